Background: an optimization exercise with open tools, aiming at small area. Do not read the settings as production practice. Only simulation tests tie the RTL to the original design; equivalence was not proved. The runs stand in the order in which they began. Some may have run side by side, so a run need not build on the results above it, and the first need not be the original design. Not every run is shown, and edits may drop behaviour that the tests do not exercise. The clock cells of runs 5 to 16 come from the design's own scripts or RTL, not from TritonCTS. No driver is modelled on the clock port, so clock power and skew are understated where the tree is cut down; a real chip needs a root buffer or a tree.

`flow/run.sh`:
```
#!/bin/bash
# synth_recipe.tcl (not shown) runs the flow's synth.tcl, then flattens the netlist and writes it again
# the make line also repeats each setting of config.mk as NAME=value (left out here)
make -C /OpenROAD-flow-scripts/flow DESIGN_CONFIG=/design/flow/config.mk WORK_HOME=/design/flow/orfs CLKGATE_MAP_FILE= SYNTH_SCRIPT=/design/flow/synth_recipe.tcl finish
```
`flow/config.mk`:
```
export PLATFORM = sky130hd
export DESIGN_NAME = vga_top
export DESIGN_NICKNAME = vga_top
export VERILOG_FILES = /design/flow/design.v
export SDC_FILE = /design/flow/constraint.sdc
export NUM_CORES = 4
export LEC_CHECK = 0
export CAP_MARGIN = 20
export CORE_MARGIN = 2
export CORE_UTILIZATION = 35
export PLACE_DENSITY = 0.6
export SLEW_MARGIN = 20
```
`flow/constraint.sdc`:
```
create_clock -name core_clock -period 10.0 [get_ports {ClkPort}]
set_input_delay 2.0000 -clock core_clock [delete_from_list [all_inputs] [get_ports {ClkPort}]]
set_output_delay 2.0000 -clock core_clock [all_outputs]
set_load 0.01 [all_outputs]
```
`flow/design.v`:
```
`timescale 1ns / 1ps
module display_controller(
	input clk,
	input rst,
	output hSync, vSync,
	output reg bright,
	output reg[9:0] hCount, 
	output reg [9:0] vCount  
	);
	reg pulse;
	reg clk25;
	always @(posedge clk, posedge rst)
		begin
		if (rst)
			begin
			pulse <= 0;
			clk25 <= 0;
			end
		else
			begin
			pulse <= ~pulse;
			if (~pulse)
				clk25 <= ~clk25;
			end
		end
	wire tick25;
	assign tick25 = ~pulse & ~clk25;
	always @ (posedge clk, posedge rst)
		begin
		if (rst)
			begin
			hCount <= 0;
			vCount <= 0;
			end
		else if (tick25)
			begin
			if (hCount < 10'd799)
				begin
				hCount <= hCount + 1;
				end
			else if (vCount < 10'd524)
				begin
				hCount <= 0;
				vCount <= vCount + 1;
				end
			else
				begin
				hCount <= 0;
				vCount <= 0;
				end
			end
		end
	assign hSync = (hCount < 96) ? 0:1;
	assign vSync = (vCount < 2) ? 0:1;
	always @(posedge clk, posedge rst)
		begin
		if (rst)
			bright <= 0;
		else if (tick25)
			begin
			if(hCount > 10'd143 && hCount < 10'd784 && vCount > 10'd34 && vCount < 10'd516)
				bright <= 1;
			else
				bright <= 0;
			end
		end	
endmodule
`timescale 1ns / 1ps
module block_controller(
	input clk,
	input move_en,  
	input bright,
	input rst,
	input up, input down, input left, input right,
	input [9:0] hCount, vCount,
	output reg [11:0] rgb,
	output reg [11:0] background
   );
	wire block_fill;
	wire apple_fill;
	reg [9:0] xpos, ypos;
	reg [9:0] appXPos, appYPos;
	reg [1:0] direction;
	reg apple, apple_inX, apple_inY;
	parameter RED   = 12'b1111_0000_0000;
	parameter BLUE = 12'b1111_1111_0000;
	parameter SPEED = 1'd1;
	always@ (*) begin
    	if(~bright )	 
			rgb = 12'b0000_0000_0000;
		else if (apple_fill) 
			rgb = RED; 
		else if (block_fill) 
			rgb = RED; 
		else	
			rgb=background;
	end
	assign apple_fill = vCount>=(appYPos-5) && vCount<=(appYPos+5) && hCount>=(appXPos-5) && hCount<=(appXPos+5);
	assign block_fill= vCount>=(ypos-5) && vCount<=(ypos+5) && hCount>=(xpos-5) && hCount<=(xpos+5);
	always@(posedge clk, posedge rst) 
	begin
		if(rst)
		begin 
			xpos<=450;
			ypos<=250;
			appXPos<=450;
			appYPos <= 250;
			direction<=2'b00;
		end
		else if (move_en) begin
			if(right)
			begin
				direction <= 2'b00;
			end
			else if(left)
			begin
				direction <= 2'b01;
			end
			else if(up)
			begin
				direction <= 2'b10;
			end
			else if(down)
			begin
				direction <= 2'b11;
			end
			if(direction == 2'b00) begin
				xpos<=xpos+SPEED;  
				if(xpos==800)  
					xpos<=150;
			end
			else if(direction == 2'b01) begin
				xpos<=xpos-SPEED;
				if(xpos==150)
					xpos<=800;
			end
			else if(direction == 2'b10) begin
				ypos<=ypos-SPEED;
				if(ypos==34)
					ypos<=514;
			end
			else if(direction == 2'b11) begin
				ypos<=ypos+SPEED;
				if(ypos==514)
					ypos<=34;
			end
		end
	end
	always@(posedge clk, posedge rst) begin
		if(rst)
			background <= 12'b1111_1111_1111;
		else if (move_en)
			background <= 12'b0000_1111_1111;
	end
endmodule
`timescale 1ns / 1ps
module vga_top(
	input ClkPort,
	input BtnC,
	input BtnU,
	input BtnR,
	input BtnL,
	input BtnD,
	output hSync, vSync,
	output [3:0] vgaR, vgaG, vgaB,
	output An0, An1, An2, An3, An4, An5, An6, An7,
	output Ca, Cb, Cc, Cd, Ce, Cf, Cg, Dp,
	output MemOE, MemWR, RamCS, QuadSpiFlashCS
	);
	wire Reset;
	assign Reset=BtnC;
	wire bright;
	wire[9:0] hc, vc;
	wire[15:0] score;
	wire up,down,left,right;
	wire [3:0] anode;
	wire [11:0] rgb;
	wire rst;
	reg [3:0]	SSD;
	wire [3:0]	SSD3, SSD2, SSD1, SSD0;
	reg [7:0]  	SSD_CATHODES;
	wire [1:0] 	ssdscan_clk;
	reg [27:0]	DIV_CLK;
	always @ (posedge ClkPort, posedge Reset)  
	begin : CLOCK_DIVIDER
      if (Reset)
			DIV_CLK <= 0;
	  else
			DIV_CLK <= DIV_CLK + 1'b1;
	end
	wire move_en;
	assign move_en=(DIV_CLK[11:0] == 12'h7FF);  
	wire [11:0] background;
	display_controller dc(.clk(ClkPort), .rst(Reset), .hSync(hSync), .vSync(vSync), .bright(bright), .hCount(hc), .vCount(vc));
	block_controller sc(.clk(ClkPort), .move_en(move_en), .bright(bright), .rst(BtnC), .up(BtnU), .down(BtnD),.left(BtnL),.right(BtnR),.hCount(hc), .vCount(vc), .rgb(rgb), .background(background));
	assign vgaR = rgb[11 : 8];
	assign vgaG = rgb[7  : 4];
	assign vgaB = rgb[3  : 0];
	assign {MemOE, MemWR, RamCS, QuadSpiFlashCS} = 4'b1111;
	assign SSD3 = 4'b0000;
	assign SSD2 = background[11:8];
	assign SSD1 = background[7:4];
	assign SSD0 = background[3:0];
	assign ssdscan_clk = DIV_CLK[19:18];
	assign An0	= !(~(ssdscan_clk[1]) && ~(ssdscan_clk[0]));   
	assign An1	= !(~(ssdscan_clk[1]) &&  (ssdscan_clk[0]));   
	assign An2	=  !((ssdscan_clk[1]) && ~(ssdscan_clk[0]));   
	assign An3	=  !((ssdscan_clk[1]) &&  (ssdscan_clk[0]));   
	assign {An7, An6, An5, An4} = 4'b1111;
	always @ (ssdscan_clk, SSD0, SSD1, SSD2, SSD3)
	begin : SSD_SCAN_OUT
		case (ssdscan_clk) 
				  2'b00: SSD = SSD0;
				  2'b01: SSD = SSD1;
				  2'b10: SSD = SSD2;
				  2'b11: SSD = SSD3;
		endcase 
	end
	always @ (SSD) 
	begin : HEX_TO_SSD
		case (SSD)  
			4'b0000: SSD_CATHODES = 8'b00000010;  
			4'b0001: SSD_CATHODES = 8'b10011110;  
			4'b0010: SSD_CATHODES = 8'b00100100;  
			4'b0011: SSD_CATHODES = 8'b00001100;  
			4'b0100: SSD_CATHODES = 8'b10011000;  
			4'b0101: SSD_CATHODES = 8'b01001000;  
			4'b0110: SSD_CATHODES = 8'b01000000;  
			4'b0111: SSD_CATHODES = 8'b00011110;  
			4'b1000: SSD_CATHODES = 8'b00000000;  
			4'b1001: SSD_CATHODES = 8'b00001000;  
			4'b1010: SSD_CATHODES = 8'b00010000;  
			4'b1011: SSD_CATHODES = 8'b11000000;  
			4'b1100: SSD_CATHODES = 8'b01100010;  
			4'b1101: SSD_CATHODES = 8'b10000100;  
			4'b1110: SSD_CATHODES = 8'b01100000;  
			4'b1111: SSD_CATHODES = 8'b01110000;  
			default: SSD_CATHODES = 8'bXXXXXXXX;  
		endcase
	end	
	assign {Ca, Cb, Cc, Cd, Ce, Cf, Cg, Dp} = {SSD_CATHODES};
endmodule
```
==> notes.md, run 1 <==
reg2reg end=sc.ypos[8]; Initial Utilization=0.355; GRT Resource Usage Total=0.166; distinct cell type count after synthesis=64; commonest non-fill, non-tap cell in the layout=o21ai_0; H-Tree Depth=3; clk sink count=66; Worst Path Arrival=4.11 ns; outcome=timing/DRC/antenna clean; PostCTS Resize Cnt=0; # rows=46; Seq cells post-synth=66; worst reg2reg path depth=7; Clock Skews=0.00511 ns; syn_area_per_cell=8.21 µm²; Cell Chain, Critical Path=inv_1 -> ha_1 -> nor2b_1 -> nor3_1 -> nand2_1 -> xor2_1 -> ha_1 -> nand4_1 -> nor3_1 -> a211o_1 -> o311ai_0 -> o41ai_1 -> clkdlybuf4s50_1; unrepaired setup endpoints after global routing=no; CTS tree=done; CP max FO=7; cts bufs inserted=9; Peak Freq=164 MHz; layout cells sized above 1=0.0603; DRC=0; Hold Crit Class=reg2reg; Worst Setup EP=vgaR[0]; hpwl dp=9820 µm; WS Path Type=reg2out; vias in the first global route=4,630; DR WL/cell=15.0 µm; setup_tns=0 ns; clk slew on worst S/H paths=0.06 ns; postcts setup bufs=0; sequential share of the synthesized area=0.298; top-area cell type share of the netlist area=0.246; first-pass GRT wire length=22,600 µm; pin count of the biggest net entering global routing=67; clock root cell=clkbuf_16; highest-delay cell along the critical path=clkdlybuf4s50_1; R2R Path Start=sc.ypos[0]; Setup violations, final=0; fin crit share=0.611; Horiz. Die Dim=130 µm; # IOs=40; core outline area=15,700 µm²; Hold Buf Count CTS=0; Synth Instances=680; initial antenna violation count=0; Startpoint Class=register; worst skew pair latency=0.34 ns; first-iteration detailed-routing DRC count=352; CP max stage delay=0.67 ns; I/O Buffers=27; crit end category=output pin; Worst slew margin=0.312; Worst Max-Slew Pin Slew=1.02 ns; area grow syn2layout=10.9%; Vias=4,917; final max-slew violation count=0; Worst R2R Setup Slack=7.44 ns; MaxCap Viol Count=0; Synth area leaders=dfrtp_1, ha_1, o21ai_0, xnor2_1, dfstp_2; number of flops mapped to enable cells by yosys=0; asr flop ratio synth=1.00; required time of the critical path=8.00 ns; cell taking the most area after synthesis=dfrtp_1; Cell Area, Synth=5590 µm²; DRT Wirelength=13,500 µm; Synth Flop Type=dfrtp_1; Yosys warnings=3; Antenna Nets Post-Route=0; nets@finish=732; CTS max path bufs=2; Final Hold Fails=0; Pre-antenna DRT Iters=5; # diodes=0; crit path time final=6.11 ns; GPL Wtd Cong=0.888; die extent in y=130 µm; most frequent cells in the layout=o21ai_0, nor2_1, dfrtp_1; vias per inst=5.49; Setup crit start=sc.xpos[0]; grt total ovfl=0; total die area=17,000 µm²
## worst max-delay path: cells and delay by family, from the launching register on
| kind | cells | cell delay [ns] |
|---|---|---|
| simple gates | 5 | 0.82 |
| flops | 1 | 0.44 |
| fa+ha+maj | 2 | 0.58 |
| buf+inv | 2 | 0.85 |
| compound gates | 3 | 0.94 |
| xor+xnor | 1 | 0.16 |
## cell families (layout without fill, tap and decap cells)
logic type,after synthesis,in the layout,synth area share
AOI/OAI and AO/OA,169,169,0.188
xor gates and xnor gates,56,56,0.0878
adders and majority gates,51,51,0.114
buffers and inverters,82,72,0.0726
DFF,66,66,0.298
muxes,3,3,0.00560
other,2,12,0.00134
and+or+nand+nor,251,251,0.232
## worst min path at each step
stage / cells past startpoint / to / slack [ns] / start
floorplan: 2 / sc.background[10] / 0.43 / sc.background[10]
global placement: 1 / DIV_CLK[17] / 0.45 / DIV_CLK[17]
detailed placement: 1 / DIV_CLK[17] / 0.47 / DIV_CLK[17]
CTS: 1 / DIV_CLK[17] / 0.48 / DIV_CLK[17]
global route: 1 / DIV_CLK[17] / 0.48 / DIV_CLK[17]
finish: 1 / DIV_CLK[17] / 0.47 / DIV_CLK[17]
## cell usage after synthesis (11+ instances only)
| cell | instances |
|---|---|
| a31oi_1 | 11 |
| a21oi_1 | 24 |
| nand4_1 | 17 |
| dfstp_2 | 11 |
| xnor2_1 | 35 |
| nand3_1 | 26 |
| nor3_1 | 24 |
| inv_1 | 28 |
| xor2_1 | 21 |
| ha_1 | 51 |
| buf_4 | 24 |
| clkbuf_1 | 23 |
| nor2_1 | 63 |
| nand2_1 | 46 |
| o21ai_0 | 72 |
| dfrtp_1 | 55 |
## sequential cells by signal, summed over array words and instances (netlist names)
register and count:
sc.xpos 10, dc.bright 1, sc.ypos 10, dc.vCount 10, dc.hCount 10, dc.clk25 1
dc.pulse 1, DIV_CLK 20, sc.background 1, sc.direction 2
## through the flow
step                      cell area [µm²]  hold slack, ns   util  instances  worst slack, ns
after floorplan                      5620           0.428      -        690             4.90
after global placement               5870           0.454  0.374        880             4.41
after detailed placement             5880           0.466  0.374        880             4.22
after CTS                            6190           0.479  0.394        896             3.84
after global routing                 6190           0.485  0.394        896             3.56
final                                6190           0.471  0.394        896             3.89
## per-layer routing
metal | track usage | vias to the layer above | wire (µm)
met2 | 0.268 | 134 | 6210
met5 | 0 | - | 0
li1 | - | 2407 | -
met3 | 0.0299 | 21 | 591
met1 | 0.224 | 2355 | 6400
met4 | 0.0595 | 0 | 249
## final cells by class
| type | instances | area [µm²] |
|---|---|---|
| Sequential cell | 66 | 1670 |
| Inverter | 28 | 105 |
| Fill cell | 1618 | 9520 |
| Multi-Input combinational cell | 542 | 3560 |
| Tap cell | 216 | 270 |
| Clock buffer | 10 | 229 |
| Timing Repair Buffer | 28 | 278 |
| Clock inverter | 6 | 90.1 |
Power of run 1 is not shown: the default activity estimate is doubtful for this run.
==> inputs of run 2 (changes only) <==
==> flow/design.v (replaced) <==
`timescale 1ns / 1ps
module vga_top(
	input ClkPort,
	input BtnC,
	input BtnU,
	input BtnR,
	input BtnL,
	input BtnD,
	output hSync, vSync,
	output [3:0] vgaR, vgaG, vgaB,
	output An0, An1, An2, An3, An4, An5, An6, An7,
	output Ca, Cb, Cc, Cd, Ce, Cf, Cg, Dp,
	output MemOE, MemWR, RamCS, QuadSpiFlashCS
	);
	reg [6:0] E;
	reg [19:7] D;
	reg [4:0] hh;
	reg [9:0] v;
	reg [9:0] p;	 
	reg [8:0] q;	 
	reg [1:0] dir;
	wire [9:0] h = {hh, E[6:2]};
	wire [7:0] cE;
	assign cE[0] = 1'b1;
	wire dtick = (E == 7'd2);		 
	wire [13:0] cD;
	assign cD[0] = dtick;
	wire [5:0] cH;
	assign cH[0] = cE[7];
	wire hend = hh[4] & hh[3];		 
	wire vtick = cE[7] & hend;
	wire [10:0] cV;
	assign cV[0] = vtick;
	wire vend = v[9] & v[3] & v[2];		 
	wire step = dtick & (D[11:7] == 5'b01111);
	wire dnx = dir[0];		 
	wire dny = ~dir[0];		 
	wire [10:0] cx;
	wire [9:0] cy;
	assign cx[0] = 1'b1;
	assign cy[0] = 1'b1;
	genvar i;
	generate
		for (i = 0; i < 7; i = i + 1) begin : gE
			assign cE[i+1] = cE[i] & E[i];
		end
		for (i = 0; i < 13; i = i + 1) begin : gD
			assign cD[i+1] = cD[i] & D[i+7];
		end
		for (i = 0; i < 5; i = i + 1) begin : gH
			assign cH[i+1] = cH[i] & hh[i];
		end
		for (i = 0; i < 10; i = i + 1) begin : gV
			assign cV[i+1] = cV[i] & v[i];
		end
		for (i = 0; i < 10; i = i + 1) begin : gx
			assign cx[i+1] = cx[i] & (p[i] ^ dnx);
		end
		for (i = 0; i < 9; i = i + 1) begin : gy
			assign cy[i+1] = cy[i] & (q[i] ^ dny);
		end
	endgenerate
	wire wrapx = dnx ? (~p[9] & ~p[8] & ~p[6] & ~p[5] & ~p[3] & ~p[2] & ~p[1])
	                 : (p[9] & p[8] & p[4] & p[3] & p[1] & p[0]);
	wire wrapy = dny ? (~q[8] & ~q[7] & ~q[6] & ~q[5] & ~q[1])
	                 : (&q[8:2] & q[0]);
	always @(posedge ClkPort, posedge BtnC) begin
		if (BtnC) begin
			E <= 7'd3;
			D <= 0;
			hh <= 0;
			v <= 0;
			p <= 10'd445;
			q <= 9'd245;
			dir <= 0;
		end else begin
			E <= E ^ cE[6:0];
			D <= D ^ cD[12:0];
			hh <= (cE[7] & hend) ? 5'd0 : hh ^ cH[4:0];
			v <= (vtick & vend) ? 10'd0 : v ^ cV[9:0];
			if (step) begin
				if (BtnR) dir <= 2'd0;
				else if (BtnL) dir <= 2'd1;
				else if (BtnU) dir <= 2'd2;
				else if (BtnD) dir <= 2'd3;
				if (~dir[1]) p <= wrapx ? (dir[0] ? 10'd795 : 10'd145) : p ^ cx[9:0];
				if (dir[1]) q <= wrapy ? (dir[0] ? 9'd29 : 9'd509) : q ^ cy[8:0];
			end
		end
	end
	wire bh = (h[9] & ~h[8]) | (~h[9] & h[8]) | (h[7] & h[5]) | (h[7] & h[6]) | (h[8] & ~h[4]) |
	          (h[7] & h[4] & (h[3] | h[2] | h[1] | h[0])) | (h[9] & ~h[3] & ~h[2] & ~h[1] & ~h[0]);
	wire bv = v[8] | v[7] | v[6] | (v[5] & (v[4] | v[3] | v[2] | (v[1] & v[0]))) | (v[9] & ~v[3] & ~v[2]);
	wire bright = bh & bv;
	wire [9:0] dx;
	wire [8:0] dy;
	wire [10:0] bx;
	wire [9:0] by;
	assign bx[0] = 1'b0;
	assign by[0] = 1'b0;
	generate
		for (i = 0; i < 10; i = i + 1) begin : gdx
			assign dx[i] = h[i] ^ p[i] ^ bx[i];
			assign bx[i+1] = (~h[i] & p[i]) | (~h[i] & bx[i]) | (p[i] & bx[i]);
		end
		for (i = 0; i < 9; i = i + 1) begin : gdy
			assign dy[i] = v[i] ^ q[i] ^ by[i];
			assign by[i+1] = (~v[i] & q[i]) | (~v[i] & by[i]) | (q[i] & by[i]);
		end
	endgenerate
	wire inx = (dx[9:4] == 0) & ~(dx[3] & (dx[2] | (dx[1] & dx[0])));
	wire iny = (dy[8:4] == 0) & ~(dy[3] & (dy[2] | (dy[1] & dy[0])));
	wire ah = h[8] & h[7] & ((h[6] & ~h[5] & ~h[4] & ~h[3]) | (~h[6] & h[5] & h[4] & h[3] & h[2] & (h[1] | h[0])));
	wire av = ~v[8] & v[7] & v[6] & v[5] & v[4] & (v[3] | (v[2] & (v[1] | v[0])));
	wire red = (inx & iny) | (ah & av);
	assign hSync = h[9] | h[8] | h[7] | (h[6] & h[5]);
	assign vSync = |v[9:1];
	assign vgaR = {4{bright & red}};
	assign vgaG = {4{bright & ~red}};
	assign vgaB = {4{bright & ~red}};
	assign An0 = ~(~D[19] & ~D[18]);
	assign An1 = ~(~D[19] & D[18]);
	assign An2 = ~(D[19] & ~D[18]);
	assign An3 = ~(D[19] & D[18]);
	assign {An7, An6, An5, An4} = 4'b1111;
	wire digF = ~D[19];
	assign {Ca, Cb, Cc, Cd, Ce, Cf, Cg, Dp} = {1'b0, digF, digF, digF, 1'b0, 1'b0, ~digF, 1'b0};
	assign {MemOE, MemWR, RamCS, QuadSpiFlashCS} = 4'b1111;
endmodule
==> run 2 against run 1 <==
Against the previous run:
- core utilization decreased by 0.55 points
- critical path type unchanged
- sequential share of layout area increased by 7.1 points
- worst hold slack improved by 0.0083 ns
- critical endpoint is now vgaR[1]
==> notes.md, run 2 <==
Reg with most FFs=D; grt total ovfl=0; Worst Max-Slew Pin Slew=0.711 ns; Setup violations, final=0; Antenna Nets Post-Route=0; Pre-antenna DRT Iters=4; Hold Buf Count CTS=0; Post-synth top cells=dfrtp_1, ha_1, inv_1, nor2_1, buf_4; DP Area=4080 µm²; # rows=38; CTS tree=done; Adder-Cell Fraction of Synth Area=0.197; outcome=timing/DRC/antenna clean; highest-delay cell along the critical path=clkdlybuf4s50_1; pin count of the biggest net entering global routing=57; hpwl dp=5330 µm; Initial Utilization=0.354; # diodes=0; crit end category=output pin; worst skew pair latency=0.32 ns; Startpoint Class=register; Synth Instances=386; asr flop ratio synth=1.00; fin crit share=0.777; crit path time final=7.77 ns; Horiz. Die Dim=108 µm; sequential share of the synthesized area=0.373; first-iteration detailed-routing DRC count=116; number of flops mapped to enable cells by yosys=0; CP max FO=4; vias per inst=5.01; GPL Wtd Cong=0.840; clk slew on worst S/H paths=0.11 ns; delay-heaviest family, CP=adder cells; required time of the critical path=8.00 ns; PostCTS Resize Cnt=0; cts bufs inserted=5; Hold Crit Class=reg2reg; Cell Area, Synth=3810 µm²; Vias=2,703; distinct cell type count after synthesis=59; MaxCap Viol Count=0; max reg flops=13; nets@finish=455; Fill cells=1,086; Worst Path Arrival=5.77 ns; CP max stage delay=0.63 ns; most frequent cell after synthesis=dfrtp_1; WS Path Type=reg2out; DR WL/cell=13.4 µm; Final Hold Fails=0; largest family of logic cells by synthesized area=adder cells; DRC=0; first-pass GRT wire length=12,700 µm; Synth area leaders=dfrtp_1, ha_1, dfstp_2, fa_1, buf_4; DRT Wirelength=7210 µm; Synth Flop Type=dfrtp_1; Worst slew margin=0.526; most frequent cells in the layout=dfrtp_1, ha_1, inv_1; Synth Area in Simple Gates=0.177; vias in the first global route=2,622; CTS max path bufs=2; final max-slew violation count=0; unrepaired setup endpoints after global routing=no; core outline area=10,700 µm²; I/O Buffers=27; die extent in y=108 µm; mux contribution to synthesized area=0.00789; area grow syn2layout=9.73%; Top Registers=D (13), p (10), v (10); GRT Resource Usage Total=0.135; H-Tree Depth=2; design area=4180 µm²; Synth Area in Compound Gates=0.122; # IOs=40; setup_tns=0 ns; layout cells sized above 1=0.0852; Clock Skews=0.00668 ns; clk sink count=56; Hold WS=0.479 ns; Most common cell on crit path=fa_1; clock root cell=clkbuf_8; Post-Synth XOR/XNOR Area=0.0276; top-area cell type share of the netlist area=0.269; Seq cells post-synth=56; Cell Chain, Critical Path=inv_1 -> ha_1 -> fa_1 -> inv_1 -> fa_1 -> inv_1 -> fa_1 -> inv_1 -> fa_1 -> inv_1 -> fa_1 -> fa_1 -> fa_1 -> fa_1 -> nand4_1 -> nor4_1 -> o221ai_1 -> o31a_1 -> nor3_1 -> clkdlybuf4s50_1; initial antenna violation count=0; buffers plus inverters on the worst setup path=6; syn_area_per_cell=9.86 µm²; Yosys warnings=1; total die area=11,700 µm²; Peak Freq=129 MHz; commonest non-fill, non-tap cell in the layout=dfrtp_1; cell taking the most area after synthesis=dfrtp_1; final core utilization=0.389; postcts setup bufs=0
[run 2: final cells by class]
type                            count  area [µm²]  share of cell area
Multi-Input combinational cell    271        2070               0.496
Sequential cell                    56        1420               0.340
Timing Repair Buffer               29         285              0.0683
Tap cell                          140         175              0.0419
Inverter                           35         131              0.0314
Clock buffer                        5        68.8              0.0165
Clock inverter                      3        26.3             0.00629
[run 2: kinds of logic (layout without fill, tap and decap cells)]
logic type / after synthesis / after routing
muxes: 3 / 3
and+or+nand+nor: 127 / 127
AOI/OAI and AO/OA: 66 / 66
adders and majority gates: 51 / 51
buffers and inverters: 69 / 72
DFF: 56 / 56
other: 2 / 12
xor gates and xnor gates: 12 / 12
[run 2: metal layers]
metal  share of wire  wire length (µm)  vias to the layer above  global-route usage
li1                -                 -                     1330                   -
met1            0.48              3430                     1313               0.182
met2            0.48              3440                       51               0.225
met3           0.029               209                        9              0.0175
met4           0.018               127                        0              0.0458
met5               0                 0                        -                   0
[run 2: metrics by stage]
stage | worst slack [ns] | std cells
4_1_cts | 2.16 | 539
5_1_grt | 1.87 | 539
3_5_place_dp | 2.56 | 531
3_3_place_gp | 2.79 | 531
2_1_floorplan | 3.16 | 396
6_report | 2.23 | 539
[run 2: path summary, 6_finish.rpt]
kind / start / to / slack (ns) / cells past startpoint
setup reg to reg: E[0] / v[9] / 6.21 / 19
hold reg to reg: E[0] / E[0] / 0.48 / 1
setup / recovery: E[2] / vgaR[1] / 2.23 / 20
max in group asynchronous: BtnC / q[3] / 7.34 / 3
min in group asynchronous: BtnC / p[9] / 2.19 / 3
hold / removal: E[0] / E[0] / 0.48 / 1
Power of run 2 is not shown: the default activity estimate is doubtful for this run.
==> inputs of run 3 (changes only) <==
--- a/flow/design.v
+++ b/flow/design.v
@@ -39,4 +39,10 @@
 	wire [9:0] cy;
-	assign cx[0] = 1'b1;
-	assign cy[0] = 1'b1;
+	wire wrapx = dnx ? (~p[9] & ~p[8] & ~p[6] & ~p[5] & ~p[3] & ~p[2] & ~p[1])
+	                 : (p[9] & p[8] & p[4] & p[3] & p[1] & p[0]);
+	wire wrapy = dny ? (~q[8] & ~q[7] & ~q[6] & ~q[5] & ~q[1])
+	                 : (&q[8:2] & q[0]);
+	wire mvx = step & ~dir[1];
+	wire mvy = step & dir[1];
+	assign cx[0] = mvx & ~wrapx;
+	assign cy[0] = mvy & ~wrapy;
 	genvar i;
@@ -62,6 +68,2 @@
 	endgenerate
-	wire wrapx = dnx ? (~p[9] & ~p[8] & ~p[6] & ~p[5] & ~p[3] & ~p[2] & ~p[1])
-	                 : (p[9] & p[8] & p[4] & p[3] & p[1] & p[0]);
-	wire wrapy = dny ? (~q[8] & ~q[7] & ~q[6] & ~q[5] & ~q[1])
-	                 : (&q[8:2] & q[0]);
 	always @(posedge ClkPort, posedge BtnC) begin
@@ -80,2 +82,4 @@
 			v <= (vtick & vend) ? 10'd0 : v ^ cV[9:0];
+			p <= (mvx & wrapx) ? (dir[0] ? 10'd795 : 10'd145) : p ^ cx[9:0];
+			q <= (mvy & wrapy) ? (dir[0] ? 9'd29 : 9'd509) : q ^ cy[8:0];
 			if (step) begin
@@ -85,4 +89,2 @@
 				else if (BtnD) dir <= 2'd3;
-				if (~dir[1]) p <= wrapx ? (dir[0] ? 10'd795 : 10'd145) : p ^ cx[9:0];
-				if (dir[1]) q <= wrapy ? (dir[0] ? 9'd29 : 9'd509) : q ^ cy[8:0];
 			end
==> flow/flow/run.sh (new file) <==
#!/bin/bash
# Own layout flow: the standard flow (standard synthesis unchanged), with
#  - port buffers of the smallest buffer cell,
#  - every combinational cell downsized to its smallest variant after floorplan
#    (repair_design / repair_timing later size up whatever needs it).
set -euo pipefail
W=$(pwd)
F=$W/flow
bash standard.sh \
  "BUFFER_PORTS_ARGS=-buffer_cell sky130_fd_sc_hd__buf_1" \
  "POST_FLOORPLAN_TCL=$F/downsize.tcl" \
  "CTS_ARGS=-sink_clustering_enable -repair_clock_nets -dont_use_dummy_load -buf_list sky130_fd_sc_hd__clkbuf_8" \
  finish > $W/flow_make.log 2>&1
==> flow/flow/downsize.tcl (new file) <==
# Replace each combinational cell by the smallest-area variant of the same function
# (same base name, different drive strength). Registers and physical cells are kept.
set_dont_use $::env(DONT_USE_CELLS)
proc smallest_variant { base } {
  set best ""
  set best_area 1e9
  foreach lc [get_lib_cells "*/sky130_fd_sc_hd__${base}_*"] {
    set n [get_name $lc]
    if { ![regexp "^sky130_fd_sc_hd__${base}_\[0-9\]+\$" $n] } { continue }
    if { [get_property $lc dont_use] } { continue }
    set a [get_property $lc area]
    if { $a < $best_area - 1e-6 || ($a < $best_area + 1e-6 && [string match "*_1" $n]) } {
      set best $n
      set best_area $a
    }
  }
  return $best
}
set n_changed 0
foreach inst [get_cells *] {
  set m [get_property $inst ref_name]
  if { ![regexp {^sky130_fd_sc_hd__(.+)_([0-9]+)$} $m -> base sz] } { continue }
  if { [string match "df*" $base] || [string match "sdf*" $base] || [string match "tap*" $base]
       || [string match "fill*" $base] || [string match "decap*" $base] || [string match "conb" $base] } { continue }
  set v [smallest_variant $base]
  if { $v ne "" && $v ne $m } {
    replace_cell $inst [lindex [get_lib_cells "*/$v"] 0]
    incr n_changed
  }
}
puts "downsize: replaced $n_changed cells"
==> flow/standard.sh (new file) <==
#!/bin/bash
# synth_recipe.tcl (not shown) runs the flow's synth.tcl, then flattens the netlist and writes it again
# the make line also repeats each setting of config.mk as NAME=value (left out here)
make -C /OpenROAD-flow-scripts/flow DESIGN_CONFIG=/design/flow/config.mk WORK_HOME=/design/flow/orfs CLKGATE_MAP_FILE= SYNTH_SCRIPT=/design/flow/synth_recipe.tcl "${@:-finish}"
removed: flow/run.sh
==> run 3 against run 2 <==
Against the previous run:
- clock skew rose by 0.014 ns
- sequential cell count unchanged
- synthesized area decreased by 3.0%
- sequential share of layout area grew 2.6 points
- cell count shrank 4.3%
- critical path type unchanged
==> notes.md, run 3 <==
grt total ovfl=0; core outline area=10,300 µm²; placed instance count=511; Most common cell on crit path=fa_1; area taken by flip-flops and latches=1420 µm²; area grow syn2layout=5.02%; Initial Utilization=0.359; clk slew on worst S/H paths=0.09 ns; asr flop ratio synth=1.00; postcts setup bufs=0; DRC=0; final max-slew violation count=0; vias per inst=4.93; fin crit share=0.716; required time of the critical path=8.00 ns; cts bufs inserted=5; setup_tns=0 ns; clock root cell=clkbuf_8; total die area=11,400 µm²; Worst slew margin=0.503; Seq cells post-synth=56; worst skew pair latency=0.32 ns; # IOs=40; die extent in y=107 µm; most frequent cells in the layout=dfrtp_1, ha_1, inv_1; Startpoint Class=register; Worst Path Arrival=5.16 ns; Antenna Nets Post-Route=0; highest-delay cell along the critical path=fa_1; Top Registers=D (13), p (10), v (10); # diodes=0; first-pass GRT wire length=11,400 µm; Fill cells=1,039; CP max stage delay=0.49 ns; Synth Flop Type=dfrtp_1; CTS tree=done; Worst Max-Slew Pin Slew=0.739 ns; Peak Freq=140 MHz; most frequent cell after synthesis=dfrtp_1; DR WL/cell=12.7 µm; vias in the first global route=2,365; sequential share of the synthesized area=0.385; post-route setup slack=2.84 ns; Hold Crit Class=reg2reg; pin count of the biggest net entering global routing=57; outcome=timing/DRC/antenna clean; I/O Buffers=27; Clock Skews=0.0208 ns; DRT Wirelength=6530 µm; H-Tree Depth=2; WS Path Type=reg2out; crit end category=output pin; Horiz. Die Dim=107 µm; cell taking the most area after synthesis=dfrtp_1; initial antenna violation count=0; Post-synth top cells=dfrtp_1, ha_1, inv_1, nor2_1, buf_4; Final Hold Fails=0; GRT Resource Usage Total=0.123; final core utilization=0.377; Synth area leaders=dfrtp_1, ha_1, dfstp_2, fa_1, buf_4; # rows=37; nets@finish=439; commonest non-fill, non-tap cell in the layout=dfrtp_1; distinct cell type count after synthesis=50; dpl ws=3.16 ns; number of flops mapped to enable cells by yosys=0; hpwl dp=4970 µm; area of the multi-input gates=1980 µm²; Worst R2R Setup Slack=6.19 ns; Pre-antenna DRT Iters=5; Layout Cells excl Fill=516; Cell Chain, Critical Path=inv_1 -> ha_1 -> fa_1 -> inv_1 -> fa_1 -> inv_1 -> fa_1 -> inv_1 -> fa_1 -> inv_1 -> fa_1 -> fa_1 -> fa_1 -> fa_1 -> nand4_1 -> nor4_1 -> o221ai_1 -> nor3_1 -> a21oi_1 -> nor3_1 -> buf_1; crit path time final=7.16 ns; Reg with most FFs=D; MaxCap Viol Count=0; GPL Wtd Cong=0.790; CP max FO=4; syn_area_per_cell=10.1 µm²; first-iteration detailed-routing DRC count=104; Yosys warnings=1; PostCTS Resize Cnt=0; Cell Area, Synth=3690 µm²; Setup violations, final=0; CTS max path bufs=2; top-area cell type share of the netlist area=0.278; max reg flops=13; Vias=2,546; Hold Buf Count CTS=0; Synth Instances=365; clk sink count=56; unrepaired setup endpoints after global routing=no; layout cells sized above 1=0.0632
==> run 3: path summary, 6_finish.rpt <==
kind	from	end	depth (start not counted)
max	E[2]	vgaR[3]	21
min	E[0]	E[0]	1
max reg2reg	E[0]	v[9]	19
min reg2reg	E[0]	E[0]	1
max in group asynchronous	BtnC	p[9]	3
min in group asynchronous	BtnC	dir[1]	3
==> run 3: routing by layer <==
layer,global-route usage,wire [µm],vias up
li1,-,-,1248
met1,0.170,3060,1233
met2,0.202,3120,57
met3,0.0213,278,8
met4,0.0306,75,0
met5,0,0,-
==> run 3: metrics by stage <==
| step | cell area [µm²] | hold slack [ns] |
|---|---|---|
| after floorplan | 3730 | 0.441 |
| final | 3880 | 0.475 |
| after global placement | 3810 | 0.450 |
| after global routing | 3880 | 0.500 |
| after CTS | 3880 | 0.479 |
| after detailed placement | 3810 | 0.455 |
==> run 3: logic make-up (layout without fill, tap and decap cells) <==
| group | count (synthesis) | after routing | synth area share |
|---|---|---|---|
| AOI/OAI and AO/OA | 50 | 50 | 0.0844 |
| xor gates and xnor gates | 20 | 20 | 0.0474 |
| adders and majority gates | 51 | 51 | 0.203 |
| buffers and inverters | 60 | 65 | 0.0861 |
| DFF | 56 | 56 | 0.385 |
| muxes | 5 | 5 | 0.0142 |
| other | 2 | 12 | 0.00203 |
| and+or+nand+nor | 121 | 121 | 0.178 |
==> run 3: final cells by class <==
cell class              count  area share
clock buffers               5      0.0177
inverters                  30      0.0290
multi-input cells         259       0.511
flip-flops and latches     56       0.366
well taps                 136      0.0439
repair buffers             30      0.0319
==> run 3: worst max-delay path: cells and delay by family (launching register included) <==
family | cells | cell delay (ns)
adders and majority gates | 9 | 2.85
AOI/OAI and AO/OA | 2 | 0.24
buffers and inverters | 6 | 0.51
and+or+nand+nor | 4 | 0.87
DFF | 1 | 0.39
Power of run 3 is not shown: the default activity estimate is doubtful for this run.
==> inputs of run 4 (changes only) <==
--- a/flow/design.v
+++ b/flow/design.v
@@ -18,3 +18,2 @@
 	reg [9:0] v;
-	reg [9:0] p;	 
 	reg [8:0] q;	 
@@ -35,13 +34,24 @@
 	wire step = dtick & (D[11:7] == 5'b01111);
-	wire dnx = dir[0];		 
+	reg [9:0] ex;
+	reg [1:0] xmode;
+	reg atend;
+	wire pix = (E[1:0] == 2'b11);
+	wire skip = ~xmode[1] & xmode[0];
+	wire pr = xmode[1] & ~xmode[0];
+	wire pl = xmode[1] & xmode[0];
+	wire right = step & ~dir[1] & ~dir[0];
+	wire left = step & ~dir[1] & dir[0];
+	wire h144 = ~h[9] & ~h[8] & h[7] & ~h[6] & ~h[5] & h[4] & ~h[3] & ~h[2] & ~h[1] & ~h[0];
+	wire h794 = h[9] & h[8] & h[4] & h[3] & ~h[2] & h[1] & ~h[0];
+	wire hS = dir[0] ? h144 : h794;
+	wire ld0 = pix & ((pr & h144) | (pl & h794));
+	wire exend = ex[9] & ex[8] & ex[4] & ex[3] & ex[2] & ex[1] & ex[0];	 
+	wire ex0 = ~|ex;
+	wire [10:0] cx;
+	assign cx[0] = (pix & ~skip) | left;
 	wire dny = ~dir[0];		 
-	wire [10:0] cx;
 	wire [9:0] cy;
-	wire wrapx = dnx ? (~p[9] & ~p[8] & ~p[6] & ~p[5] & ~p[3] & ~p[2] & ~p[1])
-	                 : (p[9] & p[8] & p[4] & p[3] & p[1] & p[0]);
 	wire wrapy = dny ? (~q[8] & ~q[7] & ~q[6] & ~q[5] & ~q[1])
 	                 : (&q[8:2] & q[0]);
-	wire mvx = step & ~dir[1];
 	wire mvy = step & dir[1];
-	assign cx[0] = mvx & ~wrapx;
 	assign cy[0] = mvy & ~wrapy;
@@ -62,3 +72,3 @@
 		for (i = 0; i < 10; i = i + 1) begin : gx
-			assign cx[i+1] = cx[i] & (p[i] ^ dnx);
+			assign cx[i+1] = cx[i] & ex[i];
 		end
@@ -74,3 +84,5 @@
 			v <= 0;
-			p <= 10'd445;
+			ex <= 10'd355;
+			xmode <= 2'd0;
+			atend <= 1'b0;
 			q <= 9'd245;
@@ -82,3 +94,7 @@
 			v <= (vtick & vend) ? 10'd0 : v ^ cV[9:0];
-			p <= (mvx & wrapx) ? (dir[0] ? 10'd795 : 10'd145) : p ^ cx[9:0];
+			ex <= (ld0 | (cx[0] & exend)) ? 10'd0 : ex ^ cx[9:0];
+			if (right) xmode <= atend ? 2'd2 : 2'd1;
+			else if (left & atend) xmode <= 2'd3;
+			else if (pix & (skip | ld0)) xmode <= 2'd0;
+			if (pix & hS) atend <= (~xmode[1] & ~xmode[0] & exend) | (skip & ex0) | (xmode[1] & (xmode[0] ^ dir[0]));
 			q <= (mvy & wrapy) ? (dir[0] ? 9'd29 : 9'd509) : q ^ cy[8:0];
@@ -96,13 +112,6 @@
 	wire bright = bh & bv;
-	wire [9:0] dx;
 	wire [8:0] dy;
-	wire [10:0] bx;
 	wire [9:0] by;
-	assign bx[0] = 1'b0;
 	assign by[0] = 1'b0;
 	generate
-		for (i = 0; i < 10; i = i + 1) begin : gdx
-			assign dx[i] = h[i] ^ p[i] ^ bx[i];
-			assign bx[i+1] = (~h[i] & p[i]) | (~h[i] & bx[i]) | (p[i] & bx[i]);
-		end
 		for (i = 0; i < 9; i = i + 1) begin : gdy
@@ -112,3 +121,4 @@
 	endgenerate
-	wire inx = (dx[9:4] == 0) & ~(dx[3] & (dx[2] | (dx[1] & dx[0])));
+	wire exlo = skip ? ((ex[3:0] != 4'd0) & ~(ex[3] & ex[2])) : ~(ex[3] & (ex[2] | (ex[1] & ex[0])));
+	wire inx = ~xmode[1] & (ex[9:4] == 6'd0) & exlo;
 	wire iny = (dy[8:4] == 0) & ~(dy[3] & (dy[2] | (dy[1] & dy[0])));
==> run 4 against run 3 <==
Against the previous run:
- still clean
- cell count is 5.2% lower
- design area fell by 2.6%
- worst hold slack worse by 0.013 ns
- sequential cell count is 3 higher
- synthesized area is 3.6% lower
- clock-buffer cell count grew 4
- wire length down 5.6%
- maximum frequency grew 7.0%
- core utilization grew 0.71 points
- die area decreased by 3.5%
- via count decreased by 5.1%
- global-route usage up 0.29 points
- critical path type unchanged
- critical endpoint unchanged
- largest cell class unchanged
==> notes.md, run 4 <==
outcome=timing/DRC/antenna clean; Peak Freq=149 MHz; vias per inst=4.94; final core utilization=0.384; Layout Cells excl Fill=489; Reg with most FFs=D; post-route setup slack=3.31 ns; max reg flops=13; Synth Instances=333; unrepaired setup endpoints after global routing=no; core outline area=9820 µm²; distinct cell type count after synthesis=51; sequential share of the synthesized area=0.419; GR peak layer=met2; placed instance count=480; H-Tree Depth=3; Most common cell on crit path=fa_1; I/O Buffers=27; routing usage on met3=0.0337; clk sink count=59; GR met1 Demand/Resource=0.154; layout cells sized above 1=0.0702; CTS max path bufs=2; Yosys warnings=1; first-iteration detailed-routing DRC count=117; Setup violations, final=0; worst skew pair latency=0.33 ns; commonest non-fill, non-tap cell in the layout=dfrtp_1; postcts setup bufs=0; Cell Chain, Critical Path=inv_1 -> ha_1 -> fa_1 -> inv_1 -> fa_1 -> inv_1 -> fa_1 -> fa_1 -> fa_1 -> fa_1 -> fa_1 -> nand4_1 -> nor2_1 -> o21ai_1 -> o41ai_1 -> and2_1 -> buf_1; Final Hold Fails=0; Vias=2,415; cts bufs inserted=9; Post-synth top cells=dfrtp_1, ha_1, inv_1, and2_1, buf_4; PostCTS Resize Cnt=0; Worst Max-Slew Pin Slew=0.809 ns; GRT met2 Usage=0.207; # IOs=40; area grow syn2layout=6.05%; hpwl dp=4590 µm; DRT Wirelength=6160 µm; fin crit share=0.669; Worst slew margin=0.456; syn_area_per_cell=10.7 µm²; crit path time final=6.69 ns; DRC=0; Seq cells post-synth=59; total die area=11,000 µm²; cell taking the most area after synthesis=dfrtp_1; clk slew on worst S/H paths=0.06 ns; GPL Wtd Cong=0.827; CP max stage delay=0.49 ns; Antenna Nets Post-Route=0; nets@finish=415; Startpoint Class=register; Horiz. Die Dim=105 µm; Initial Utilization=0.363; first-pass GRT wire length=11,100 µm; final max-slew violation count=0; WS Path Type=reg2out; Pre-antenna DRT Iters=4; Worst Path Arrival=4.69 ns; Synth area leaders=dfrtp_1, ha_1, dfstp_2, buf_4, and2_1; dpl ws=3.58 ns; Top Registers=D (13), ex (10), v (10); Clock Skews=0.0154 ns; number of flops mapped to enable cells by yosys=0; clock root cell=clkbuf_8; most frequent cell after synthesis=dfrtp_1; CP max FO=4; die extent in y=105 µm; initial antenna violation count=0; top-area cell type share of the netlist area=0.323; grt total ovfl=0; highest-delay cell along the critical path=fa_1; Synth Flop Type=dfrtp_1; required time of the critical path=8.00 ns; Cell Area, Synth=3560 µm²; # rows=36; pin count of the biggest net entering global routing=60; Hold Crit Class=reg2reg; most frequent cells in the layout=dfrtp_1, ha_1, and2_1, buf_1, inv_1; asr flop ratio synth=1.00; DR WL/cell=12.6 µm; crit end category=output pin; CTS tree=done; GRT Resource Usage Total=0.126; setup_tns=0 ns; vias in the first global route=2,408; MaxCap Viol Count=0; # diodes=0; Hold Buf Count CTS=0
[run 4: critical path, delay by kind of cell (launching register included)]
kind,cells,cell delay (ns)
AO/OA/AOI/OAI,2,0.49
adder cells (fa/ha/maj),8,2.72
buffers and inverters,4,0.36
flip-flops,1,0.38
AND/OR/NAND/NOR,3,0.41
[run 4: cell type report]
| cell class | instances | area, µm² |
|---|---|---|
| fill | 981 | 6040 |
| multi-input combinational | 233 | 1780 |
| sequential | 59 | 1490 |
| tap | 133 | 166 |
| clock buffer | 9 | 124 |
| timing repair buffer | 29 | 116 |
| inverter | 26 | 97.6 |
[run 4: metal layers]
layer / share of wire / up-vias
met5: 0 / -
met1: 0.45 / 1164
met4: 0.021 / 0
met3: 0.040 / 11
li1: - / 1190
met2: 0.49 / 50
[run 4: worst paths after layout]
kind	startpoint	to	slack, ns	depth (start not counted)
worst max-delay path	v[0]	vgaR[3]	3.31	17
worst min-delay path	E[0]	E[0]	0.46	1
worst max register to register	E[0]	v[9]	6.10	19
worst min register to register	E[0]	E[0]	0.46	1
max in group asynchronous	BtnC	v[8]	7.65	3
min in group asynchronous	BtnC	D[12]	1.85	3
[run 4: cells by family after synthesis]
group | synth area share
AO/OA/AOI/OAI | 0.102
XOR/XNOR | 0.0221
adder cells (fa/ha/maj) | 0.194
buffers and inverters | 0.0791
flip-flops | 0.419
multiplexers | 0.00703
other | 0.00211
AND/OR/NAND/NOR | 0.174
[run 4: metrics by stage]
stage,hold WS [ns],instance area [µm²]
global placement,0.448,3650
CTS,0.464,3770
floorplan,0.441,3600
finish,0.462,3770
detailed placement,0.450,3650
global route,0.503,3770
Power of run 4 is not shown: the default activity estimate is doubtful for this run.
==> inputs of run 5 (changes only) <==
--- a/flow/flow/run.sh
+++ b/flow/flow/run.sh
@@ -12,2 +12,3 @@
   "CTS_ARGS=-sink_clustering_enable -repair_clock_nets -dont_use_dummy_load -buf_list sky130_fd_sc_hd__clkbuf_8" \
+  "POST_CTS_TCL=$F/clock1.tcl" \
   finish > $W/flow_make.log 2>&1
==> flow/flow/clock1.tcl (new file) <==
# Replace the clock tree that CTS built by four clock buffers, each driving the
# clock sinks of one quarter of the layout directly (the design has only a few
# dozen registers); the clock port drives the four buffers.
set clk_buf_master "sky130_fd_sc_hd__clkbuf_8"
set block [ord::get_db_block]
set db [ord::get_db]
set root [$block findNet ClkPort]
set sinks {}
set bufs {}
set nets {}
set todo [list $root]
while { [llength $todo] > 0 } {
  set net [lindex $todo 0]
  set todo [lrange $todo 1 end]
  foreach it [$net getITerms] {
    if { [$it isOutputSignal] } { continue }
    set inst [$it getInst]
    set m [[$inst getMaster] getName]
    if { [string match "*clkbuf*" $m] || [string match "*clkinv*" $m] || [string match "*__buf_*" $m] } {
      if { [string match "*clkinv*" $m] } { error "clock1: inverter in the clock tree" }
      lappend bufs $inst
      foreach o [$inst getITerms] {
        if { [$o isOutputSignal] && [$o getNet] != "NULL" } {
          lappend todo [$o getNet]
          lappend nets [$o getNet]
        }
      }
    } else {
      lappend sinks $it
    }
  }
}
puts "clock1: [llength $bufs] clock buffers, [llength $sinks] sinks"
set master [$db findMaster $clk_buf_master]
# sink positions
set pts {}
foreach it $sinks {
  set b [[$it getInst] getBBox]
  lappend pts [list [expr { ([$b xMin] + [$b xMax]) / 2 }] [expr { ([$b yMin] + [$b yMax]) / 2 }] $it]
}
# split into four groups: by y at the median, then each half by x at its median
proc halves { pts idx } {
  set s [lsort -integer -index $idx $pts]
  set h [expr { [llength $s] / 2 }]
  return [list [lrange $s 0 [expr { $h - 1 }]] [lrange $s $h end]]
}
set groups {}
foreach half [halves $pts 1] {
  foreach q [halves $half 0] { lappend groups $q }
}
foreach inst $bufs {
  foreach it [$inst getITerms] { $it disconnect }
  odb::dbInst_destroy $inst
}
foreach net $nets { odb::dbNet_destroy $net }
set k 0
foreach g $groups {
  set newnet [odb::dbNet_create $block "clknet_leaf_$k"]
  $newnet setSigType CLOCK
  set newbuf [odb::dbInst_create $block $master "clkbuf_leaf_$k"]
  [$newbuf findITerm A] connect $root
  [$newbuf findITerm X] connect $newnet
  set sx 0
  set sy 0
  foreach p $g {
    set it [lindex $p 2]
    $it disconnect
    $it connect $newnet
    set sx [expr { $sx + [lindex $p 0] }]
    set sy [expr { $sy + [lindex $p 1] }]
  }
  set n [llength $g]
  $newbuf setLocation [expr { $sx / $n }] [expr { $sy / $n }]
  $newbuf setPlacementStatus PLACED
  puts "clock1: buffer $k drives $n sinks"
  incr k
}
global_connect
detailed_placement
check_placement -verbose
estimate_parasitics -placement
report_clock_min_period
report_checks -path_delay min -format full_clock_expanded -group_path_count 1
==> run 5 against run 4 <==
Against the previous run:
- die area unchanged
- first-iteration DRC count decreased by 4.3%
- sequential cell count unchanged
==> notes.md, run 5 <==
clk slew on worst S/H paths=0.09 ns; most frequent cell after synthesis=dfrtp_1; Antenna Nets Post-Route=0; final max-slew violation count=0; crit end category=output pin; Vias=2,369; area of the multi-input gates=1780 µm²; # diodes=0; crit path time final=6.53 ns; die extent in y=105 µm; Horiz. Die Dim=105 µm; GPL Wtd Cong=0.827; syn_area_per_cell=10.7 µm²; Setup violations, final=0; Pre-antenna DRT Iters=4; Hold Crit Class=reg2reg; DRC=0; most frequent cells in the layout=dfrtp_1, ha_1, and2_1, buf_1, inv_1; Startpoint Class=register; total die area=11,000 µm²; fin crit share=0.653; initial antenna violation count=0; commonest non-fill, non-tap cell in the layout=dfrtp_1; Synth Instances=333; worst skew pair latency=0.16 ns; clk sink count=59; distinct cell type count after synthesis=51; Initial Utilization=0.363; vias per inst=4.89; area grow syn2layout=4.11%; DR WL/cell=12.6 µm; hpwl dp=4590 µm; MaxCap Viol Count=0; pin count of the biggest net entering global routing=60; Peak Freq=153 MHz; Worst slew margin=0.455; number of flops mapped to enable cells by yosys=0; layout cells sized above 1=0.0570; # rows=36; Final Hold Fails=0; grt total ovfl=0; WS Path Type=reg2out; first-iteration detailed-routing DRC count=112; CP max FO=4; asr flop ratio synth=1.00; Seq cells post-synth=59; Fill cells=984; core outline area=9820 µm²; DRT Wirelength=6110 µm; max reg flops=13; first-pass GRT wire length=11,000 µm; outcome=timing/DRC/antenna clean; Clock Skews=0.0149 ns; Post-synth top cells=dfrtp_1, ha_1, inv_1, and2_1, buf_4; area taken by flip-flops and latches=1490 µm²; Reg with most FFs=D; unrepaired setup endpoints after global routing=no; Top Registers=D (13), ex (10), v (10); sequential share of the synthesized area=0.419; Synth Flop Type=dfrtp_1; required time of the critical path=8.00 ns; Synth area leaders=dfrtp_1, ha_1, dfstp_2, buf_4, and2_1; cell taking the most area after synthesis=dfrtp_1; top-area cell type share of the netlist area=0.323; nets@finish=410; Cell Area, Synth=3560 µm²; I/O Buffers=27; vias in the first global route=2,369; # IOs=40; Worst Max-Slew Pin Slew=0.810 ns; GRT Resource Usage Total=0.123; Yosys warnings=1; Worst Path Arrival=4.53 ns; setup_tns=0 ns
[run 5: cell counts after synthesis]
Identical to the previous run, type by type.
[run 5: cell families after synthesis]
group | share of synthesized area
muxes | 0.00703
and+or+nand+nor | 0.174
adders and majority gates | 0.194
other | 0.00211
AOI/OAI and AO/OA | 0.102
xor gates and xnor gates | 0.0221
buffers and inverters | 0.0791
DFF | 0.419
[run 5: layout make-up]
cell class,count,area share
Multi-Input combinational cell,233,0.480
Sequential cell,59,0.403
Tap cell,133,0.0449
Timing Repair Buffer,29,0.0314
Inverter,26,0.0263
Buffer,4,0.0149
[run 5: final timing paths]
kind	from	depth (start not counted)	slack, ns	end
worst min register to register	E[0]	1	0.47	E[0]
max in group asynchronous	BtnC	3	7.50	ex[2]
worst max-delay path	v[0]	17	3.47	vgaR[3]
worst min-delay path	E[0]	1	0.47	E[0]
min in group asynchronous	BtnC	3	2.02	atend
worst max register to register	E[0]	19	6.12	v[9]
[run 5: through the flow]
stage	worst slack, ns	utilization	area (µm²)	hold slack [ns]	std cells
floorplan	3.84	-	3600	0.441	343
global placement	3.67	0.372	3650	0.448	480
detailed placement	3.58	0.372	3650	0.450	480
global route	3.13	0.377	3710	0.509	484
finish	3.47	0.377	3710	0.470	484
[run 5: critical path, cell delays in order, from the launching register on]
cell and delay [ns]:
dfrtp_1 0.39, inv_1 0.07, ha_1 0.20, fa_1 0.35
inv_1 0.07, fa_1 0.16, inv_1 0.05, fa_1 0.37
fa_1 0.39, fa_1 0.38, fa_1 0.38, fa_1 0.49
nand4_1 0.09, nor2_1 0.08, o21ai_1 0.07, o41ai_1 0.42
and2_1 0.24, buf_1 0.17
[run 5: metal layers]
metal	up-vias	track usage	wire, µm
li1	1178	-	-
met1	1158	0.153	2780
met2	28	0.210	3010
met3	5	0.0318	237
met4	0	0.0400	84
met5	-	0	0
Power of run 5 is not shown: the default activity estimate is doubtful for this run.
==> inputs of run 6 (changes only) <==
--- a/flow/config.mk
+++ b/flow/config.mk
@@ -9,4 +9,4 @@
 export CORE_MARGIN = 2
-export CORE_UTILIZATION = 35
-export PLACE_DENSITY = 0.6
+export CORE_UTILIZATION = 60
+export PLACE_DENSITY = 0.75
 export SLEW_MARGIN = 20
==> run 6 against run 5 <==
Against the previous run:
- synthesized cell count unchanged
- first-iteration DRC count is 13% higher
- wire length fell by 3.1%
- sequential share of layout area is 0.80 points higher
==> notes.md, run 6 <==
asr flop ratio synth=1.00; fin crit share=0.651; top-area cell type share of the netlist area=0.323; CP max stage delay=0.49 ns; cell taking the most area after synthesis=dfrtp_1; GRT Resource Usage Total=0.201; Initial Utilization=0.612; sequential share of the synthesized area=0.419; GRT met2 Usage=0.344; DRC=0; Synth Flop Type=dfrtp_1; Cell Chain, Critical Path=inv_1 -> ha_1 -> fa_1 -> inv_1 -> fa_1 -> inv_1 -> fa_1 -> fa_1 -> fa_1 -> fa_1 -> fa_1 -> nand4_1 -> nor2_1 -> o21ai_1 -> o41ai_1 -> and2_1 -> buf_1; Antenna Nets Post-Route=0; Synth area leaders=dfrtp_1, ha_1, dfstp_2, buf_4, and2_1; CP max FO=4; most frequent cell after synthesis=dfrtp_1; most frequent cells in the layout=dfrtp_1, ha_1, and2_1, buf_1, inv_1; setup_tns=0 ns; worst reg2reg path depth=19; # IOs=40; MaxCap Viol Count=0; Min-Delay Endpoint=E[0]; crit end category=output pin; crit path time final=6.51 ns; Vias=2,388; Setup violations, final=0; outcome=timing/DRC/antenna clean; vias in the first global route=2,267; # rows=28; Startpoint Class=register; Horiz. Die Dim=81.0 µm; Final Hold Fails=0; Yosys warnings=1; Min-Delay Path Depth=1; Post-synth top cells=dfrtp_1, ha_1, inv_1, and2_1, buf_4; clk slew on worst S/H paths=0.10 ns; hold_sp=E[0]; first-pass GRT wire length=10,100 µm; syn_area_per_cell=10.7 µm²; routing usage on met3=0.0500; GR peak layer=met2; I/O Buffers=27; distinct cell type count after synthesis=51; layout cells sized above 1=0.0570; DRT Wirelength=5930 µm; max reg flops=13; Seq cells post-synth=59; # diodes=0; Worst slew margin=0.484; Peak Freq=154 MHz; Hold Crit Class=reg2reg; Worst Path Arrival=4.51 ns; WS Path Type=reg2out; initial antenna violation count=0; Pre-antenna DRT Iters=4; Top Registers=D (13), ex (10), v (10); highest-delay cell along the critical path=fa_1; reg2reg end=v[9]; Cell Area, Synth=3560 µm²; clk sink count=59; Reg with most FFs=D; number of flops mapped to enable cells by yosys=0; total die area=6570 µm²; hpwl dp=4450 µm; R2R Path Start=E[0]; dpl ws=3.66 ns; pin count of the biggest net entering global routing=60; nets@finish=410; first-iteration detailed-routing DRC count=126; post-route setup slack=3.49 ns; core outline area=5820 µm²; grt total ovfl=0; worst skew pair latency=0.16 ns; DR WL/cell=13.9 µm; required time of the critical path=8.00 ns; vias per inst=5.61; Synth Instances=333; unrepaired setup endpoints after global routing=no; Most common cell on crit path=fa_1; Hold WS=0.479 ns; Worst R2R Setup Slack=6.09 ns; GR met1 Demand/Resource=0.256; Clock Skews=0.0168 ns; GPL Wtd Cong=0.856; Worst Max-Slew Pin Slew=0.766 ns; commonest non-fill, non-tap cell in the layout=dfrtp_1; final max-slew violation count=0; die extent in y=81.0 µm; area grow syn2layout=2.07%
run 6: cell counts after synthesis:
No cell type changed its count.
run 6: cell type report:
class / count / area (µm²)
multi-input combinational: 233 / 1780
sequential: 59 / 1490
timing repair buffer: 29 / 116
tap: 75 / 93.8
inverter: 26 / 97.6
fill: 492 / 2180
buffer: 4 / 55.1
run 6: how the worst max path moves through the flow:
stage          start  endpoint  slack (ns)  depth (start not counted)
5_1_grt         v[0]   vgaR[1]        3.13                         17
3_3_place_gp    v[0]   vgaR[0]        3.78                         17
6_report        v[0]   vgaR[1]        3.49                         17
2_1_floorplan   v[0]   vgaR[1]        3.84                         17
3_5_place_dp    v[0]   vgaR[1]        3.66                         17
run 6: metrics by stage:
stage,utilization,cell area [µm²],cells
floorplan,-,3600,343
global placement,0.615,3580,422
detailed placement,0.615,3580,422
global route,0.625,3630,426
finish,0.625,3630,426
run 6: cell families after synthesis:
logic type / count (synthesis) / synth area share
xor+xnor: 9 / 0.0221
simple gates: 103 / 0.174
mux: 2 / 0.00703
other cells: 2 / 0.00211
fa+ha+maj: 51 / 0.194
flops: 59 / 0.419
compound gates: 56 / 0.102
buf+inv: 51 / 0.0791
run 6: metal layers:
layer | wire, µm | share of wire | up-vias
li1 | - | - | 1172
met1 | 2650 | 0.45 | 1156
met2 | 2920 | 0.49 | 48
met3 | 266 | 0.045 | 12
met4 | 93 | 0.016 | 0
met5 | 0 | 0 | -
run 6: worst max-delay path: cells and delay by family, from the launching register on:
family,cells,cell delay (ns)
AO/OA/AOI/OAI,2,0.42
AND/OR/NAND/NOR,3,0.42
buffers and inverters,4,0.37
flip-flops,1,0.38
adder cells (fa/ha/maj),8,2.76
Power of run 6 is not shown: the default activity estimate is doubtful for this run.
==> inputs of run 7 (changes only) <==
--- a/flow/flow/downsize.tcl
+++ b/flow/flow/downsize.tcl
@@ -31 +31,41 @@
 puts "downsize: replaced $n_changed cells"
+
+# Drive every constant output from one tie cell: its HI pin for the ones and its
+# LO pin for the zeros (the floorplan step left one tie cell per load).
+set block [ord::get_db_block]
+set keep ""
+set keep_hi ""
+set keep_lo ""
+set n_tie 0
+foreach inst [$block getInsts] {
+  if { [[$inst getMaster] getName] ne "sky130_fd_sc_hd__conb_1" } { continue }
+  incr n_tie
+  if { $keep eq "" } {
+    set keep $inst
+    continue
+  }
+  foreach pin { HI LO } {
+    set it [$inst findITerm $pin]
+    set net [$it getNet]
+    if { $net eq "NULL" } { continue }
+    set knet [[$keep findITerm $pin] getNet]
+    if { $knet eq "NULL" } {
+      $it disconnect
+      [$keep findITerm $pin] connect $net
+      continue
+    }
+    foreach l [$net getITerms] {
+      if { [$l getInst] == $inst } { continue }
+      $l disconnect
+      $l connect $knet
+    }
+    foreach bt [$net getBTerms] {
+      # a port on this net: move the port to the kept net
+      $bt connect $knet
+    }
+    $it disconnect
+    odb::dbNet_destroy $net
+  }
+  odb::dbInst_destroy $inst
+}
+puts "tie merge: $n_tie tie cells merged into one"
--- a/flow/config.mk
+++ b/flow/config.mk
@@ -9,4 +9,4 @@
 export CORE_MARGIN = 2
-export CORE_UTILIZATION = 60
-export PLACE_DENSITY = 0.75
+export CORE_UTILIZATION = 35
+export PLACE_DENSITY = 0.6
 export SLEW_MARGIN = 20
==> run 7 against run 6 <==
Against the previous run:
- highest routed layer unchanged
- largest cell class unchanged
- critical path depth did not move
- setup slack worse by 0.044 ns
- sequential share of layout area fell by 0.35 points
- global-route usage shrank 8.1 points
- still clean on timing, DRC and antenna
- first-iteration DRC count is 33% lower
- die area increased by 67%
- clock skew about the same
- critical endpoint is now vgaR[3]
==> notes.md, run 7 <==
outcome=timing/DRC/antenna clean; # diodes=0; Reg with most FFs=D; met2 routed WL=3090 µm; pin count of the biggest net entering global routing=60; MaxCap Viol Count=0; Startpoint Class=register; worst skew pair latency=0.16 ns; top-area cell type share of the netlist area=0.323; cell taking the most area after synthesis=dfrtp_1; Antenna Nets Post-Route=0; area grow syn2layout=2.95%; Min-Delay Path Depth=1; Synth Instances=333; # rows=36; commonest non-fill, non-tap cell in the layout=dfrtp_1; sequential share of the synthesized area=0.419; largest family of logic cells by synthesized area=adder cells; Top Registers=D (13), ex (10), v (10); total die area=11,000 µm²; Fill cells=1,016; grt total ovfl=0; WS Path Type=reg2out; asr flop ratio synth=1.00; Min-Delay Endpoint=E[0]; Worst R2R Setup Slack=6.11 ns; Synth Area in Simple Gates=0.174; Post-Synth XOR/XNOR Area=0.0221; DR WL/cell=13.3 µm; most frequent cell after synthesis=dfrtp_1; mux contribution to synthesized area=0.00703; first-pass GRT wire length=10,600 µm; met1 WL=2850 µm; core outline area=9820 µm²; GPL Wtd Cong=0.876; Top Layer Used=met4; Worst Max-Slew Pin Slew=0.753 ns; Peak Freq=153 MHz; Seq cells post-synth=59; buffers plus inverters on the worst setup path=4; CP max FO=4; metal3 WL=240 µm; Most common cell on crit path=fa_1; required time of the critical path=8.00 ns; Initial Utilization=0.363; post-route setup slack=3.45 ns; final core utilization=0.373; Cell Chain, Critical Path=inv_1 -> ha_1 -> fa_1 -> inv_1 -> fa_1 -> inv_1 -> fa_1 -> fa_1 -> fa_1 -> fa_1 -> fa_1 -> nand4_1 -> nor2_1 -> o21ai_1 -> o41ai_1 -> and2_1 -> buf_1; Setup violations, final=0; Vias=2,354; max reg flops=13; vias in the first global route=2,329; vias per inst=4.98; initial antenna violation count=0; syn_area_per_cell=10.7 µm²; GRT Resource Usage Total=0.120; crit end category=output pin; placed instance count=469; Hold Crit Class=reg2reg; Post-synth top cells=dfrtp_1, ha_1, inv_1, and2_1, buf_4; Synth Area in Compound Gates=0.102; number of flops mapped to enable cells by yosys=0; Layout Cells excl Fill=473; unrepaired setup endpoints after global routing=no; Adder-Cell Fraction of Synth Area=0.194; final max-slew violation count=0; hpwl dp=4680 µm; setup_tns=0 ns; fin crit share=0.655; clk slew on worst S/H paths=0.10 ns; Clock Skews=0.0164 ns; Horiz. Die Dim=105 µm; Synth area leaders=dfrtp_1, ha_1, dfstp_2, buf_4, and2_1; Pre-antenna DRT Iters=4; most frequent cells in the layout=dfrtp_1, ha_1, and2_1, buf_1, inv_1; I/O Buffers=27; R2R Path Start=E[0]; worst reg2reg path depth=19; Synth Flop Type=dfrtp_1; dpl ws=3.59 ns; highest-delay cell along the critical path=fa_1; Final Hold Fails=0; hold_sp=E[0]; area of the multi-input gates=1740 µm²; first-iteration detailed-routing DRC count=85; Cell Area, Synth=3560 µm²; distinct cell type count after synthesis=51; layout cells sized above 1=0.0588; clk sink count=59; Yosys warnings=1; DRC=0; CP max stage delay=0.49 ns; # IOs=40; area taken by flip-flops and latches=1490 µm²; reg2reg end=v[9]; die extent in y=105 µm; DRT Wirelength=6270 µm; Worst slew margin=0.498; delay-heaviest family, CP=adder cells; crit path time final=6.55 ns; Worst Path Arrival=4.55 ns; nets@finish=400
## run 7: cell counts after synthesis
No cell type changed its count.
## run 7: cells by family after synthesis
kind of cell / after synthesis
other: 2
muxes: 2
AOI/OAI and AO/OA: 56
DFF: 59
and+or+nand+nor: 103
buffers and inverters: 51
adders and majority gates: 51
xor gates and xnor gates: 9
## run 7: layout make-up
cell class | instances | area share
flip-flops and latches | 59 | 0.407
plain buffers | 4 | 0.0150
multi-input cells | 222 | 0.474
inverters | 26 | 0.0266
well taps | 133 | 0.0454
repair buffers | 29 | 0.0318
## run 7: per-layer routing
metal,vias to the layer above,global-route usage
li1,1158,-
met1,1147,0.149
met2,41,0.207
met3,8,0.0287
met4,0,0.0343
met5,-,0
## run 7: worst max path at each step
stage / from / to / slack [ns] / depth (start not counted)
2_1_floorplan: v[0] / vgaR[1] / 3.84 / 17
3_5_place_dp: v[0] / vgaG[2] / 3.59 / 16
5_1_grt: v[0] / vgaG[0] / 3.13 / 16
3_3_place_gp: v[0] / vgaB[1] / 3.74 / 16
6_report: v[0] / vgaR[3] / 3.45 / 17
## run 7: metrics by stage
| step | hold slack (ns) | instance area [µm²] |
|---|---|---|
| after floorplan | 0.441 | 3600 |
| after global placement | 0.447 | 3610 |
| after detailed placement | 0.452 | 3610 |
| after global routing | 0.497 | 3660 |
| final | 0.472 | 3660 |
Power of run 7 is not shown: the default activity estimate is doubtful for this run.
==> inputs of run 8 (changes only) <==
--- a/flow/flow/clock1.tcl
+++ b/flow/flow/clock1.tcl
@@ -47,5 +47,5 @@
 set groups {}
-foreach half [halves $pts 1] {
-  foreach q [halves $half 0] { lappend groups $q }
-}
+set s [lsort -integer -index 1 $pts]
+set n3 [expr { [llength $s] / 3 }]
+lappend groups [lrange $s 0 [expr { $n3 - 1 }]] [lrange $s $n3 [expr { 2 * $n3 - 1 }]] [lrange $s [expr { 2 * $n3 }] end]
 foreach inst $bufs {
==> run 8 against run 7 <==
Against the previous run:
- still clean on timing, DRC and antenna
- setup slack worse by 0.015 ns
- synthesized area unchanged
- die area unchanged
- core utilization down 0.14 points
- register-to-register slack worse by 0.03 ns
- via count up 0.81%
- wire length down 0.56%
- global-route usage down 0.16 points
- critical endpoint is now vgaB[1]
==> notes.md, run 8 <==
Post-synth top cells=dfrtp_1, ha_1, inv_1, and2_1, buf_4; CP max FO=8; Antenna Nets Post-Route=0; area grow syn2layout=2.57%; Final Hold Fails=0; CP max stage delay=0.50 ns; DRT Wirelength=6240 µm; MaxCap Viol Count=0; initial antenna violation count=0; Worst slew margin=0.502; Reg with most FFs=D; Seq cells post-synth=59; setup_tns=0 ns; crit path time final=6.57 ns; Synth Flop Type=dfrtp_1; layout cells sized above 1=0.0560; worst skew pair latency=0.17 ns; vias per inst=5.03; Peak Freq=152 MHz; Cell Area, Synth=3560 µm²; Most common cell on crit path=fa_1; area taken by flip-flops and latches=1490 µm²; final max-slew violation count=0; Vias=2,373; first-pass GRT wire length=10,700 µm; area of the multi-input gates=1740 µm²; highest-delay cell along the critical path=nor2b_1; Yosys warnings=1; first-iteration detailed-routing DRC count=101; required time of the critical path=8.00 ns; core outline area=9820 µm²; hpwl dp=4680 µm; I/O Buffers=27; Fill cells=1,018; total die area=11,000 µm²; Setup violations, final=0; max reg flops=13; clk slew on worst S/H paths=0.12 ns; cell taking the most area after synthesis=dfrtp_1; asr flop ratio synth=1.00; outcome=timing/DRC/antenna clean; buffers plus inverters on the worst setup path=4; WS Path Type=reg2out; distinct cell type count after synthesis=51; DRC=0; Worst Path Arrival=4.57 ns; crit end category=output pin; commonest non-fill, non-tap cell in the layout=dfrtp_1; Synth Instances=333; unrepaired setup endpoints after global routing=no; # rows=36; Pre-antenna DRT Iters=4; Clock Skews=0.00989 ns; pin count of the biggest net entering global routing=60; delay-heaviest family, CP=adder cells; GRT Resource Usage Total=0.118; Top Registers=D (13), ex (10), v (10); top-area cell type share of the netlist area=0.323; DR WL/cell=13.2 µm; GPL Wtd Cong=0.876; # IOs=40; nets@finish=399; Startpoint Class=register; Worst Max-Slew Pin Slew=0.747 ns; Horiz. Die Dim=105 µm; most frequent cell after synthesis=dfrtp_1; most frequent cells in the layout=dfrtp_1, ha_1, and2_1, buf_1, inv_1; grt total ovfl=0; fin crit share=0.657; Synth area leaders=dfrtp_1, ha_1, dfstp_2, buf_4, and2_1; sequential share of the synthesized area=0.419; Hold Crit Class=reg2reg; clk sink count=59; number of flops mapped to enable cells by yosys=0; vias in the first global route=2,331; Initial Utilization=0.363; syn_area_per_cell=10.7 µm²; Cell Chain, Critical Path=inv_1 -> ha_1 -> fa_1 -> inv_1 -> fa_1 -> inv_1 -> fa_1 -> fa_1 -> fa_1 -> fa_1 -> fa_1 -> xnor2_1 -> xnor2_1 -> o41ai_1 -> nor2b_1 -> buf_1; # diodes=0; die extent in y=105 µm
==> run 8: cells by family after synthesis <==
family	synth area share
AND/OR/NAND/NOR	0.174
buffers and inverters	0.0791
XOR/XNOR	0.0221
other	0.00211
adder cells (fa/ha/maj)	0.194
multiplexers	0.00703
flip-flops	0.419
AO/OA/AOI/OAI	0.102
==> run 8: through the flow <==
step | worst slack (ns) | instances | util | area [µm²] | hold slack, ns
after floorplan | 3.84 | 343 | - | 3600 | 0.441
after global placement | 3.74 | 469 | 0.368 | 3610 | 0.447
after detailed placement | 3.59 | 469 | 0.368 | 3610 | 0.452
after global routing | 3.10 | 472 | 0.372 | 3650 | 0.506
final | 3.43 | 472 | 0.372 | 3650 | 0.479
==> run 8: final cells by class <==
| class | instances | area share |
|---|---|---|
| multi-input combinational | 222 | 0.476 |
| buffer | 3 | 0.0113 |
| inverter | 26 | 0.0267 |
| timing repair buffer | 29 | 0.0319 |
| tap | 133 | 0.0456 |
| sequential | 59 | 0.409 |
==> run 8: worst reg2reg max path, delay by kind of cell, from the launching register on <==
family	cells	cell delay, ns
xor gates and xnor gates	1	0.14
adders and majority gates	15	2.87
buffers and inverters	1	0.11
DFF	1	0.39
and+or+nand+nor	2	0.29
==> run 8: worst paths after layout <==
path,start,end,slack [ns],cells after the start
min reg2reg,E[0],E[0],0.48,1
max in group asynchronous,BtnC,v[8],7.50,3
min,E[0],E[0],0.48,1
max,v[0],vgaB[1],3.43,16
max reg2reg,E[0],v[9],6.08,19
min in group asynchronous,BtnC,D[13],1.99,3
==> run 8: routing by layer <==
| layer | track usage | vias up | routed length [µm] |
|---|---|---|---|
| met5 | 0 | - | 0 |
| met4 | 0.0390 | 0 | 96 |
| met3 | 0.0137 | 8 | 148 |
| met2 | 0.205 | 38 | 3070 |
| met1 | 0.154 | 1167 | 2930 |
| li1 | - | 1160 | - |
Power of run 8 is not shown: the default activity estimate is doubtful for this run.
==> inputs of run 9 (changes only) <==
--- a/flow/flow/clock1.tcl
+++ b/flow/flow/clock1.tcl
@@ -3,3 +3,3 @@
 # dozen registers); the clock port drives the four buffers.
-set clk_buf_master "sky130_fd_sc_hd__clkbuf_8"
+set clk_buf_master "sky130_fd_sc_hd__clkbuf_16"
 set block [ord::get_db_block]
@@ -47,5 +47,3 @@
 set groups {}
-set s [lsort -integer -index 1 $pts]
-set n3 [expr { [llength $s] / 3 }]
-lappend groups [lrange $s 0 [expr { $n3 - 1 }]] [lrange $s $n3 [expr { 2 * $n3 - 1 }]] [lrange $s [expr { 2 * $n3 }] end]
+foreach half [halves $pts 1] { lappend groups $half }
 foreach inst $bufs {
==> run 9 against run 8 <==
Against the previous run:
- first-iteration DRC count rose by 13%
- global-route usage down 0.053 points
- die area unchanged
==> notes.md, run 9 <==
Adder-Cell Fraction of Synth Area=0.194; grt total ovfl=0; crit end category=output pin; Synth area leaders=dfrtp_1, ha_1, dfstp_2, buf_4, and2_1; die extent in y=105 µm; # rows=36; DR WL/cell=13.2 µm; # IOs=40; nets@finish=398; final max-slew violation count=0; number of flops mapped to enable cells by yosys=0; routing usage on met3=0.0137; WS Path Type=reg2out; Synth Instances=333; highest-delay cell along the critical path=nor2b_1; I/O Buffers=27; vias in the first global route=2,305; Initial Utilization=0.363; crit path time final=6.57 ns; Hold Crit Class=reg2reg; syn_area_per_cell=10.7 µm²; Synth Area in Simple Gates=0.174; area of the multi-input gates=1740 µm²; clk slew on worst S/H paths=0.11 ns; max reg flops=13; DRC=0; delay-heaviest family, CP=adder cells; area taken by flip-flops and latches=1490 µm²; total die area=11,000 µm²; commonest non-fill, non-tap cell in the layout=dfrtp_1; CP max stage delay=0.50 ns; largest family of logic cells by synthesized area=adder cells; Seq cells post-synth=59; area grow syn2layout=2.81%; unrepaired setup endpoints after global routing=no; distinct cell type count after synthesis=51; Cell Chain, Critical Path=inv_1 -> ha_1 -> fa_1 -> inv_1 -> fa_1 -> inv_1 -> fa_1 -> fa_1 -> fa_1 -> fa_1 -> fa_1 -> xnor2_1 -> xnor2_1 -> o41ai_1 -> nor2b_1 -> buf_1; GRT Resource Usage Total=0.118; worst skew pair latency=0.17 ns; GR peak layer=met2; asr flop ratio synth=1.00; Antenna Nets Post-Route=0; Fill cells=1,016; Startpoint Class=register; initial antenna violation count=0; cell taking the most area after synthesis=dfrtp_1; Synth Flop Type=dfrtp_1; Worst Max-Slew Pin Slew=0.740 ns; Peak Freq=152 MHz; outcome=timing/DRC/antenna clean; GRT met2 Usage=0.208; Setup violations, final=0; sequential share of the synthesized area=0.419; pin count of the biggest net entering global routing=60; Top Registers=D (13), ex (10), v (10); first-pass GRT wire length=10,600 µm; Cell Area, Synth=3560 µm²; # diodes=0; DRT Wirelength=6230 µm; Clock Skews=0.00801 ns; Yosys warnings=1; Synth Area in Compound Gates=0.102; GPL Wtd Cong=0.876; Worst Path Arrival=4.57 ns; Horiz. Die Dim=105 µm; mux contribution to synthesized area=0.00703; setup_tns=0 ns; Pre-antenna DRT Iters=4; GR met1 Demand/Resource=0.149; required time of the critical path=8.00 ns; hpwl dp=4680 µm; first-iteration detailed-routing DRC count=114; top-area cell type share of the netlist area=0.323; core outline area=9820 µm²; layout cells sized above 1=0.0533; MaxCap Viol Count=0; Post-Synth XOR/XNOR Area=0.0221; fin crit share=0.657; Post-synth top cells=dfrtp_1, ha_1, inv_1, and2_1, buf_4; most frequent cell after synthesis=dfrtp_1; Worst slew margin=0.507; vias per inst=5.01; clk sink count=59; buffers plus inverters on the worst setup path=4; Vias=2,361; Most common cell on crit path=fa_1; CP max FO=8; most frequent cells in the layout=dfrtp_1, ha_1, and2_1, buf_1, inv_1; Final Hold Fails=0; Reg with most FFs=D
## run 9: cell type report
class	instances	share of cell area
Buffer	2	0.0137
Inverter	26	0.0267
Multi-Input combinational cell	222	0.475
Sequential cell	59	0.408
Tap cell	133	0.0455
Timing Repair Buffer	29	0.0318
## run 9: metrics by stage
step	std cells	hold WS (ns)	setup slack, ns	area, µm²	utilization
floorplan	343	0.441	3.84	3600	-
global placement	469	0.447	3.74	3610	0.368
detailed placement	469	0.452	3.59	3610	0.368
global route	471	0.502	3.11	3660	0.373
finish	471	0.477	3.43	3660	0.373
## run 9: cell families (layout without fill, tap and decap cells)
family	after synthesis	in the layout
buf+inv	51	57
fa+ha+maj	51	51
compound gates	56	56
other cells	2	1
simple gates	103	103
flops	59	59
mux	2	2
xor+xnor	9	9
## run 9: path summary, 6_finish.rpt
path | from | endpoint | slack [ns] | cells past startpoint
min in group asynchronous | BtnC | D[13] | 1.99 | 3
worst min register to register | E[0] | E[0] | 0.48 | 1
worst max-delay path | v[0] | vgaB[1] | 3.43 | 16
worst max register to register | E[0] | v[9] | 6.09 | 19
worst min-delay path | E[0] | E[0] | 0.48 | 1
max in group asynchronous | BtnC | v[9] | 7.51 | 3
## run 9: worst register-to-register path, stage by stage, from the launching register on
cell,delay [ns]
dfstp_2,0.39
ha_1,0.26
ha_1,0.21
ha_1,0.18
ha_1,0.18
ha_1,0.18
ha_1,0.20
nand2_1,0.14
inv_1,0.11
ha_1,0.19
ha_1,0.18
ha_1,0.17
ha_1,0.19
ha_1,0.19
ha_1,0.19
ha_1,0.18
ha_1,0.18
ha_1,0.18
xor2_1,0.14
and2_1,0.15
## run 9: per-layer routing
metal	share of wire	routed length [µm]	up-vias
li1	-	-	1162
met5	0	0	-
met2	0.50	3090	35
met4	0.015	93	0
met3	0.026	159	5
met1	0.46	2880	1159
Power of run 9 is not shown: the default activity estimate is doubtful for this run.
==> inputs of run 10 (changes only) <==
--- a/flow/design.v
+++ b/flow/design.v
@@ -92,4 +92,4 @@
 			D <= D ^ cD[12:0];
-			hh <= (cE[7] & hend) ? 5'd0 : hh ^ cH[4:0];
-			v <= (vtick & vend) ? 10'd0 : v ^ cV[9:0];
+			hh <= (hh ^ cH[4:0]) & ~({5{cE[7] & hend}} & 5'b11001);
+			v <= (v ^ cV[9:0]) & ~({10{vtick & vend}} & 10'b1000001101);
 			ex <= (ld0 | (cx[0] & exend)) ? 10'd0 : ex ^ cx[9:0];
==> flow/flow/run.sh (replaced) <==
#!/bin/bash
# Own layout flow: the standard flow (standard.sh, with the standard synthesis
# unchanged) with these changes, all through ORFS's own variables and step hooks:
#  - input and output ports are buffered with the smallest buffer cell (buf_1);
#  - after floorplan (downsize.tcl) every combinational cell is set to its smallest
#    variant (repair_design / repair_timing later size up whatever needs it), and the
#    constant outputs share one tie cell;
#  - after CTS (clock1.tcl) the clock tree is rebuilt as four clkbuf_8 cells driven by
#    the clock port, each driving the registers of one quarter of the layout.
# make's full output goes to flow_make.log here; each ORFS step logs under orfs/logs/.
set -euo pipefail
W=$(pwd)
F=$W/flow
bash standard.sh \
  "BUFFER_PORTS_ARGS=-buffer_cell sky130_fd_sc_hd__buf_1" \
  "POST_FLOORPLAN_TCL=$F/downsize.tcl" \
  "CTS_ARGS=-sink_clustering_enable -repair_clock_nets -dont_use_dummy_load -buf_list sky130_fd_sc_hd__clkbuf_8" \
  "POST_CTS_TCL=$F/clock1.tcl" \
  finish > $W/flow_make.log 2>&1
--- a/flow/flow/clock1.tcl
+++ b/flow/flow/clock1.tcl
@@ -3,3 +3,3 @@
 # dozen registers); the clock port drives the four buffers.
-set clk_buf_master "sky130_fd_sc_hd__clkbuf_16"
+set clk_buf_master "sky130_fd_sc_hd__clkbuf_8"
 set block [ord::get_db_block]
@@ -47,3 +47,5 @@
 set groups {}
-foreach half [halves $pts 1] { lappend groups $half }
+foreach half [halves $pts 1] {
+  foreach q [halves $half 0] { lappend groups $q }
+}
 foreach inst $bufs {
==> run 10 against run 9 <==
Against the previous run:
- highest routed layer unchanged
- critical endpoint is now vgaR[2]
- cell count down 1.1%
- clock skew up 0.0084 ns
- synthesized cell count down 1.8%
- via count down 1.6%
- sequential share of layout area up 0.44 points
- core utilization down 0.22 points
- largest cell class unchanged
==> notes.md, run 10 <==
most frequent cells in the layout=dfrtp_1, ha_1, buf_1; hold_sp=E[0]; CP max FO=4; DRC=0; Post-synth top cells=dfrtp_1, ha_1, buf_4, inv_1, and2_1; post-route setup slack=3.51 ns; first-pass GRT wire length=10,800 µm; distinct cell type count after synthesis=50; initial antenna violation count=0; unrepaired setup endpoints after global routing=no; delay-heaviest family, CP=adder cells; outcome=timing/DRC/antenna clean; buffers plus inverters on the worst setup path=4; crit path time final=6.49 ns; GPL Wtd Cong=0.819; layout cells sized above 1=0.0601; Worst Max-Slew Pin Slew=0.731 ns; Min-Delay Endpoint=E[0]; dpl ws=3.65 ns; worst reg2reg path depth=18; Hold Crit Class=reg2reg; clk slew on worst S/H paths=0.09 ns; Most common cell on crit path=fa_1; WS Path Type=reg2out; MaxCap Viol Count=0; sequential share of the synthesized area=0.425; vias per inst=4.98; Worst Path Arrival=4.49 ns; Horiz. Die Dim=104 µm; # rows=36; fin crit share=0.649; core outline area=9770 µm²; Top Registers=D (13), ex (10), v (10); Seq cells post-synth=59; Antenna Nets Post-Route=0; Final Hold Fails=0; reg2reg end=v[9]; # diodes=0; total die area=10,900 µm²; Pre-antenna DRT Iters=4; GRT Resource Usage Total=0.121; crit end category=output pin; R2R Path Start=E[0]; Peak Freq=154 MHz; required time of the critical path=8.00 ns; Initial Utilization=0.360; worst skew pair latency=0.16 ns; # IOs=40; nets@finish=393; top-area cell type share of the netlist area=0.328; highest-delay cell along the critical path=fa_1; pin count of the biggest net entering global routing=60; area grow syn2layout=3.03%; Synth area leaders=dfrtp_1, ha_1, dfstp_2, buf_4, fa_1; asr flop ratio synth=1.00; syn_area_per_cell=10.7 µm²; die extent in y=104 µm; final max-slew violation count=0; max reg flops=13; I/O Buffers=27; Worst slew margin=0.513; first-iteration detailed-routing DRC count=123; Setup violations, final=0; Synth Instances=327; Cell Area, Synth=3510 µm²; Min-Delay Path Depth=1; DR WL/cell=13.1 µm; most frequent cell after synthesis=dfrtp_1; Vias=2,323; clk sink count=59; DRT Wirelength=6130 µm; setup_tns=0 ns; commonest non-fill, non-tap cell in the layout=dfrtp_1; Cell Chain, Critical Path=inv_1 -> ha_1 -> fa_1 -> inv_1 -> fa_1 -> inv_1 -> fa_1 -> fa_1 -> fa_1 -> fa_1 -> fa_1 -> nand4_1 -> nor2_1 -> o2111ai_1 -> o32a_1 -> nor2b_1 -> buf_1; Reg with most FFs=D; Synth Flop Type=dfrtp_1; grt total ovfl=0; CP max stage delay=0.49 ns; cell taking the most area after synthesis=dfrtp_1; hpwl dp=4620 µm; vias in the first global route=2,352; Worst R2R Setup Slack=6.11 ns; Yosys warnings=1; Startpoint Class=register; number of flops mapped to enable cells by yosys=0; Clock Skews=0.0164 ns
[run 10: cells by family (layout without fill, tap and decap cells)]
kind of cell             Yosys count  count (layout)  share of synthesized area
buffers and inverters             46              53                     0.0780
AND/OR/NAND/NOR                  106             106                      0.174
XOR/XNOR                           8               8                     0.0199
multiplexers                       1               1                    0.00320
adder cells (fa/ha/maj)           51              51                      0.197
flip-flops                        59              59                      0.425
AO/OA/AOI/OAI                     54              54                      0.101
other                              2               1                    0.00214
[run 10: layout make-up]
class	count	area (µm²)
Tap cell	133	166
Inverter	20	75.1
Sequential cell	59	1490
Timing Repair Buffer	29	116
Buffer	4	55.1
Multi-Input combinational cell	221	1720
Fill cell	980	6150
[run 10: metal layers]
layer,wire (µm),GRT usage,vias to the layer above
met3,183,0.0169,9
met5,0,0,-
met2,3100,0.214,30
met1,2720,0.147,1141
li1,-,-,1143
met4,127,0.0502,0
[run 10: how the worst max path moves through the flow]
stage,slack [ns],from,cells after the start,to
floorplan,3.79,v[0],17,vgaR[1]
global placement,3.79,v[0],17,vgaR[1]
detailed placement,3.65,v[0],17,vgaR[2]
global route,3.21,v[0],17,vgaR[2]
finish,3.51,v[0],17,vgaR[2]
[run 10: metrics by stage]
step	cell area [µm²]	hold WS (ns)	instances	util
6_report	3620	0.474	466	0.370
5_1_grt	3620	0.505	466	0.370
3_5_place_dp	3570	0.456	462	0.365
3_3_place_gp	3570	0.448	462	0.365
2_1_floorplan	3550	0.441	337	-
Power of run 10 is not shown: the default activity estimate is doubtful for this run.
==> inputs of run 11 (changes only) <==
--- a/flow/flow/run.sh
+++ b/flow/flow/run.sh
@@ -2,3 +2,5 @@
 # Own layout flow: the standard flow (standard.sh, with the standard synthesis
-# unchanged) with these changes, all through ORFS's own variables and step hooks:
+# otherwise unchanged) with these changes, all through ORFS's own variables and hooks:
+#  - synthesis (synth_area.tcl) is synth_recipe.tcl with an area-oriented ABC script
+#    for the final technology mapping (abc_area.script); the registers are untouched;
 #  - input and output ports are buffered with the smallest buffer cell (buf_1);
@@ -14,2 +16,3 @@
 bash standard.sh \
+  "SYNTH_SCRIPT=$F/synth_area.tcl" \
   "BUFFER_PORTS_ARGS=-buffer_cell sky130_fd_sc_hd__buf_1" \
==> flow/flow/abc_area.script (new file) <==
strash
&get -n
&deepsyn -T 60
&put
dch -f
amap
topo
==> flow/flow/synth_area.tcl (new file) <==
# The standard synthesis (synth_recipe.tcl in the work folder, unchanged), except
# that the final ABC technology mapping uses an area-oriented script (abc_area.script:
# deep AIG resynthesis, structural choices, area-only standard-cell mapping) in place
# of ORFS's speed script. ABC maps only the combinational logic, so the registers,
# their names and cell types are those of the standard synthesis.
set ::area_abc_script [file join [file dirname [file normalize [info script]]] abc_area.script]
proc abc {args} {
  set i [lsearch $args -script]
  if { $i >= 0 } {
    lset args [expr { $i + 1 }] $::area_abc_script
    puts "synth_area.tcl: ABC runs with $::area_abc_script in place of the script named above"
  }
  yosys abc {*}$args
}
source [file join [file dirname [file dirname $::area_abc_script]] synth_recipe.tcl]
==> run 11 against run 10 <==
Against the previous run:
- sequential cell count did not move
- still clean
- global-route usage fell by 0.17 points
- synthesized cell count fell by 0.31%
- design area fell by 4.1%
- cell count fell by 0.86%
- core utilization rose by 0.52 points
- maximum frequency fell by 3.1%
- die area fell by 5.1%
- synthesized area fell by 5.3%
- critical path depth rose by 1
==> notes.md, run 11 <==
outcome=timing/DRC/antenna clean; DRC=0; first-iteration detailed-routing DRC count=93; delay-heaviest family, CP=adder cells; clk slew on worst S/H paths=0.09 ns; vias per inst=4.78; mux contribution to synthesized area=0; # IOs=40; worst skew pair latency=0.15 ns; total die area=10,300 µm²; Reg with most FFs=D; DR WL/cell=11.8 µm; crit end category=output pin; Antenna Nets Post-Route=0; sequential share of the synthesized area=0.448; Worst slew margin=0.442; asr flop ratio synth=1.00; Synth Area in Simple Gates=0.144; Fill cells=912; MaxCap Viol Count=0; Synth Instances=326; setup_tns=0 ns; area of the multi-input gates=1500 µm²; required time of the critical path=8.00 ns; Synth area leaders=dfrtp_1, ha_1, dfstp_2, buf_4, clkinv_1; commonest non-fill, non-tap cell in the layout=dfrtp_1; Post-synth top cells=dfrtp_1, ha_1, clkinv_1, nor2_1, buf_4; # diodes=0; Layout Cells excl Fill=462; Top Registers=D (13), ex (10), v (10); syn_area_per_cell=10.2 µm²; nets@finish=393; initial antenna violation count=0; distinct cell type count after synthesis=37; most frequent cells in the layout=dfrtp_1, ha_1, clkinv_1; number of flops mapped to enable cells by yosys=0; final max-slew violation count=0; # rows=35; Final Hold Fails=0; Hold Crit Class=reg2reg; most frequent cell after synthesis=dfrtp_1; Cell Area, Synth=3330 µm²; unrepaired setup endpoints after global routing=no; Synth Area in Compound Gates=0.0973; layout cells sized above 1=0.0571; area grow syn2layout=4.25%; crit path time final=6.70 ns; Worst Max-Slew Pin Slew=0.826 ns; Most common cell on crit path=fa_1; Peak Freq=149 MHz; WS Path Type=reg2out; DRT Wirelength=5440 µm; grt total ovfl=0; Yosys warnings=1; largest family of logic cells by synthesized area=adder cells; die extent in y=102 µm; cell taking the most area after synthesis=dfrtp_1; Vias=2,207; Post-Synth XOR/XNOR Area=0; Startpoint Class=register; clk sink count=59; Horiz. Die Dim=102 µm; CP max stage delay=0.48 ns; GRT Resource Usage Total=0.119; Adder-Cell Fraction of Synth Area=0.207; pin count of the biggest net entering global routing=60; Cell Chain, Critical Path=clkinv_1 -> ha_1 -> fa_1 -> clkinv_1 -> fa_1 -> clkinv_1 -> fa_1 -> fa_1 -> fa_1 -> fa_1 -> fa_1 -> and3_1 -> o2111ai_1 -> nor3_1 -> nand4_1 -> o41ai_1 -> nor2b_1 -> buf_1; fin crit share=0.670; CP max FO=4; core outline area=9240 µm²; placed instance count=458; first-pass GRT wire length=9870 µm; GPL Wtd Cong=0.820; I/O Buffers=27; Worst Path Arrival=4.70 ns; Worst R2R Setup Slack=5.95 ns; hpwl dp=4260 µm; Setup violations, final=0; top-area cell type share of the netlist area=0.346; highest-delay cell along the critical path=fa_1; Pre-antenna DRT Iters=4; buffers plus inverters on the worst setup path=4; Synth Flop Type=dfrtp_1; Seq cells post-synth=59; max reg flops=13; Clock Skews=0.00746 ns; area taken by flip-flops and latches=1490 µm²; vias in the first global route=2,184; Initial Utilization=0.360
==> run 11: cell types whose count changed after synthesis, sizes merged, moves of 6 or more <==
cell and change:
clkinv +41, inv -20, nand2b -6, nor2b +9, a21oi -8, nor2 +20, and2 -18
==> run 11: routing by layer <==
layer  vias to the layer above  routed length [µm]  track usage  share of wire
li1                       1107                   -            -              -
met1                      1040                2590        0.156           0.48
met2                        50                2510        0.199           0.46
met3                        10                 229       0.0166          0.042
met4                         0                 102       0.0478          0.019
met5                         -                   0            0              0
==> run 11: worst paths after layout <==
path,startpoint,to,cells past startpoint
worst min-delay path,E[0],E[0],1
min in group asynchronous,BtnC,D[14],3
worst max register to register,E[3],ex[9],17
worst min register to register,E[0],E[0],1
worst max-delay path,v[0],vgaR[2],18
max in group asynchronous,BtnC,v[2],3
==> run 11: per-stage QoR <==
stage	hold slack [ns]	cell area, µm²	util	setup slack [ns]
6_report	0.460	3470	0.376	3.30
5_1_grt	0.475	3470	0.376	2.93
3_5_place_dp	0.439	3420	0.370	3.51
3_3_place_gp	0.433	3420	0.370	3.58
2_1_floorplan	0.427	3370	-	3.64
==> run 11: area by class of cell <==
class                      instances  share of cell area
buffer                             4              0.0159
inverter                          41              0.0443
multi-input combinational        201               0.432
sequential                        59               0.430
tap                              129              0.0465
timing repair buffer              28              0.0314
==> run 11: logic make-up (layout without fill, tap and decap cells) <==
| kind of cell | count (synthesis) | count (layout) |
|---|---|---|
| buf+inv | 65 | 73 |
| simple gates | 100 | 100 |
| flops | 59 | 59 |
| fa+ha+maj | 51 | 51 |
| compound gates | 49 | 49 |
| other cells | 2 | 1 |
Power of run 11 is not shown: the default activity estimate is doubtful for this run.
==> inputs of run 12 (changes only) <==
--- a/flow/design.v
+++ b/flow/design.v
@@ -48,3 +48,2 @@
 	wire exend = ex[9] & ex[8] & ex[4] & ex[3] & ex[2] & ex[1] & ex[0];	 
-	wire ex0 = ~|ex;
 	wire [10:0] cx;
@@ -98,4 +97,5 @@
 			else if (pix & (skip | ld0)) xmode <= 2'd0;
-			if (pix & hS) atend <= (~xmode[1] & ~xmode[0] & exend) | (skip & ex0) | (xmode[1] & (xmode[0] ^ dir[0]));
-			q <= (mvy & wrapy) ? (dir[0] ? 9'd29 : 9'd509) : q ^ cy[8:0];
+			if (pix & hS) atend <= (~xmode[1] & ~xmode[0] & exend) | (xmode[1] & (xmode[0] ^ dir[0]));
+			q <= ((q ^ cy[8:0]) | ({9{mvy & wrapy & dny}} & 9'b111100000))
+			     & ~({9{mvy & wrapy & ~dny}} & 9'b111100000);
 			if (step) begin
==> run 12 against run 11 <==
Against the previous run:
- sequential cell count unchanged
- global-route usage shrank 0.19 points
- setup slack gained 0.16 ns
- worst hold slack barely moved
- largest cell class unchanged
==> notes.md, run 12 <==
routing usage on met3=0.0317; hpwl dp=4200 µm; most frequent cell after synthesis=dfrtp_1; Worst Path Arrival=4.54 ns; commonest non-fill, non-tap cell in the layout=dfrtp_1; first-iteration detailed-routing DRC count=124; GRT met2 Usage=0.194; worst skew pair latency=0.15 ns; max reg flops=13; # IOs=40; GR met1 Demand/Resource=0.150; final core utilization=0.373; first-pass GRT wire length=9450 µm; core outline area=9200 µm²; asr flop ratio synth=1.00; Hold Crit Class=reg2reg; outcome=timing/DRC/antenna clean; fin crit share=0.654; layout cells sized above 1=0.0585; top-area cell type share of the netlist area=0.348; GR peak layer=met2; MaxCap Viol Count=0; CP max FO=8; Worst slew margin=0.491; Post-synth top cells=dfrtp_1, ha_1, clkinv_1, nor2_1, buf_4; WS Path Type=reg2out; pin count of the biggest net entering global routing=60; Startpoint Class=register; Synth Instances=318; grt total ovfl=0; DRC=0; Synth Flop Type=dfrtp_1; Antenna Nets Post-Route=0; Top Registers=D (13), ex (10), v (10); Yosys warnings=1; Horiz. Die Dim=101 µm; Reg with most FFs=D; nets@finish=385; clk slew on worst S/H paths=0.10 ns; Hold WS=0.460 ns; Cell Area, Synth=3310 µm²; Vias=2,181; Seq cells post-synth=59; syn_area_per_cell=10.4 µm²; Worst Max-Slew Pin Slew=0.753 ns; cell taking the most area after synthesis=dfrtp_1; R2R Path Start=E[2]; most frequent cells in the layout=dfrtp_1, ha_1, clkinv_1, nor2_1, buf_1; reg2reg end=ex[9]; Clock Skews=0.0121 ns; Worst Setup EP=vgaB[1]; crit end category=output pin; GRT Resource Usage Total=0.117; GPL Wtd Cong=0.771; Final Hold Fails=0; Fill cells=898; # rows=35; initial antenna violation count=0; required time of the critical path=8.00 ns; Pre-antenna DRT Iters=5; Initial Utilization=0.360; Worst R2R Setup Slack=5.94 ns; setup_tns=0 ns; vias per inst=5.00; crit path time final=6.54 ns; number of flops mapped to enable cells by yosys=0; worst reg2reg path depth=17; total die area=10,200 µm²; die extent in y=101 µm; distinct cell type count after synthesis=39; sequential share of the synthesized area=0.451; unrepaired setup endpoints after global routing=no; clk sink count=59; I/O Buffers=27; Setup crit start=v[0]; DR WL/cell=12.7 µm; DRT Wirelength=5520 µm; Setup violations, final=0; Synth area leaders=dfrtp_1, ha_1, dfstp_2, buf_4, fa_1; final max-slew violation count=0; # diodes=0; area grow syn2layout=3.59%; Peak Freq=153 MHz; vias in the first global route=2,062
run 12: routing by layer:
| metal | vias to the layer above | wire, µm |
|---|---|---|
| li1 | 1092 | - |
| met4 | 0 | 75 |
| met3 | 7 | 283 |
| met2 | 47 | 2630 |
| met5 | - | 0 |
| met1 | 1035 | 2540 |
run 12: logic make-up (layout without fill, tap and decap cells):
logic type | after synthesis | after routing | synth area share
flip-flops | 59 | 59 | 0.451
AO/OA/AOI/OAI | 49 | 49 | 0.0961
other | 2 | 1 | 0.00227
buffers and inverters | 59 | 67 | 0.0942
AND/OR/NAND/NOR | 98 | 98 | 0.147
adder cells (fa/ha/maj) | 51 | 51 | 0.209
run 12: worst min-delay path by stage:
stage	to	depth (start not counted)	startpoint
after global routing	E[0]	1	E[0]
after floorplan	E[0]	1	E[0]
final	E[0]	1	E[0]
after detailed placement	E[0]	1	E[0]
after global placement	E[0]	1	E[0]
run 12: area by class of cell:
class / instances / area [µm²] / area share
multi-input combinational: 199 / 1500 / 0.438
sequential: 59 / 1490 / 0.436
tap: 111 / 139 / 0.0405
inverter: 35 / 131 / 0.0383
timing repair buffer: 28 / 109 / 0.0318
buffer: 4 / 55.1 / 0.0161
run 12: worst max-delay path, cell delays in order, from the launching register on:
cell and delay [ns]:
dfrtp_1 0.41, clkinv_1 0.08, ha_1 0.20, fa_1 0.36
clkinv_1 0.06, fa_1 0.15, clkinv_1 0.07, fa_1 0.37
fa_1 0.39, fa_1 0.40, fa_1 0.39, fa_1 0.39
nor2_1 0.11, a21oi_1 0.06, nor2_1 0.09, a21oi_1 0.05
a31oi_1 0.17, nor2b_1 0.42, buf_1 0.20
run 12: per-stage QoR:
step                      worst slack (ns)  cells  cell area, µm²
after global routing                  3.17    436            3430
after detailed placement              3.64    432            3370
after global placement                3.75    432            3370
after floorplan                       3.75    328            3340
final                                 3.46    436            3430
Power of run 12 is not shown: the default activity estimate is doubtful for this run.
==> inputs of run 13 (changes only) <==
--- a/flow/design.v
+++ b/flow/design.v
@@ -18,3 +18,3 @@
 	reg [9:0] v;
-	reg [8:0] q;	 
+	reg [8:0] nq;	 
 	reg [1:0] dir;
@@ -50,6 +50,6 @@
 	assign cx[0] = (pix & ~skip) | left;
-	wire dny = ~dir[0];		 
+	wire upy = ~dir[0];		 
 	wire [9:0] cy;
-	wire wrapy = dny ? (~q[8] & ~q[7] & ~q[6] & ~q[5] & ~q[1])
-	                 : (&q[8:2] & q[0]);
+	wire wrapy = upy ? (nq[8] & nq[7] & nq[6] & nq[5] & nq[1])
+	                 : (~|nq[8:2] & ~nq[0]);
 	wire mvy = step & dir[1];
@@ -74,3 +74,3 @@
 		for (i = 0; i < 9; i = i + 1) begin : gy
-			assign cy[i+1] = cy[i] & (q[i] ^ dny);
+			assign cy[i+1] = cy[i] & ~(nq[i] ^ upy);
 		end
@@ -86,3 +86,3 @@
 			atend <= 1'b0;
-			q <= 9'd245;
+			nq <= ~9'd245;
 			dir <= 0;
@@ -98,4 +98,4 @@
 			if (pix & hS) atend <= (~xmode[1] & ~xmode[0] & exend) | (xmode[1] & (xmode[0] ^ dir[0]));
-			q <= ((q ^ cy[8:0]) | ({9{mvy & wrapy & dny}} & 9'b111100000))
-			     & ~({9{mvy & wrapy & ~dny}} & 9'b111100000);
+			nq <= ((nq ^ cy[8:0]) | ({9{mvy & wrapy & ~upy}} & 9'b111100000))
+			      & ~({9{mvy & wrapy & upy}} & 9'b111100000);
 			if (step) begin
@@ -113,8 +113,8 @@
 	wire [8:0] dy;
-	wire [9:0] by;
-	assign by[0] = 1'b0;
+	wire [9:0] ky;
+	assign ky[0] = 1'b1;
 	generate
 		for (i = 0; i < 9; i = i + 1) begin : gdy
-			assign dy[i] = v[i] ^ q[i] ^ by[i];
-			assign by[i+1] = (~v[i] & q[i]) | (~v[i] & by[i]) | (q[i] & by[i]);
+			assign dy[i] = v[i] ^ nq[i] ^ ky[i];
+			assign ky[i+1] = (v[i] & nq[i]) | (v[i] & ky[i]) | (nq[i] & ky[i]);
 		end
==> run 13 against run 12 <==
Against the previous run:
- largest cell class is now registers
- die area about the same
- clock skew about the same
- maximum frequency decreased by 2.8%
==> notes.md, run 13 <==
DR WL/cell=12.4 µm; Synth Instances=320; Pre-antenna DRT Iters=4; pin count of the biggest net entering global routing=60; commonest non-fill, non-tap cell in the layout=dfrtp_1; Setup violations, final=0; Antenna Nets Post-Route=0; asr flop ratio synth=1.00; Peak Freq=149 MHz; crit end category=output pin; Min-Delay Path Depth=1; GPL Wtd Cong=0.749; cell taking the most area after synthesis=dfrtp_1; Worst Path Arrival=4.73 ns; max reg flops=13; Startpoint Class=register; top-area cell type share of the netlist area=0.371; die extent in y=101 µm; total die area=10,200 µm²; area grow syn2layout=3.59%; Hold WS=0.459 ns; clk sink count=59; grt total ovfl=0; setup_tns=0 ns; # diodes=0; Seq cells post-synth=59; outcome=timing/DRC/antenna clean; vias in the first global route=2,100; Worst Max-Slew Pin Slew=0.818 ns; initial antenna violation count=0; Hold Crit Class=reg2reg; number of flops mapped to enable cells by yosys=0; final core utilization=0.373; Clock Skews=0.0124 ns; Yosys warnings=1; CP max FO=4; CP max stage delay=0.44 ns; first-iteration detailed-routing DRC count=76; vias per inst=4.97; hpwl dp=4200 µm; required time of the critical path=8.00 ns; fin crit share=0.673; Initial Utilization=0.360; Final Hold Fails=0; worst skew pair latency=0.16 ns; unrepaired setup endpoints after global routing=no; distinct cell type count after synthesis=36; Vias=2,176; core outline area=9200 µm²; Cell Area, Synth=3310 µm²; most frequent cells in the layout=dfrtp_1, ha_1, clkinv_1; Most common cell on crit path=fa_1; I/O Buffers=27; worst reg2reg path depth=16; final max-slew violation count=0; MaxCap Viol Count=0; stages on the worst setup path=18; Top Registers=D (13), ex (10), v (10); Synth Flop Type=dfrtp_1; most frequent cell after synthesis=dfrtp_1; nets@finish=387; DRC=0; GRT Resource Usage Total=0.120; crit path time final=6.73 ns; Worst slew margin=0.447; WS Path Type=reg2out; # IOs=40; sequential share of the synthesized area=0.450; Horiz. Die Dim=101 µm; syn_area_per_cell=10.3 µm²; Cell Chain, Critical Path=clkinv_1 -> ha_1 -> clkinv_1 -> fa_1 -> clkinv_1 -> fa_1 -> clkinv_1 -> fa_1 -> fa_1 -> fa_1 -> fa_1 -> fa_1 -> nor3_1 -> nand4_1 -> a2111oi_0 -> o22ai_1 -> nor2_1 -> buf_1; Post-synth top cells=dfrtp_1, ha_1, clkinv_1, nor2_1, buf_4; buffers plus inverters on the worst setup path=5; clk slew on worst S/H paths=0.10 ns; layout cells sized above 1=0.0489; first-pass GRT wire length=9690 µm; delay-heaviest family, CP=adder cells; highest-delay cell along the critical path=fa_1; DRT Wirelength=5440 µm; # rows=35; Reg with most FFs=D; Synth area leaders=dfrtp_1, ha_1, dfstp_2, buf_4, clkinv_1
## run 13: cell types whose count changed after synthesis, sizes merged, moves of 3 or more
cell	previous run	this run
clkinv	35	42
dfrtp	46	49
dfstp	13	10
nand2	18	15
nor2	34	28
nor3	5	10
o21ai	17	14
o22ai	2	6
## run 13: logic make-up (layout without fill, tap and decap cells)
group	count (synthesis)	after routing	share of synthesized area
flops	59	59	0.450
fa+ha+maj	51	51	0.209
simple gates	96	96	0.146
buf+inv	66	74	0.102
other cells	2	1	0.00227
compound gates	46	46	0.0915
## run 13: per-layer routing
layer | share of wire | global-route usage | vias to the layer above
met1 | 0.48 | 0.161 | 1048
met3 | 0.033 | 0.0235 | 6
met5 | 0 | 0 | -
met4 | 0.016 | 0.0457 | 0
li1 | - | - | 1086
met2 | 0.47 | 0.193 | 36
## run 13: final cells by class
class | instances | area, µm²
flip-flops and latches | 59 | 1490
plain buffers | 4 | 55.1
inverters | 42 | 158
well taps | 111 | 139
multi-input cells | 194 | 1480
repair buffers | 28 | 109
fillers | 929 | 5770
## run 13: worst paths after layout
| check | slack, ns | startpoint | endpoint |
|---|---|---|---|
| min in group asynchronous | 2.04 | BtnC | D[14] |
| max in group asynchronous | 7.48 | BtnC | ex[9] |
| worst max register to register | 5.85 | E[3] | ex[9] |
| worst max-delay path | 3.27 | nq[0] | vgaR[2] |
| worst min-delay path | 0.46 | E[0] | E[0] |
| worst min register to register | 0.46 | E[0] | E[0] |
## run 13: per-stage QoR
| stage | cell area [µm²] | worst slack (ns) | std cells |
|---|---|---|---|
| floorplan | 3350 | 3.60 | 330 |
| global placement | 3370 | 3.56 | 434 |
| detailed placement | 3370 | 3.40 | 434 |
| global route | 3430 | 2.88 | 438 |
| finish | 3430 | 3.27 | 438 |
Power of run 13 is not shown: the default activity estimate is doubtful for this run.
==> inputs of run 14 (changes only) <==
--- a/flow/flow/run.sh
+++ b/flow/flow/run.sh
@@ -4,3 +4,4 @@
 #  - synthesis (synth_area.tcl) is synth_recipe.tcl with an area-oriented ABC script
-#    for the final technology mapping (abc_area.script); the registers are untouched;
+#    for the final technology mapping, run with a few seeds, keeping the smallest
+#    result; the registers are untouched;
 #  - input and output ports are buffered with the smallest buffer cell (buf_1);
==> flow/flow/synth_area.tcl (replaced) <==
# The standard synthesis (synth_recipe.tcl in the work folder, unchanged), except
# that the final ABC technology mapping is area-oriented: deep AIG resynthesis
# (&deepsyn), structural choices and area-only standard-cell mapping (amap), in
# place of ORFS's speed script. &deepsyn is randomized (it stops after 200 steps
# without improvement, so each seed gives a fixed result), so the mapping is run
# with a few seeds and the smallest result is kept. ABC maps only the combinational
# logic, so the registers, their names and cell types are those of the standard
# synthesis.
set ::area_abc_seeds {0 11 22 33 44 55 66 77}
set ::area_flow_dir [file dirname [file normalize [info script]]]
proc abc {args} {
  set i [lsearch $args -script]
  if { $i < 0 } {
    yosys abc {*}$args
    return
  }
  set libs {}
  foreach lib $::env(LIB_FILES) {
    lappend libs -liberty $lib
  }
  yosys design -save pre_area_abc
  set best_area 1e12
  set best_seed -1
  foreach seed $::area_abc_seeds {
    set script [file join $::env(OBJECTS_DIR) abc_area_$seed.script]
    set f [open $script w]
    puts $f "strash\n&get -n\n&deepsyn -J 200 -T 600 -S $seed\n&put\ndch -f\namap\ntopo"
    close $f
    yosys design -load pre_area_abc
    lset args [expr { $i + 1 }] $script
    puts "synth_area.tcl: ABC with $script in place of the script named above"
    yosys abc {*}$args
    set st [yosys tee -q -s result.string stat {*}$libs]
    regexp {Chip area for module[^:]*:\s*([0-9.]+)} $st -> area
    puts "synth_area.tcl: seed $seed gives cell area $area"
    if { $area < $best_area } {
      set best_area $area
      set best_seed $seed
      yosys design -save best_area_abc
    }
  }
  yosys design -load best_area_abc
  puts "synth_area.tcl: kept seed $best_seed (cell area $best_area)"
}
source [file join [file dirname $::area_flow_dir] synth_recipe.tcl]
removed: flow/flow/abc_area.script
==> run 14 against run 13 <==
Against the previous run:
- clock skew fell by 0.0040 ns
- synthesized cell count did not move
- die area fell by 0.26%
- register-to-register slack improved by 0.33 ns
- sequential share of layout area barely moved
- setup slack got worse by 0.16 ns
- largest cell class unchanged
- highest routed layer unchanged
==> notes.md, run 14 <==
outcome=timing/DRC/antenna clean; Setup violations, final=0; Horiz. Die Dim=101 µm; DRC=0; syn_area_per_cell=10.3 µm²; reg2reg end=v[9]; area grow syn2layout=3.83%; Top Registers=D (13), ex (10), v (10); WS Path Type=reg2out; Final Hold Fails=0; DRT Wirelength=5740 µm; Post-synth top cells=dfrtp_1, ha_1, clkinv_1, nor2_1, buf_4; layout cells sized above 1=0.0518; Min-Delay Endpoint=E[0]; # diodes=0; grt total ovfl=0; cell taking the most area after synthesis=dfrtp_1; top-area cell type share of the netlist area=0.371; # IOs=40; GPL Wtd Cong=0.799; final max-slew violation count=0; pin count of the biggest net entering global routing=60; crit path time final=6.88 ns; # rows=35; I/O Buffers=27; Seq cells post-synth=59; total die area=10,200 µm²; Reg with most FFs=D; max reg flops=13; buffers plus inverters on the worst setup path=5; Most common cell on crit path=fa_1; sequential share of the synthesized area=0.451; first-iteration detailed-routing DRC count=33; Cell Area, Synth=3300 µm²; worst skew pair latency=0.15 ns; unrepaired setup endpoints after global routing=no; GRT Resource Usage Total=0.124; nets@finish=388; most frequent cell after synthesis=dfrtp_1; Clock Skews=0.00846 ns; asr flop ratio synth=1.00; Hold Crit Class=reg2reg; Worst slew margin=0.517; most frequent cells in the layout=dfrtp_1, ha_1, clkinv_1; fin crit share=0.688; Yosys warnings=1; CP max FO=4; setup_tns=0 ns; Worst R2R Setup Slack=6.18 ns; Synth Flop Type=dfrtp_1; hpwl dp=4500 µm; required time of the critical path=8.00 ns; Startpoint Class=register; Synth Instances=320; design area=3430 µm²; Worst Max-Slew Pin Slew=0.720 ns; number of flops mapped to enable cells by yosys=0; Fill cells=935; delay-heaviest family, CP=adder cells; Peak Freq=145 MHz; clk slew on worst S/H paths=0.09 ns; clk sink count=59; distinct cell type count after synthesis=36; Cell Chain, Critical Path=clkinv_1 -> ha_1 -> clkinv_1 -> fa_1 -> clkinv_1 -> fa_1 -> clkinv_1 -> fa_1 -> fa_1 -> fa_1 -> fa_1 -> fa_1 -> nor3_1 -> nand4_1 -> a2111o_1 -> o21ai_1 -> nor2b_1 -> buf_1; Synth area leaders=dfrtp_1, ha_1, dfstp_2, buf_4, clkinv_1; DR WL/cell=13.1 µm; DP Area=3370 µm²; crit end category=output pin; Worst Path Arrival=4.88 ns; Pre-antenna DRT Iters=4; Initial Utilization=0.359; core outline area=9200 µm²; vias in the first global route=2,114; Min-Delay Path Depth=1; vias per inst=4.93; worst reg2reg path depth=17; Antenna Nets Post-Route=0; MaxCap Viol Count=0; hold_sp=E[0]; R2R Path Start=E[0]; first-pass GRT wire length=9910 µm; Vias=2,164; initial antenna violation count=0; CP max stage delay=0.44 ns; die extent in y=101 µm; highest-delay cell along the critical path=fa_1; commonest non-fill, non-tap cell in the layout=dfrtp_1
## run 14: logic make-up after synthesis
| kind of cell | synth area share |
|---|---|
| buf+inv | 0.0978 |
| simple gates | 0.144 |
| compound gates | 0.0959 |
| other cells | 0.00228 |
| fa+ha+maj | 0.209 |
| flops | 0.451 |
## run 14: how the worst max path moves through the flow
| stage | startpoint | end | slack, ns | depth (start not counted) |
|---|---|---|---|---|
| finish | nq[0] | vgaR[0] | 3.12 | 18 |
| global route | nq[0] | vgaR[0] | 2.75 | 18 |
| global placement | nq[0] | vgaR[0] | 3.39 | 18 |
| detailed placement | nq[0] | vgaR[0] | 3.29 | 18 |
| floorplan | nq[0] | vgaR[1] | 3.58 | 18 |
## run 14: metal layers
layer,wire (µm),track usage,vias up
met5,0,0,-
met4,92,0.0385,0
met3,146,0.0298,6
met2,2780,0.208,26
met1,2720,0.160,1033
li1,-,-,1099
## run 14: worst reg2reg max path, cell delays in order, from the launching register on
cell      delay [ns]
dfstp_2         0.38
ha_1            0.28
ha_1            0.22
ha_1            0.18
ha_1            0.19
ha_1            0.18
ha_1            0.19
and2_1          0.24
ha_1            0.21
ha_1            0.18
ha_1            0.18
ha_1            0.18
ha_1            0.18
ha_1            0.17
ha_1            0.18
ha_1            0.18
ha_1            0.20
a211oi_1        0.22
## run 14: area by class of cell
class	count	area [µm²]	area share
multi-input combinational	198	1490	0.433
inverter	38	143	0.0416
timing repair buffer	29	116	0.0340
tap	111	139	0.0405
buffer	4	55.1	0.0161
sequential	59	1490	0.434
## run 14: metrics by stage
stage | worst slack [ns] | util | instances | hold WS [ns]
final | 3.12 | 0.373 | 439 | 0.458
after detailed placement | 3.29 | 0.367 | 435 | 0.440
after floorplan | 3.58 | - | 330 | 0.427
after global routing | 2.75 | 0.373 | 439 | 0.493
after global placement | 3.39 | 0.367 | 435 | 0.434
Power of run 14 is not shown: the default activity estimate is doubtful for this run.
==> inputs of run 15 (changes only) <==
--- a/flow/flow/run.sh
+++ b/flow/flow/run.sh
@@ -5,3 +5,4 @@
 #    for the final technology mapping, run with a few seeds, keeping the smallest
-#    result; the registers are untouched;
+#    result, and without extracting adders into fa/ha cells before it; the
+#    registers are untouched;
 #  - input and output ports are buffered with the smallest buffer cell (buf_1);
--- a/flow/flow/synth_area.tcl
+++ b/flow/flow/synth_area.tcl
@@ -7,3 +7,8 @@
 # logic, so the registers, their names and cell types are those of the standard
-# synthesis.
+# synthesis. Full and half adders are not extracted into fa/ha cells before ABC
+# (extract_fa is skipped): ABC then maps the counters and adders together with the
+# logic around them, which comes out smaller.
+proc extract_fa {args} {
+  puts "synth_area.tcl: extract_fa skipped"
+}
 set ::area_abc_seeds {0 11 22 33 44 55 66 77}
==> run 15 against run 14 <==
Against the previous run:
- worst hold slack better by 0.018 ns
- sequential cell count stayed put
- global-route usage is 1.4 points higher
- critical path type unchanged
==> notes.md, run 15 <==
Pre-antenna DRT Iters=5; Vias=2,609; I/O Buffers=27; Seq cells post-synth=59; Worst Path Arrival=2.72 ns; Initial Utilization=0.361; area grow syn2layout=3.65%; Worst slew margin=0.507; required time of the critical path=8.00 ns; die extent in y=98.9 µm; Peak Freq=212 MHz; core outline area=8720 µm²; initial antenna violation count=0; unrepaired setup endpoints after global routing=no; # diodes=0; outcome=timing/DRC/antenna clean; distinct cell type count after synthesis=33; Cell Area, Synth=3150 µm²; highest-delay cell along the critical path=dfrtp_1; Reg with most FFs=D; MaxCap Viol Count=0; worst skew pair latency=0.16 ns; first-iteration detailed-routing DRC count=142; Final Hold Fails=0; setup_tns=0 ns; DRT Wirelength=6390 µm; asr flop ratio synth=1.00; crit end category=output pin; GPL Wtd Cong=0.898; vias in the first global route=2,483; hpwl dp=4830 µm; Synth Flop Type=dfrtp_1; clk slew on worst S/H paths=0.10 ns; Synth area leaders=dfrtp_1, nor2_1, dfstp_2, clkinv_1, buf_4; buffers plus inverters on the worst setup path=3; Horiz. Die Dim=98.9 µm; nets@finish=405; max reg flops=13; delay-heaviest family, CP=compound AO/OA/AOI/OAI gates; fin crit share=0.472; Clock Skews=0.0128 ns; total die area=9780 µm²; crit path time final=4.72 ns; final max-slew violation count=0; cell taking the most area after synthesis=dfrtp_1; Setup violations, final=0; Antenna Nets Post-Route=0; vias per inst=5.18; WS Path Type=reg2out; Yosys warnings=1; CP max FO=6; commonest non-fill, non-tap cell in the layout=nor2_1; number of flops mapped to enable cells by yosys=0; Hold Crit Class=reg2reg; CP max stage delay=0.40 ns; top-area cell type share of the netlist area=0.389; Cell Chain, Critical Path=clkinv_1 -> a22oi_1 -> o21ai_1 -> o21bai_1 -> o21ai_1 -> clkinv_1 -> a22oi_1 -> a21oi_1 -> o32ai_1 -> o2111ai_1 -> o41ai_1 -> nor2b_1 -> buf_1; layout cells sized above 1=0.0404; grt total ovfl=0; Post-synth top cells=nor2_1, clkinv_1, dfrtp_1, nand2_1, a21oi_1; first-pass GRT wire length=11,100 µm; Synth Instances=389; Top Registers=D (13), ex (10), v (10); Worst Max-Slew Pin Slew=0.740 ns; pin count of the biggest net entering global routing=60; GRT Resource Usage Total=0.138; # rows=34; most frequent cell after synthesis=nor2_1; # IOs=40; DRC=0; DR WL/cell=12.7 µm; sequential share of the synthesized area=0.472; syn_area_per_cell=8.10 µm²; Startpoint Class=register; most frequent cells in the layout=nor2_1, clkinv_1, dfrtp_1; clk sink count=59
==> run 15: cell types whose count changed after synthesis, moves of 14 or more <==
cell,delta
nor2_1,+45
clkinv_1,+15
nand2_1,+16
nor2b_1,-14
ha_1,-44
a21oi_1,+22
==> run 15: cells by family after synthesis <==
| group | synth area share |
|---|---|
| compound gates | 0.191 |
| simple gates | 0.214 |
| buf+inv | 0.120 |
| flops | 0.472 |
| other cells | 0.00238 |
==> run 15: per-layer routing <==
layer / GRT usage / wire length (µm) / vias up
li1: - / - / 1323
met1: 0.174 / 2970 / 1229
met2: 0.239 / 3100 / 49
met3: 0.0312 / 260 / 8
met4: 0.0348 / 53 / 0
met5: 0 / 0 / -
==> run 15: path summary, 6_finish.rpt <==
| kind | from | slack [ns] | end | depth (start not counted) |
|---|---|---|---|---|
| worst max register to register | E[0] | 5.63 | v[9] | 22 |
| min in group asynchronous | BtnC | 2.01 | dir[1] | 3 |
| worst min register to register | E[0] | 0.48 | E[0] | 1 |
| worst min-delay path | E[0] | 0.48 | E[0] | 1 |
| max in group asynchronous | BtnC | 7.49 | D[10] | 3 |
| worst max-delay path | v[2] | 5.28 | vgaR[0] | 13 |
==> run 15: stage by stage <==
step | hold WS (ns) | instances | worst slack (ns) | instance area [µm²] | util
detailed placement | 0.455 | 500 | 5.54 | 3210 | 0.368
floorplan | 0.434 | 399 | 5.68 | 3190 | -
global route | 0.495 | 504 | 5.04 | 3270 | 0.375
global placement | 0.444 | 500 | 5.67 | 3210 | 0.368
finish | 0.476 | 504 | 5.28 | 3270 | 0.375
==> run 15: final cells by class <==
type / instances / area [µm²]
fill: 892 / 5450
sequential: 59 / 1490
multi-input combinational: 252 / 1280
inverter: 53 / 199
tap: 108 / 135
timing repair buffer: 28 / 109
buffer: 4 / 55.1
==> run 15: worst reg2reg max path: stages, from the launching register on <==
cell and delay (ns):
dfstp_2 0.54, clkinv_1 0.10, nor2_1 0.33, clkinv_1 0.19, nor2b_1 0.24, nand2_1 0.13, nor2_1 0.15, clkinv_1 0.10
nor2_1 0.13, clkinv_1 0.10, nor2_1 0.21, nand3_1 0.24, nor2_1 0.23, nand2_1 0.14, nor3_1 0.32, nand2_1 0.15
nor2_1 0.17, clkinv_1 0.11, nor2_1 0.20, clkinv_1 0.12, nor2_1 0.17, nand2_1 0.10, a21oi_1 0.14
Power of run 15 is not shown: the default activity estimate is doubtful for this run.
==> inputs of run 16 (changes only) <==
--- a/flow/design.v
+++ b/flow/design.v
@@ -46,6 +46,8 @@
 	wire hS = dir[0] ? h144 : h794;
-	wire ld0 = pix & ((pr & h144) | (pl & h794));
+	wire ldr = pix & pr & h144;
+	wire ldl = pix & pl & h794;
+	wire ld0 = ldr | ldl;
 	wire exend = ex[9] & ex[8] & ex[4] & ex[3] & ex[2] & ex[1] & ex[0];	 
 	wire [10:0] cx;
-	assign cx[0] = (pix & ~skip) | left;
+	assign cx[0] = (pix & ~skip) | (left & ~atend);
 	wire upy = ~dir[0];		 
@@ -93,3 +95,5 @@
 			v <= (v ^ cV[9:0]) & ~({10{vtick & vend}} & 10'b1000001101);
-			ex <= (ld0 | (cx[0] & exend)) ? 10'd0 : ex ^ cx[9:0];
+			ex <= (ex ^ cx[9:0]) & ~(({10{cx[0] & exend}} & 10'b1100100000)
+			                       | ({10{ldr}} & 10'b0010010110)
+			                       | ({10{ldl}} & 10'b1010001010));
 			if (right) xmode <= atend ? 2'd2 : 2'd1;
==> run 16 against run 15 <==
Against the previous run:
- synthesized area shrank 0.16%
- setup slack lost 0.11 ns
- first-iteration DRC count shrank 30%
- worst hold slack lost 0.0096 ns
- sequential cell count is the same
- synthesized cell count grew 0.77%
- global-route usage shrank 0.27 points
- wire length shrank 5.1%
- clock skew is essentially flat
- critical path depth shrank 5
==> notes.md, run 16 <==
clk slew on worst S/H paths=0.10 ns; fin crit share=0.482; Worst slew margin=0.511; distinct cell type count after synthesis=33; area taken by flip-flops and latches=1490 µm²; worst skew pair latency=0.16 ns; Hold Crit Class=reg2reg; total die area=9770 µm²; Top Registers=D (13), ex (10), v (10); # rows=34; stages on the worst setup path=8; CP max FO=4; top-area cell type share of the netlist area=0.390; Reg with most FFs=D; outcome=timing/DRC/antenna clean; Seq cells post-synth=59; Startpoint Class=register; MaxCap Viol Count=0; Setup violations, final=0; Fill cells=899; Initial Utilization=0.361; Worst Path Arrival=2.82 ns; number of flops mapped to enable cells by yosys=0; GRT Resource Usage Total=0.135; Worst Max-Slew Pin Slew=0.734 ns; area of the multi-input gates=1300 µm²; I/O Buffers=27; initial antenna violation count=0; unrepaired setup endpoints after global routing=no; Cell Area, Synth=3150 µm²; Worst Setup EP=vgaR[2]; commonest non-fill, non-tap cell in the layout=nor2_1; vias in the first global route=2,449; Final Hold Fails=0; required time of the critical path=8.00 ns; most frequent cell after synthesis=nor2_1; crit path time final=4.82 ns; DRC=0; most frequent cells in the layout=nor2_1, dfrtp_1, clkinv_1; hpwl dp=4640 µm; Pre-antenna DRT Iters=4; vias per inst=4.92; DRT Wirelength=6070 µm; Vias=2,495; worst reg2reg path depth=23; Synth Flop Type=dfrtp_1; CP max stage delay=0.52 ns; nets@finish=408; Hold WS=0.467 ns; highest-delay cell along the critical path=or4b_1; setup_tns=0 ns; Setup crit start=ex[9]; buffers plus inverters on the worst setup path=1; Peak Freq=207 MHz; Horiz. Die Dim=98.8 µm; max reg flops=13; first-iteration detailed-routing DRC count=100; DR WL/cell=12.0 µm; Synth Instances=392; Clock Skews=0.0124 ns; Yosys warnings=1; syn_area_per_cell=8.03 µm²; layout cells sized above 1=0.0401; final max-slew violation count=0; crit end category=output pin; grt total ovfl=0; core outline area=8720 µm²; clk sink count=59; reg2reg end=v[9]; GPL Wtd Cong=0.807; Synth area leaders=dfrtp_1, nor2_1, dfstp_2, buf_4, clkinv_1; delay-heaviest family, CP=simple AND/OR/NAND/NOR gates; pin count of the biggest net entering global routing=60; hold_sp=E[0]; Antenna Nets Post-Route=0; Post-synth top cells=nor2_1, dfrtp_1, clkinv_1, a21oi_1, nand2_1; WS Path Type=reg2out; first-pass GRT wire length=10,900 µm; sequential share of the synthesized area=0.473; die extent in y=98.8 µm; Cell Chain, Critical Path=or3_1 -> nor4_1 -> o21ai_1 -> or4_1 -> or4b_1 -> o41ai_1 -> nor2b_1 -> buf_1; Worst R2R Setup Slack=5.67 ns; cell taking the most area after synthesis=dfrtp_1; # IOs=40; # diodes=0; asr flop ratio synth=1.00; R2R Path Start=E[0]; area grow syn2layout=3.66%
==> run 16: changes by cell type after synthesis, sizes merged, moves of 4 or more <==
cell,delta
clkinv,-6
nand2,-10
nand4,+4
nor2,+20
nor3,+10
o21ai,-6
==> run 16: per-stage QoR <==
step	utilization	setup slack (ns)	area, µm²	std cells
floorplan	-	5.51	3180	402
global placement	0.368	5.45	3210	503
detailed placement	0.368	5.44	3210	503
global route	0.374	5.02	3260	507
finish	0.374	5.18	3260	507
==> run 16: area by class of cell <==
type	count	share of cell area
Buffer	4	0.0169
Inverter	47	0.0541
Multi-Input combinational cell	261	0.398
Sequential cell	59	0.456
Tap cell	108	0.0414
Timing Repair Buffer	28	0.0334
==> run 16: worst min path at each step <==
stage,to,slack (ns),depth (start not counted)
after global placement,E[0],0.44,1
final,E[0],0.47,1
after global routing,E[0],0.49,1
after detailed placement,E[0],0.45,1
after floorplan,E[0],0.43,1
==> run 16: cells by family after synthesis <==
group                  Yosys count  share of synthesized area
AOI/OAI and AO/OA               76                      0.149
and+or+nand+nor                184                      0.262
other                            2                    0.00239
DFF                             59                      0.473
buffers and inverters           71                      0.113
==> run 16: metal layers <==
layer,track usage,vias up,share of wire
li1,-,1325,-
met1,0.177,1134,0.48
met2,0.229,32,0.47
met3,0.0312,4,0.030
met4,0.0295,0,0.011
met5,0,-,0
==> run 16: worst register-to-register path, stage by stage (launching register included) <==
cell and delay [ns]:
dfstp_2 0.54, clkinv_1 0.09, nor2_1 0.42, and2_1 0.27, nand2_1 0.09, nor2_1 0.13
clkinv_1 0.11, nor2_1 0.22, clkinv_1 0.15, nor2_1 0.28, clkinv_1 0.19, nor2_1 0.19
nand2_1 0.11, nor2_1 0.19, nand2_1 0.13, nor2_1 0.17, clkinv_1 0.10, nor2_1 0.15
clkinv_1 0.10, nor2_1 0.13, clkinv_1 0.10, nor2_1 0.21, a21oi_1 0.11, nor2_1 0.10
Power of run 16 is not shown: the default activity estimate is doubtful for this run.

[re-timing with driven ports]
The flow's constraints put no driver on any port. The routed layouts listed below were extracted and timed again, unchanged, in two steps.
Step 1 assumes that a clkbuf_16 drives the clock port and a buf_2 every other input.
Step 2 also shifts input and output timing later by t, the mid clock arrival at the registers, as if the neighbouring blocks saw the same clock.
Three values: ideal, step 1, step 2; two values: the first two.
run | shift t [ns] | slack for setup (ns) | worst hold slack (ns)
run 1 | 0.376 | 3.894 / 3.854 / 4.230 | 0.471 / 0.471 / 0.471
run 2 | 0.344 | 2.229 / 2.200 / 2.543 | 0.479 / 0.479 / 0.479
run 3 | 0.335 | 2.844 / 2.815 / 3.150 | 0.475 / 0.475 / 0.475
run 4 | 0.357 | 3.311 / 3.280 / 3.637 | 0.462 / 0.462 / 0.462
run 5 | 0.213 | 3.470 / 3.408 / 3.621 | 0.470 / 0.470 / 0.470
run 6 | 0.209 | 3.492 / 3.432 / 3.640 | 0.479 / 0.479 / 0.479
run 7 | 0.210 | 3.448 / 3.388 / 3.598 | 0.472 / 0.472 / 0.472
run 8 | 0.217 | 3.433 / 3.386 / 3.603 | 0.479 / 0.479 / 0.479
run 9 | 0.220 | 3.432 / 3.381 / 3.601 | 0.477 / 0.477 / 0.477
run 10 | 0.212 | 3.505 / 3.443 / 3.655 | 0.474 / 0.474 / 0.474
run 11 | 0.207 | 3.301 / 3.244 / 3.451 | 0.460 / 0.460 / 0.460
run 12 | 0.208 | 3.464 / 3.405 / 3.613 | 0.460 / 0.460 / 0.460
run 13 | 0.208 | 3.273 / 3.215 / 3.423 | 0.459 / 0.459 / 0.459
run 14 | 0.210 | 3.118 / 3.056 / 3.266 | 0.458 / 0.458 / 0.458
run 15 | 0.210 | 5.285 / 5.227 / 5.437 | 0.476 / 0.476 / 0.476
run 16 | 0.211 | 5.177 / 5.118 / 5.329 | 0.467 / 0.467 / 0.467
After both steps setup and hold are still met in every run listed.
